From an optimization exercise on the open Yosys and OpenROAD flow, aimed at small area; shortcuts taken in it are not production practice. RTL that was checked went through simulation tests only; none was proved equivalent to the original. The runs stand in the order in which they began. Some may have run side by side, so a run need not build on the results above it, and the first need not be the original design. Not every run is shown, and edits may drop behaviour that the tests do not exercise. For runs 4 to 7, only the layout was checked, not whether the RTL still works. The clock port is modelled as an ideal driver; clocking choices that lean on that would not hold on a real chip.

**config.mk**
```make
export PLATFORM = sky130hd
export DESIGN_NAME = hex_to_decimal
export DESIGN_NICKNAME = hex_to_decimal
export VERILOG_FILES = /design/flow/design.v
export SDC_FILE = /design/flow/constraint.sdc
export NUM_CORES = 4
export LEC_CHECK = 0
export CAP_MARGIN = 20
export CORE_MARGIN = 2
export CORE_UTILIZATION = 40
export SLEW_MARGIN = 20
```
**constraint.sdc**
```tcl
create_clock -name core_clock -period 3.0 [get_ports {CLK}]
set_input_delay 0.6000 -clock core_clock [delete_from_list [all_inputs] [get_ports {CLK}]]
set_output_delay 0.6000 -clock core_clock [all_outputs]
set_load 0.01 [all_outputs]
```
**design.v**
```verilog
`timescale 1ns / 10ps
module hex_to_decimal(
	CLK,
	RST,
	INP_VALID,
	INP_HEX_DATA,
	OUT_DEC_DATA
);
parameter	IDLE		=	3'b000;
parameter	FIRST_SHIFT	=	3'b001;
parameter	SHIFTING	=	3'b010;
parameter	DONE		=	3'b011;
input	CLK;
input	RST;
input	INP_VALID;
input	[15:0]	INP_HEX_DATA;
output	[15:0]	OUT_DEC_DATA;
wire 	CLK;
wire	RST;
wire	INP_VALID;
wire	[15:0]	INP_HEX_DATA;
reg	[15:0]	OUT_DEC_DATA;
reg	[15:0]	local_dec_data;
reg	[15:0]	inp_data_reg;
reg	[15:0]	inp_conv_data;
reg	[2:0]	state;
reg	[3:0]	count;
always @(*)
begin
	if(inp_conv_data[3:0] > 4'h4)
		local_dec_data[3:0]	=	inp_conv_data[3:0]	+ 4'h3;
	else
		local_dec_data[3:0]	=	inp_conv_data[3:0];
	if(inp_conv_data[7:4] > 4'h4)
		local_dec_data[7:4]	=	inp_conv_data[7:4]	+ 4'h3;
	else
		local_dec_data[7:4]	=	inp_conv_data[7:4];
	if(inp_conv_data[11:8] > 4'h4)
		local_dec_data[11:8]	=	inp_conv_data[11:8]	+ 4'h3;
	else
		local_dec_data[11:8]	=	inp_conv_data[11:8];
	if(inp_conv_data[15:12] > 4'h4)
		local_dec_data[15:12]	=	inp_conv_data[15:12]	+ 4'h3;
	else
		local_dec_data[15:12]	=	inp_conv_data[15:12];
end
always @(posedge CLK or posedge RST)
begin
	if(RST)
	begin
		OUT_DEC_DATA	<=	16'h0000;
		inp_conv_data	<=	16'h0000;
		state		<=	3'b000;
		count		<=	4'h0;
	end
	else
	begin
		case(state)
			IDLE:
			begin
				if(INP_VALID)
					state		<=	FIRST_SHIFT;
				else
					state		<=	IDLE;
				count			<=	4'hF;
			end
			FIRST_SHIFT:
			begin
				if(INP_VALID)
					state		<=	FIRST_SHIFT;
				else
				begin
					inp_conv_data	<=	{13'h0, inp_data_reg[15:13]};		
					count		<=	4'hC;
					state		<=	SHIFTING;
				end
			end
			SHIFTING:
			begin
				if(INP_VALID)
					state		<=	FIRST_SHIFT;
				else
				begin
					inp_conv_data	<=	{local_dec_data[14:0], inp_data_reg[count]};		
					count		<=	count - 4'h1;
					if(count	==	0)
						state	<=	DONE;
					else
						state	<=	SHIFTING;
				end
			end
			DONE:
			begin
				OUT_DEC_DATA		<=	inp_conv_data;
				if(INP_VALID)
					state		<=	FIRST_SHIFT;
				else
					state		<=	IDLE;
			end
			default:	state		<=	IDLE;
		endcase
	end
end
always @(posedge CLK or posedge RST)
begin
	if(RST)
	begin
		inp_data_reg	<=	16'h0000;
	end
	else
	begin
		if(INP_VALID)
			inp_data_reg	<=	INP_HEX_DATA;
		else
			inp_data_reg	<=	inp_data_reg;
	end
end
endmodule
```
**run.sh**
```bash
#!/bin/bash
# synth_recipe.tcl (not shown) runs the flow's synth.tcl, then flattens the netlist and writes it again
# the make line also repeats each setting of config.mk as NAME=value (left out here)
make -C /OpenROAD-flow-scripts/flow DESIGN_CONFIG=/design/flow/config.mk WORK_HOME=/design/flow/orfs CLKGATE_MAP_FILE= SYNTH_SCRIPT=/design/flow/synth_recipe.tcl finish
```
==> results by group, run 1 <==
STA
  • Fmax: 541.3 MHz
  • Worst-Margin Slew: 0.7441 ns
  • RSZ-0062 raised after global routing: no
  • Slew Limit Fails: 0
  • Final Skew: 0.009778 ns
  • Hold Vio Cnt, Final: 0
  • Setup violators final: 0
  • Sum of negative setup slack: 0 ns
  • Worst slew margin: 50.39%
  • Crit path time final: 1.847 ns
  • Crit share post-route: 61.58%

Logic synthesis
  • Synth area leader: dfrtp_1
  • Cell count after synthesis: 218
  • Yosys warns: 1
  • Post-synthesis async set-or-reset flop share: 100.0%
  • Mapped Area: 0.002605 sq mm
  • Net Count, Synth: 247
  • Syn_area_per_cell: 11.95 sq um
  • Synth Register Bits: 54
  • Distinct cell type count after synthesis: 38
  • Top FF cell, synth: dfrtp_1
  • Sequential area share after synthesis: 51.87%
  • Area contributors post-synth: dfrtp_1 52%, mux2_2 14%, ha_1 4.8%, inv_1 2.6%, mux4_1 2.0%
  • Share of the synthesized area in the top cell type: 51.87%
  • Post-synth EDFFs: 0

Placement
  • GP Congestion: 0.7685
  • Detail Placement HPWL: 3302 um
  • PortBufs: 34

Detailed routing
  • Via count: 1759
  • Post-route ant nets: 0
  • Final wirelength: 4721 um
  • Vias per Instance: 5.347
  • DR WL/cell: 14.35 um
  • Pre-antenna DRT Iters: 4
  • Remaining DRCs: 0
  • DR iter-0 viols: 93

Clock tree
  • H-tree levels: 2
  • Post-CTS Setup Bufs: 0
  • Post-CTS Resized: 0
  • CTS tree: built
  • Hold Buf Count CTS: 0
  • Worst-path clk slew: 0.09 ns
  • Clock tree buffer depth: 2
  • Clk root buf: clkbuf_8
  • Clk Latency, worst-skew pair: 0.31 ns
  • TritonCTS Buffers: 5
  • Clk sinks: 54

Critical path
  • Worst endpoint required time: 3.23 ns
  • CP endpoint kind: flip-flop
  • Max FO, Critical Path: 11
  • Critical path class: flip-flop to flip-flop
  • Worst EP arrival: 2.08 ns
  • CP startpoint kind: flip-flop

Floorplanning
  • Die ar.: 0.007174 sq mm
  • Die Width: 84.70 um
  • Starting Density: 41.26%
  • Chip height: 84.70 um
  • Core area: 0.006314 sq mm
  • Ports: 35
  • FP Rows: 29

Final layout
  • Area Overhead vs Synth: 20.89%
  • Share of cells above drive strength 1: 19.84%
  • Antenna cells: 0
  • Nets: 280

Global routing
  • Congestion Overflow GR: 0
  • Largest net degree at the start of global routing: 55
  • Initial antenna violation count: 0
  • Vias in the first global route: 1738
  • First-pass GRT wire length: 8487 um
  • GRT Total Usage: 14.68%

Flow run
  • Total of max-cap violations: 0

Worst hold path
  • Min-delay worst type: flip-flop to flip-flop

Outcome
  • Outcome: timing/DRC/antenna clean
[routing by layer]
layer,track usage (%),up-vias,wire (um)
met4,3.752,0,51
met3,3.441,5,182
met1,20.33,870,2300
met5,0,-,0
li1,-,848,-
met2,23.41,36,2186
[worst max-delay path: stages (launching register included)]
cell and delay, ns:
dfrtp_1 0.44, inv_1 0.08, ha_1 0.39, inv_2 0.12, nor2_1 0.47, a21oi_1 0.13
o21ai_0 0.15
[cells by family (layout without fill, tap and decap cells)]
logic type | Yosys count | count (layout) | share of synthesized area (%)
simple gates | 33 | 33 | 6.485
mux | 41 | 41 | 19.12
fa+ha+maj | 10 | 10 | 4.803
compound gates | 47 | 47 | 11.77
xor+xnor | 3 | 3 | 1.009
buf+inv | 30 | 64 | 4.947
flops | 54 | 54 | 51.87
[path summary, 6_finish.rpt]
path / startpoint / end / slack (ns) / cells after the start
hold / removal: inp_data_reg[12] / inp_data_reg[12] / 0.51 / 1
setup / recovery: state[0] / count[0] / 1.15 / 6
hold reg to reg: inp_data_reg[12] / inp_data_reg[12] / 0.51 / 1
min in group asynchronous: RST / inp_conv_data[15] / 0.78 / 3
setup reg to reg: state[0] / count[0] / 1.15 / 6
max in group asynchronous: RST / OUT_DEC_DATA[1] / 1.75 / 3
[cells in the mapped netlist, types with 5 or more instances]
cell     number
buf_2         7
o21ai_0       9
nor2_1       10
ha_1         10
o21ai_1       5
mux2_2       33
a21oi_1       9
o22ai_1       7
nand2_1       5
dfrtp_1      54
inv_1        18
nor3_1        6
[per-stage QoR]
| stage | setup WS [ns] | utilization [%] | cells | area (sq um) | hold slack [ns] |
|---|---|---|---|---|---|
| after floorplan | 1.085 | - | 218 | 2605 | 0.4720 |
| after global placement | 0.9179 | 47.62 | 321 | 3007 | 0.4826 |
| after detailed placement | 0.8663 | 47.62 | 321 | 3007 | 0.4880 |
| after CTS | 1.111 | 49.88 | 329 | 3149 | 0.5113 |
| after global routing | 0.9761 | 49.88 | 329 | 3149 | 0.5320 |
| final | 1.153 | 49.88 | 329 | 3149 | 0.5082 |
[final cells by class]
type,instances,area (sq um)
Timing Repair Buffer,37,362.8
Tap cell,77,96.34
Clock buffer,6,82.58
Sequential cell,54,1351
Inverter,19,71.32
Clock inverter,2,60.06
Multi-Input combinational cell,134,1125
Fill cell,603,3164
[cells in the final DEF, fill, tap and decap left out, types with 3 or more instances in the layout]
cell type,count
o31ai_1,4
dfrtp_1,54
o21ai_1,5
inv_1,17
a32o_1,4
a21oi_1,9
nor4_1,3
nand2_1,5
clkdlybuf4s50_1,34
nor3_1,6
ha_1,10
o22ai_1,7
mux2_2,33
mux2i_1,4
clkbuf_8,6
nor2_1,10
buf_4,3
o21ai_0,9
xnor2_1,3
Power of run 1 is not shown: the default activity estimate is doubtful for this run.
==> inputs of run 2 (changes only) <==
==> design.v (replaced) <==
module hex_to_decimal(
	input		CLK,
	input		RST,
	input		INP_VALID,
	input	[15:0]	INP_HEX_DATA,
	output reg [15:0] OUT_DEC_DATA
);
reg	[13:0]	bin;
reg	[15:0]	acc;
reg	[3:0]	cnt;
wire	done = (cnt == 4'd1);
function [3:0] dbl;
	input [3:0] x;
	begin
		dbl[3] = x[3] | (x[2] & (x[1] | x[0]));
		dbl[2] = (x[3] & x[0]) | (x[2] & ~x[1] & ~x[0]);
		dbl[1] = (x[1] & (~x[2] | x[0])) | (x[3] & ~x[0]);
		dbl[0] = (~x[3] & ~x[2] & x[0]) | (x[2] & x[1] & ~x[0]) | (x[3] & ~x[0]);
	end
endfunction
wire	[3:0]	a0 = dbl(acc[3:0]);
wire	[3:0]	a1 = dbl(acc[7:4]);
wire	[3:0]	a2 = dbl(acc[11:8]);
wire	[3:0]	a3 = dbl(acc[15:12]);
wire	[15:0]	step = {a3[2:0], a2[3], a2[2:0], a1[3], a1[2:0], a0[3], a0[2:0], bin[13]};
always @(posedge CLK)
begin
	if(INP_VALID)
	begin
		bin	<=	INP_HEX_DATA[13:0];
		acc	<=	{14'h0, INP_HEX_DATA[15:14]};
	end
	else
	begin
		bin	<=	{bin[12:0], INP_HEX_DATA[0]};
		acc	<=	step;
	end
end
always @(posedge CLK or posedge RST)
begin
	if(RST)
	begin
		cnt		<=	4'h0;
		OUT_DEC_DATA	<=	16'h0000;
	end
	else
	begin
		if(INP_VALID)
			cnt	<=	4'hF;
		else if(cnt != 4'h0)
			cnt	<=	cnt - 4'h1;
		if(done)
			OUT_DEC_DATA	<=	acc;
	end
end
endmodule
==> results by group, run 2 <==
Placement
  • GP Congestion: 0.6979
  • Detail Placement HPWL: 2202 um
  • PortBufs: 34

Final layout
  • Biggest register: OUT_DEC_DATA
  • Area Overhead vs Synth: 26.86%
  • Commonest non-fill, non-tap cell in the layout: clkdlybuf4s50_1
  • Max reg flops: 16
  • Flip-flop and latch area: 0.001101 sq mm
  • Share of cells above drive strength 1: 20.92%
  • Nets: 217
  • Multi-input logic area: 710.7 sq um
  • Antenna cells: 0
  • Most frequent cells in the layout: 34 x clkdlybuf4s50_1, 30 x mux2_2, 30 x dfxtp_1, 20 x dfrtp_1, 12 x inv_1
  • Fill count: 400

STA
  • Setup violators final: 0
  • Fmax: 524.9 MHz
  • RSZ-0062 raised after global routing: no
  • Final Skew: 0.009786 ns
  • Crit share post-route: 63.50%
  • Worst-Margin Slew: 0.8544 ns
  • Sum of negative setup slack: 0 ns
  • Slew Limit Fails: 0
  • Hold Vio Cnt, Final: 0
  • Crit path time final: 1.905 ns
  • Worst slew margin: 42.98%

Critical path
  • Critical path class: flip-flop to flip-flop
  • FF-to-FF End: OUT_DEC_DATA[4]
  • Max FO, Critical Path: 16
  • CP endpoint kind: flip-flop
  • CP startpoint kind: flip-flop
  • FF-to-FF Start: cnt[1]
  • CP endpoint: OUT_DEC_DATA[4]
  • R2r setup slk: 1.09 ns
  • CP startpoint: cnt[1]
  • Worst endpoint required time: 3.17 ns
  • Worst EP arrival: 2.08 ns
  • Cell count of the worst reg-to-reg path: 4

Clock tree
  • TritonCTS Buffers: 5
  • Post-CTS Setup Bufs: 0
  • Clk Latency, worst-skew pair: 0.29 ns
  • Clock tree buffer depth: 2
  • Clk sinks: 50
  • Hold Buf Count CTS: 0
  • H-tree levels: 2
  • Post-CTS Resized: 0
  • Worst-path clk slew: 0.09 ns
  • CTS tree: built
  • Clk root buf: clkbuf_8

Logic synthesis
  • Syn_area_per_cell: 12.02 sq um
  • Yosys warns: 1
  • Mapped Area: 0.001887 sq mm
  • Top FF cell, synth: dfxtp_1
  • Net Count, Synth: 179
  • Post-synth EDFFs: 0
  • Synth Register Bits: 50
  • Synth area leader: dfxtp_1
  • Area contributors post-synth: dfxtp_1 32%, dfrtp_1 27%, mux2_2 18%, a21oi_1 2.9%, o21ai_0 2.4%
  • Post-synthesis async set-or-reset flop share: 40.00%
  • Cell count after synthesis: 157
  • Top cells by count, synth: 30 x dfxtp_1, 30 x mux2_2, 20 x dfrtp_1
  • Share of the synthesized area in the top cell type: 31.83%
  • Sequential area share after synthesis: 58.36%
  • Distinct cell type count after synthesis: 24

Detailed routing
  • DR iter-0 viols: 68
  • Via count: 1266
  • Remaining DRCs: 0
  • DR WL/cell: 12.75 um
  • Final wirelength: 3161 um
  • Vias per Instance: 5.105
  • Post-route ant nets: 0
  • Pre-antenna DRT Iters: 4

Worst hold path
  • Min-delay worst type: flip-flop to flip-flop

Global routing
  • GRT Total Usage: 13.26%
  • First-pass GRT wire length: 5313 um
  • Congestion Overflow GR: 0
  • Largest net degree at the start of global routing: 21
  • Vias in the first global route: 1235
  • Initial antenna violation count: 0

Floorplanning
  • Chip height: 72.68 um
  • Core area: 0.004444 sq mm
  • Die Width: 72.68 um
  • Die ar.: 0.005282 sq mm
  • Ports: 35
  • Starting Density: 42.45%
  • FP Rows: 24

Outcome
  • Outcome: timing/DRC/antenna clean

Flow run
  • Total of max-cap violations: 0
-- run 2: changes by cell type after synthesis, moves of 5 or more --
| cell | change |
|---|---|
| dfrtp_1 | -34 |
| dfxtp_1 | +30 |
| ha_1 | -7 |
| inv_1 | -6 |
| nand2_1 | -5 |
| o21ai_1 | -5 |
| o22ai_1 | -7 |
-- run 2: through the flow --
| stage | setup WS (ns) | cells | utilization [%] | hold WS (ns) | instance area (sq um) |
|---|---|---|---|---|---|
| 6_report | 1.095 | 248 | 53.86 | 0.4576 | 2394 |
| 5_1_grt | 0.9597 | 248 | 53.86 | 0.4694 | 2394 |
| 4_1_cts | 1.051 | 248 | 53.86 | 0.4634 | 2394 |
| 3_5_place_dp | 0.7822 | 240 | 51.24 | 0.4442 | 2277 |
| 3_3_place_gp | 0.8434 | 240 | 51.24 | 0.4374 | 2277 |
| 2_1_floorplan | 1.467 | 157 | - | 0.4340 | 1887 |
-- run 2: worst min-delay path by stage --
stage,from,endpoint,slack [ns],cells after the start
after floorplan,bin[13],acc[0],0.43,1
after global placement,bin[12],bin[13],0.44,1
after detailed placement,bin[12],bin[13],0.44,1
after CTS,bin[5],bin[6],0.46,1
after global routing,bin[12],bin[13],0.47,1
final,bin[5],bin[6],0.46,1
-- run 2: area by class of cell --
| cell class | count | area share, % |
|---|---|---|
| Sequential cell | 50 | 46.00 |
| Inverter | 12 | 1.882 |
| Timing Repair Buffer | 36 | 14.85 |
| Clock buffer | 7 | 3.607 |
| Multi-Input combinational cell | 90 | 29.69 |
| Clock inverter | 1 | 1.255 |
| Tap cell | 52 | 2.718 |
-- run 2: critical path, cell delays in order (launching register included) --
cell and delay [ns]:
dfrtp_1 0.40, inv_1 0.10, ha_1 0.15, nor3b_4 0.72, mux2_2 0.42
-- run 2: routing by layer --
layer	vias to the layer above	GRT usage, %	part of all wire, %
met1	610	14.75	43
met3	4	5.249	7.8
li1	616	-	-
met2	36	22.32	48
met4	0	5.967	1.3
met5	-	0	0
-- run 2: logic make-up (layout without fill, tap and decap cells) --
group	after synthesis	after routing	synth area share [%]
simple gates	24	24	7.095
compound gates	32	32	10.21
mux	30	30	17.90
buf+inv	17	56	3.978
fa+ha+maj	3	3	1.990
xor+xnor	1	1	0.4643
flops	50	50	58.36
Power of run 2 is not shown: the default activity estimate is doubtful for this run.
==> inputs of run 3 (changes only) <==
==> flow/run.sh (new file) <==
#!/bin/bash
# Standard ORFS layout, with the smallest buffer on every port and a clock tree
# without dummy loads.
set -euo pipefail
bash standard.sh \
  "BUFFER_PORTS_ARGS=-buffer_cell sky130_fd_sc_hd__buf_1" \
  "CTS_ARGS=-sink_clustering_enable -repair_clock_nets -dont_use_dummy_load -buf_list sky130_fd_sc_hd__clkbuf_8" \
  finish > make_finish.log 2>&1
==> standard.sh (new file) <==
#!/bin/bash
# synth_recipe.tcl (not shown) runs the flow's synth.tcl, then flattens the netlist and writes it again
# the make line also repeats each setting of config.mk as NAME=value (left out here)
make -C /OpenROAD-flow-scripts/flow DESIGN_CONFIG=/design/flow/config.mk WORK_HOME=/design/flow/orfs CLKGATE_MAP_FILE= SYNTH_SCRIPT=/design/flow/synth_recipe.tcl "${@:-finish}"
removed: run.sh
==> results by group, run 3 <==
Outcome
  • Outcome: timing/DRC/antenna clean

Critical path
  • Worst endpoint required time: 3.17 ns
  • Critical path class: flip-flop to flip-flop
  • CP startpoint kind: flip-flop
  • CP startpoint: cnt[1]
  • CP endpoint: OUT_DEC_DATA[8]
  • CP endpoint kind: flip-flop
  • FF-to-FF Start: cnt[1]
  • FF-to-FF End: OUT_DEC_DATA[8]
  • R2r setup slk: 1.14 ns
  • Worst EP arrival: 2.04 ns
  • Max FO, Critical Path: 16
  • Cell count of the worst reg-to-reg path: 4

Clock tree
  • Clk Latency, worst-skew pair: 0.29 ns
  • Post-CTS Setup Bufs: 0
  • Clk sinks: 50
  • CTS tree: built
  • H-tree levels: 2
  • Clk root buf: clkbuf_8
  • Post-CTS Resized: 0
  • Clock tree buffer depth: 2
  • Worst-path clk slew: 0.07 ns
  • Hold Buf Count CTS: 0
  • TritonCTS Buffers: 5

STA
  • Final Skew: 0.006459 ns
  • Setup violators final: 0
  • Hold Vio Cnt, Final: 0
  • Fmax: 536.3 MHz
  • Sum of negative setup slack: 0 ns
  • Crit share post-route: 62.15%
  • Worst slew margin: 45.05%
  • RSZ-0062 raised after global routing: no
  • Worst-Margin Slew: 0.8234 ns
  • Crit path time final: 1.864 ns
  • Slew Limit Fails: 0

Floorplanning
  • Chip height: 72.68 um
  • Core area: 0.004444 sq mm
  • Starting Density: 42.45%
  • FP Rows: 24
  • Ports: 35
  • Die ar.: 0.005282 sq mm
  • Die Width: 72.68 um

Final layout
  • Most frequent cells in the layout: 34 x buf_1, 30 x mux2_2, 30 x dfxtp_1, 20 x dfrtp_1, 12 x inv_1
  • Biggest register: OUT_DEC_DATA
  • Max reg flops: 16
  • Nets: 216
  • Share of cells above drive strength 1: 19.79%
  • Area Overhead vs Synth: 12.67%
  • Commonest non-fill, non-tap cell in the layout: buf_1
  • Antenna cells: 0

Logic synthesis
  • Cell count after synthesis: 157
  • Net Count, Synth: 179
  • Distinct cell type count after synthesis: 24
  • Top FF cell, synth: dfxtp_1
  • Post-synth EDFFs: 0
  • Yosys warns: 1
  • Post-synthesis async set-or-reset flop share: 40.00%
  • Top cells by count, synth: 30 x dfxtp_1, 30 x mux2_2, 20 x dfrtp_1
  • Mapped Area: 0.001887 sq mm
  • Share of the synthesized area in the top cell type: 31.83%
  • Sequential area share after synthesis: 58.36%
  • Syn_area_per_cell: 12.02 sq um
  • Synth area leader: dfxtp_1
  • Synth Register Bits: 50
  • Area contributors post-synth: dfxtp_1 32%, dfrtp_1 27%, mux2_2 18%, a21oi_1 2.9%, o21ai_0 2.4%

Global routing
  • Initial antenna violation count: 0
  • GRT Total Usage: 12.65%
  • Vias in the first global route: 1202
  • Congestion Overflow GR: 0
  • Largest net degree at the start of global routing: 38
  • First-pass GRT wire length: 5181 um

Detailed routing
  • Vias per Instance: 4.947
  • Post-route ant nets: 0
  • DR WL/cell: 12.88 um
  • Final wirelength: 3142 um
  • Pre-antenna DRT Iters: 4
  • DR iter-0 viols: 29
  • Via count: 1207
  • Remaining DRCs: 0

Placement
  • GP Congestion: 0.7274
  • Detail Placement HPWL: 2163 um
  • PortBufs: 34

Flow run
  • Total of max-cap violations: 0

Worst hold path
  • Min-delay worst type: primary input to flip-flop
run 3: cell counts after synthesis:
Identical to the previous run, type by type.
run 3: worst min path at each step:
stage	depth (start not counted)	end	start	slack, ns
CTS	1	bin[0]	INP_HEX_DATA[0]	0.39
global placement	1	bin[13]	bin[12]	0.43
detailed placement	1	bin[1]	bin[0]	0.44
global route	1	bin[0]	INP_HEX_DATA[0]	0.39
floorplan	1	acc[0]	bin[13]	0.43
finish	1	bin[0]	INP_HEX_DATA[0]	0.40
run 3: cell type report:
type	instances	area [sq um]
Inverter	12	45.04
Tap cell	52	65.06
Timing Repair Buffer	35	135.1
Sequential cell	50	1101
Fill cell	426	2318
Multi-Input combinational cell	90	710.7
Clock buffer	5	68.82
run 3: worst max-delay path: stages, from the launching register on:
cell and delay (ns):
dfrtp_1 0.40, inv_1 0.10, ha_1 0.15, nor3b_4 0.69, mux2_2 0.41
run 3: logic make-up (layout without fill, tap and decap cells):
| group | Yosys count | count (layout) | synth area share, % |
|---|---|---|---|
| DFF | 50 | 50 | 58.36 |
| AOI/OAI and AO/OA | 32 | 32 | 10.21 |
| muxes | 30 | 30 | 17.90 |
| and+or+nand+nor | 24 | 24 | 7.095 |
| buffers and inverters | 17 | 52 | 3.978 |
| adders and majority gates | 3 | 3 | 1.990 |
| xor gates and xnor gates | 1 | 1 | 0.4643 |
run 3: per-layer routing:
metal  share of wire (%)  track usage [%]  up-vias
met1                  45            14.64      564
li1                    -                -      608
met4                 1.1            5.350        0
met3                 6.7            5.249        5
met2                  47            20.61       30
met5                   0                0        -
run 3: through the flow:
stage	setup slack [ns]	instance area, sq um	hold slack, ns	std cells	utilization [%]
2_1_floorplan	1.467	1887	0.4340	157	-
3_3_place_gp	1.212	2057	0.4347	239	46.28
3_5_place_dp	1.114	2057	0.4412	239	46.28
4_1_cts	1.117	2126	0.3919	244	47.83
5_1_grt	0.9927	2126	0.3865	244	47.83
6_report	1.136	2126	0.4024	244	47.83
Power of run 3 is not shown: the default activity estimate is doubtful for this run.
==> inputs of run 4 (changes only) <==
==> design.v (replaced) <==
module hex_to_decimal(
	input		CLK,
	input		RST,
	input		INP_VALID,
	input	[15:0]	INP_HEX_DATA,
	output reg [15:0] OUT_DEC_DATA
);
reg	[18:0]	sr;
reg	[3:0]	cnt;
wire	done = (cnt == 4'd14);
wire	en1 = (cnt >= 4'd3);
wire	en2 = (cnt >= 4'd7);
wire	en3 = (cnt >= 4'd11);
function [3:0] dbl;
	input [3:0] x;
	input en;
	begin
		if(en)
		begin
			dbl[3] = x[3] | (x[2] & (x[1] | x[0]));
			dbl[2] = (x[3] & x[0]) | (x[2] & ~x[1] & ~x[0]);
			dbl[1] = (x[1] & (~x[2] | x[0])) | (x[3] & ~x[0]);
			dbl[0] = (~x[3] & ~x[2] & x[0]) | (x[2] & x[1] & ~x[0]) | (x[3] & ~x[0]);
		end
		else
			dbl = x;
	end
endfunction
wire	[3:0]	d0 = dbl(sr[3:0], 1'b1);
wire	[3:0]	d1 = dbl(sr[7:4], en1);
wire	[3:0]	d2 = dbl(sr[11:8], en2);
wire	[3:0]	d3 = dbl(sr[15:12], en3);
wire	[18:0]	step = {sr[17:16], d3, d2, d1, d0, sr[18]};
always @(posedge CLK)
begin
	if(INP_VALID)
		sr	<=	{INP_HEX_DATA[13:0], 3'b000, INP_HEX_DATA[15:14]};
	else
		sr	<=	step;
end
always @(posedge CLK or posedge RST)
begin
	if(RST)
	begin
		cnt		<=	4'hF;
		OUT_DEC_DATA	<=	16'h0000;
	end
	else
	begin
		if(INP_VALID)
			cnt	<=	4'h0;
		else if(cnt != 4'hF)
			cnt	<=	cnt + 4'h1;
		if(done)
			OUT_DEC_DATA	<=	sr[15:0];
	end
end
endmodule
==> results by group, run 4 <==
Floorplanning
  • Die Width: 70.72 um
  • Die ar.: 0.005001 sq mm
  • Core area: 0.004324 sq mm
  • Starting Density: 41.17%
  • FP Rows: 24
  • Chip height: 70.72 um
  • Ports: 35

Final layout
  • Finished layout cell area: 0.001991 sq mm
  • Final cell count without fillers: 251
  • Nets: 222
  • Share of cells above drive strength 1: 16.08%
  • Area Overhead vs Synth: 11.81%
  • Most frequent cells in the layout: 34 x buf_1, 19 x o21ai_0, 16 x dfrtp_1, 16 x dfxtp_1, 12 x nand2_1
  • Fill count: 427
  • Antenna cells: 0
  • Commonest non-fill, non-tap cell in the layout: buf_1

STA
  • Worst slew margin: 47.97%
  • Crit share post-route: 56.78%
  • Final Skew: 0.01693 ns
  • Worst-Margin Slew: 0.7795 ns
  • Hold Vio Cnt, Final: 0
  • Fmax: 587.0 MHz
  • Setup violators final: 0
  • RSZ-0062 raised after global routing: no
  • Sum of negative setup slack: 0 ns
  • Crit path time final: 1.704 ns
  • Setup ws final: 1.296 ns
  • Slew Limit Fails: 0

Logic synthesis
  • Synth area leader: dfrtp_1
  • Yosys warns: 1
  • Post-synthesis async set-or-reset flop share: 51.28%
  • Net Count, Synth: 188
  • Sequential area share after synthesis: 51.44%
  • Top cells by count, synth: 19 x o21ai_0, 16 x dfrtp_1, 16 x dfxtp_1
  • XOR/XNOR Fraction of Synth Area: 0.4919%
  • Top FF cell, synth: dfxtp_1
  • Most common cell in the netlist: o21ai_0
  • Post-synthesis compound-gate area fraction: 16.30%
  • Synth Register Bits: 39
  • Mapped Area: 0.001780 sq mm
  • Post-synth EDFFs: 3
  • Share of the synthesized area in the top cell type: 22.49%
  • Distinct cell type count after synthesis: 41
  • Post-synthesis adder-cell area fraction: 1.405%
  • Syn_area_per_cell: 10.66 sq um
  • Largest family of logic cells by synthesized area: compound AO/OA/AOI/OAI gates
  • Area contributors post-synth: dfrtp_1 22%, dfxtp_1 18%, mux2_4 8.4%, dfstp_2 5.9%, o21ai_0 5.3%
  • Cell count after synthesis: 167
  • Synth Area in Simple Gates: 13.56%
  • Mux share of post-synthesis cell area: 10.96%

Critical path
  • Critical path class: flip-flop to flip-flop
  • CP startpoint kind: flip-flop
  • Worst EP arrival: 1.73 ns
  • CP endpoint kind: flip-flop
  • Worst endpoint required time: 3.03 ns
  • Max FO, Critical Path: 10

Placement
  • Area after DPL: 0.001922 sq mm
  • Worst slack at placement: 1.077 ns
  • GP Congestion: 0.7559
  • PortBufs: 34
  • Placed Instances: 246
  • Detail Placement HPWL: 2329 um

Detailed routing
  • Final wirelength: 3256 um
  • Remaining DRCs: 0
  • Vias per Instance: 5.108
  • Post-route ant nets: 0
  • DR iter-0 viols: 83
  • Via count: 1282
  • DR WL/cell: 12.97 um
  • Pre-antenna DRT Iters: 5

Clock tree
  • Worst-path clk slew: 0.08 ns
  • Post-CTS Resized: 0
  • Post-CTS Setup Bufs: 0
  • Clock tree buffer depth: 2
  • Hold Buf Count CTS: 0
  • Clk sinks: 39
  • H-tree levels: 2
  • Clk root buf: clkbuf_8
  • Clk Latency, worst-skew pair: 0.29 ns
  • TritonCTS Buffers: 5
  • CTS tree: built

Global routing
  • GRT Total Usage: 14.16%
  • Largest net degree at the start of global routing: 22
  • Initial antenna violation count: 0
  • First-pass GRT wire length: 5492 um
  • Congestion Overflow GR: 0
  • Vias in the first global route: 1195

Worst hold path
  • Min-delay worst type: primary input to asynchronous set/reset pin

Outcome
  • Outcome: timing/DRC/antenna clean

Flow run
  • Total of max-cap violations: 0
==> run 4: changes by cell type after synthesis, moves of 3 or more <==
cell,previous run,this run
nand2_1,0,12
nor2b_1,0,3
a31oi_1,0,5
mux2_2,30,4
dfstp_2,0,4
o21ai_0,9,19
dfxtp_1,30,16
dfrtp_1,20,16
mux2_4,0,10
a22oi_1,4,1
edfxtp_1,0,3
buf_6,1,4
==> run 4: final timing paths <==
check	start	endpoint	slack [ns]	cells past startpoint
setup / recovery	cnt[0]	flip-flop	1.30	3
hold / removal	RST	OUT_DEC_DATA[6]	0.42	2
setup reg to reg	cnt[0]	flip-flop	1.30	3
hold reg to reg	sr[18]	sr[0]	0.46	1
max in group asynchronous	RST	OUT_DEC_DATA[15]	2.08	2
min in group core_clock	sr[18]	sr[0]	0.46	1
==> run 4: metal layers <==
| layer | share of wire, % | up-vias | wire [um] | global-route usage [%] |
|---|---|---|---|---|
| li1 | - | 654 | - | - |
| met1 | 48 | 592 | 1554 | 18.97 |
| met2 | 46 | 32 | 1510 | 21.08 |
| met3 | 4.8 | 4 | 156 | 4.274 |
| met4 | 1.0 | 0 | 34 | 6.499 |
| met5 | 0 | - | 0 | 0 |
==> run 4: cell families (layout without fill, tap and decap cells) <==
family / Yosys count / after routing
compound gates: 47 / 47
xor+xnor: 1 / 1
fa+ha+maj: 2 / 2
buf+inv: 19 / 51
flops: 39 / 39
mux: 14 / 14
simple gates: 45 / 45
==> run 4: metrics by stage <==
stage	utilization, %	hold slack (ns)
final	46.04	0.4192
after global routing	46.04	0.4821
after CTS	46.04	0.4497
after detailed placement	44.44	0.4471
after global placement	44.44	0.4365
after floorplan	-	0.4339
==> run 4: area by class of cell <==
class	count	area, sq um	area share, %
Inverter	10	37.54	1.886
Sequential cell	39	915.9	46.01
Multi-Input combinational cell	109	760.7	38.21
Clock buffer	5	68.82	3.457
Timing Repair Buffer	36	142.6	7.165
Tap cell	52	65.06	3.268
==> run 4: critical path, cell delays in order, from the launching register on <==
cell     delay [ns]
dfstp_2        0.57
ha_1           0.38
a21oi_1        0.17
or3_1          0.33
Power of run 4 is not shown: the default activity estimate is doubtful for this run.
==> inputs of run 5 (changes only) <==
==> flow/run.sh (replaced) <==
#!/bin/bash
# Standard ORFS layout, with the smallest buffer on every port, logic cells
# shrunk to their smallest size after placement (the repair steps then fix
# what needs it), and a clock tree without dummy loads.
set -euo pipefail
here=$(pwd)
bash standard.sh \
  "BUFFER_PORTS_ARGS=-buffer_cell sky130_fd_sc_hd__buf_1" \
  "POST_GLOBAL_PLACE_TCL=$here/flow/downsize.tcl" \
  "CTS_ARGS=-sink_clustering_enable -repair_clock_nets -dont_use_dummy_load -buf_list sky130_fd_sc_hd__clkbuf_4 sky130_fd_sc_hd__clkbuf_8" \
  finish > make_finish.log 2>&1
==> flow/downsize.tcl (new file) <==
# Swap every logic cell for the smallest cell with the same function; the
# repair steps that follow fix any slew, capacitance or timing this breaks.
proc my_downsize {} {
  set n 0
  foreach inst [get_cells *] {
    set lc [get_lib_cells -of_objects $inst]
    set name [get_name $lc]
    if {[string match *dfxtp* $name] || [string match *df*tp* $name] || [string match *clkbuf* $name] || [string match *tap* $name]} { continue }
    set best $lc
    set best_area [get_property $lc area]
    set equivs [sta::equiv_cells $lc]
    if {$equivs eq ""} { continue }
    foreach e $equivs {
      set en [get_name $e]
      if {[string match *lpflow* $en] || [string match *probe* $en] || [string match *clk* $en]} { continue }
      set a [get_property $e area]
      if {$a < $best_area - 1e-6} { set best $e; set best_area $a }
    }
    if {$best ne $lc} {
      replace_cell $inst $best
      incr n
    }
  }
  puts "my_downsize: resized $n cells"
}
my_downsize
==> results by group, run 5 <==
Logic synthesis
  • Top cells by count, synth: 19 x o21ai_0, 16 x dfrtp_1, 16 x dfxtp_1
  • Synth Register Bits: 39
  • Post-synthesis adder-cell area fraction: 1.405%
  • Yosys warns: 1
  • Cell count after synthesis: 167
  • Post-synth EDFFs: 3
  • Post-synthesis compound-gate area fraction: 16.30%
  • Top FF cell, synth: dfxtp_1
  • Post-synthesis async set-or-reset flop share: 51.28%
  • Net Count, Synth: 188
  • Synth Area in Simple Gates: 13.56%
  • Distinct cell type count after synthesis: 41
  • Sequential area share after synthesis: 51.44%
  • XOR/XNOR Fraction of Synth Area: 0.4919%
  • Mapped Area: 0.001780 sq mm
  • Mux share of post-synthesis cell area: 10.96%
  • Syn_area_per_cell: 10.66 sq um
  • Area contributors post-synth: dfrtp_1 22%, dfxtp_1 18%, mux2_4 8.4%, dfstp_2 5.9%, o21ai_0 5.3%
  • Largest family of logic cells by synthesized area: compound AO/OA/AOI/OAI gates
  • Share of the synthesized area in the top cell type: 22.49%
  • Synth area leader: dfrtp_1
  • Most common cell in the netlist: o21ai_0

Floorplanning
  • Ports: 35
  • Chip height: 70.72 um
  • Starting Density: 41.17%
  • Die Width: 70.72 um
  • FP Rows: 24

Outcome
  • Stage reached: global placement (3_3_place_gp)
  • Outcome: aborted with a tool error
  • Run Error: Error: global_place.tcl, 78 Wrong number of arguments :sta::equiv_cells cell1 cell2  argument 2

Placement
  • PortBufs: 34
-- run 5: cell counts after synthesis --
Identical to the previous run, type by type.
-- run 5: cell families after synthesis --
family / after synthesis
flip-flops: 39
AND/OR/NAND/NOR: 45
multiplexers: 14
AO/OA/AOI/OAI: 47
adder cells (fa/ha/maj): 2
buffers and inverters: 19
XOR/XNOR: 1
==> inputs of run 6 (changes only) <==
--- a/flow/downsize.tcl
+++ b/flow/downsize.tcl
@@ -8,9 +8,9 @@
     if {[string match *dfxtp* $name] || [string match *df*tp* $name] || [string match *clkbuf* $name] || [string match *tap* $name]} { continue }
     set best $lc
     set best_area [get_property $lc area]
-    set equivs [sta::equiv_cells $lc]
-    if {$equivs eq ""} { continue }
-    foreach e $equivs {
+    if {![regexp {^(.*)_[0-9]+$} $name -> base]} { continue }
+    foreach e [get_lib_cells */${base}_*] {
+      if {![sta::equiv_cells $lc $e]} { continue }
       set en [get_name $e]
       if {[string match *lpflow* $en] || [string match *probe* $en] || [string match *clk* $en]} { continue }
       set a [get_property $e area]
==> results by group, run 6 <==
Logic synthesis
  • Sequential area share after synthesis: 51.44%
  • Synth Register Bits: 39
  • Distinct cell type count after synthesis: 41
  • Yosys warns: 1
  • Top cells by count, synth: 19 x o21ai_0, 16 x dfrtp_1, 16 x dfxtp_1
  • Top FF cell, synth: dfxtp_1
  • Net Count, Synth: 188
  • Synth area leader: dfrtp_1
  • Post-synth EDFFs: 3
  • Syn_area_per_cell: 10.66 sq um
  • Area contributors post-synth: dfrtp_1 22%, dfxtp_1 18%, mux2_4 8.4%, dfstp_2 5.9%, o21ai_0 5.3%
  • Post-synthesis async set-or-reset flop share: 51.28%
  • Share of the synthesized area in the top cell type: 22.49%
  • Most common cell in the netlist: o21ai_0
  • Mapped Area: 0.001780 sq mm
  • Cell count after synthesis: 167

Outcome
  • Outcome: aborted with a tool error
  • Stage reached: global placement (3_3_place_gp)
  • Run Error: [ERROR STA-2204] get_property NULL is not an object.

Placement
  • PortBufs: 34

Floorplanning
  • FP Rows: 24
  • Chip height: 70.72 um
  • Ports: 35
  • Starting Density: 41.17%
  • Die Width: 70.72 um
==> run 6: cell counts after synthesis <==
Identical to the previous run, type by type.
==> run 6: kinds of logic after synthesis <==
kind of cell | synth area share (%)
adders and majority gates | 1.405
and+or+nand+nor | 13.56
muxes | 10.96
DFF | 51.44
AOI/OAI and AO/OA | 16.30
xor gates and xnor gates | 0.4920
buffers and inverters | 5.833
==> inputs of run 7 (changes only) <==
--- a/flow/downsize.tcl
+++ b/flow/downsize.tcl
@@ -3,7 +3,8 @@
 proc my_downsize {} {
   set n 0
   foreach inst [get_cells *] {
-    set lc [get_lib_cells -of_objects $inst]
+    set lc [get_lib_cells -quiet -of_objects $inst]
+    if {$lc eq "" || $lc eq "NULL"} { continue }
     set name [get_name $lc]
     if {[string match *dfxtp* $name] || [string match *df*tp* $name] || [string match *clkbuf* $name] || [string match *tap* $name]} { continue }
     set best $lc
==> results by group, run 7 <==
Logic synthesis
  • Synth area leader: dfrtp_1
  • Syn_area_per_cell: 10.66 sq um
  • Synth Register Bits: 39
  • Sequential area share after synthesis: 51.44%
  • Mapped Area: 0.001780 sq mm
  • Post-synth EDFFs: 3
  • Cell count after synthesis: 167
  • Top FF cell, synth: dfxtp_1
  • Top cells by count, synth: 19 x o21ai_0, 16 x dfrtp_1, 16 x dfxtp_1
  • Area contributors post-synth: dfrtp_1 22%, dfxtp_1 18%, mux2_4 8.4%, dfstp_2 5.9%, o21ai_0 5.3%
  • Post-synthesis async set-or-reset flop share: 51.28%
  • Yosys warns: 1
  • Most common cell in the netlist: o21ai_0
  • Distinct cell type count after synthesis: 41
  • Share of the synthesized area in the top cell type: 22.49%
  • Net Count, Synth: 188

Floorplanning
  • FP Rows: 24
  • Starting Density: 41.17%
  • Die Width: 70.72 um
  • Ports: 35
  • Chip height: 70.72 um

Outcome
  • Outcome: aborted with a tool error
  • Stage reached: clock tree synthesis (4_1_cts)
  • Run Error: [ERROR STA-0564] clock_tree_synthesis positional arguments not supported.

Placement
  • PortBufs: 34
  • Detail Placement HPWL: 2294 um
-- run 7: cell counts after synthesis --
Identical to the previous run, type by type.
-- run 7: cells by family after synthesis --
family | count (synthesis) | share of synthesized area [%]
AO/OA/AOI/OAI | 47 | 16.30
buffers and inverters | 19 | 5.833
adder cells (fa/ha/maj) | 2 | 1.405
XOR/XNOR | 1 | 0.4920
flip-flops | 39 | 51.44
AND/OR/NAND/NOR | 45 | 13.56
multiplexers | 14 | 10.96
-- run 7: worst min path at each step --
stage                        end  slack [ns]  cells past startpoint
after global placement    sr[18]        0.44                      1
after floorplan            sr[0]        0.43                      1
after detailed placement   sr[0]        0.44                      1
-- run 7: metrics by stage --
step           worst slack (ns)  cell area (sq um)  std cells  util, %
2_1_floorplan             1.497               1780        167        -
3_5_place_dp             0.8966               1851        246    42.80
3_3_place_gp              1.095               1922        246    44.44
==> inputs of run 8 (changes only) <==
==> design.v (replaced) <==
module hex_to_decimal(
	input		CLK,
	input		RST,
	input		INP_VALID,
	input	[15:0]	INP_HEX_DATA,
	output reg [15:0] OUT_DEC_DATA
);
reg	[18:0]	sr;
reg	[3:0]	cnt;
wire	done = &cnt;
wire	en1 = cnt[3] | cnt[2];
wire	en2 = cnt[3];
wire	en3 = cnt[3] & cnt[2];
function [3:0] dbl;
	input [3:0] x;
	input en;
	reg c;
	begin
		c = en & (x[3] | (x[2] & (x[1] | x[0])));
		dbl[3] = x[3] | c;
		dbl[2] = c ? (x[3] & x[0]) : x[2];
		dbl[1] = c ? ~(x[1] ^ x[0]) : x[1];
		dbl[0] = x[0] ^ c;
	end
endfunction
wire	[3:0]	d0 = dbl(sr[3:0], 1'b1);
wire	[3:0]	d1 = dbl(sr[7:4], en1);
wire	[3:0]	d2 = dbl(sr[11:8], en2);
wire	[3:0]	d3 = dbl(sr[15:12], en3);
wire	[18:0]	step = {sr[17:15], d3[2:0], d2, d1, d0, sr[18]};
always @(posedge CLK)
begin
	if(INP_VALID)
		sr	<=	{INP_HEX_DATA[13:0], 3'b000, INP_HEX_DATA[15:14]};
	else
		sr	<=	step;
end
always @(posedge CLK or posedge RST)
begin
	if(RST)
	begin
		cnt		<=	4'h0;
		OUT_DEC_DATA	<=	16'h0000;
	end
	else
	begin
		cnt[0]	<=	INP_VALID | ((|cnt[3:1]) & ~cnt[0]);
		cnt[1]	<=	~INP_VALID & (cnt[1] ^ cnt[0]);
		cnt[2]	<=	~INP_VALID & (cnt[2] ^ (cnt[1] & cnt[0]));
		cnt[3]	<=	~INP_VALID & (cnt[3] ^ (cnt[2] & cnt[1] & cnt[0]));
		if(done)
			OUT_DEC_DATA	<=	sr[15:0];
	end
end
endmodule
==> flow/run.sh (replaced) <==
#!/bin/bash
# The standard ORFS layout, with three changes that only save area:
#  - synthesis maps the logic with an area-oriented ABC script (flow/area.abc);
#  - every port gets the smallest buffer, sky130_fd_sc_hd__buf_1;
#  - after global placement every logic cell is swapped for the smallest cell
#    of the same function (flow/downsize.tcl); the repair steps after it fix
#    any slew, capacitance or timing this breaks;
#  - the clock tree is built without dummy loads.
# Each tool's output stays in orfs/logs/, and make's in make_*.log here.
set -euo pipefail
here=$(pwd)
export FLOW_ABC_SCRIPT=$here/flow/area.abc
export FLOW_SYNTH_TCL=$here/synth_recipe.tcl
bash standard.sh "SYNTH_SCRIPT=$here/flow/synth.tcl" synth > make_synth.log 2>&1
bash standard.sh \
  "SYNTH_SCRIPT=$here/flow/synth.tcl" \
  "BUFFER_PORTS_ARGS=-buffer_cell sky130_fd_sc_hd__buf_1" \
  "POST_GLOBAL_PLACE_TCL=$here/flow/downsize.tcl" \
  "CTS_ARGS=-sink_clustering_enable -repair_clock_nets -dont_use_dummy_load -buf_list {sky130_fd_sc_hd__clkbuf_4 sky130_fd_sc_hd__clkbuf_8}" \
  finish > make_finish.log 2>&1
==> flow/area.abc (new file) <==
strash
dch -f
map -a -D 100000
strash
dch -f
map -a -D 100000
==> flow/synth.tcl (new file) <==
# The standard synthesis (synth_recipe.tcl), with the logic mapped by an
# area-oriented ABC script instead of ORFS's speed script, and no adder
# extraction. Registers are
# mapped before ABC runs, so they come out exactly as in the standard run.
proc abc {args} {
  set i [lsearch -exact $args -script]
  if {$i >= 0} {
    lset args [expr {$i + 1}] $::env(FLOW_ABC_SCRIPT)
  }
  yosys abc {*}$args
}
# Half and full adders are left to ABC too: extract_fa's picks are larger
# here than what ABC makes of the same logic.
proc extract_fa {args} {}
source $::env(FLOW_SYNTH_TCL)
==> results by group, run 8 <==
Outcome
  • Outcome: timing/DRC/antenna clean

Critical path
  • Crit-path max cell delay: 0.65 ns
  • Slowest CP cell: clkinv_1
  • Crit path top cell by count: buf_1
  • CP endpoint kind: flip-flop
  • R2r setup slk: 1.07 ns
  • CP startpoint: INP_VALID
  • Max FO, Critical Path: 22
  • CP Cell Sequence: buf_1, buf_1, clkinv_1, o21ai_0, nor2_1
  • Worst EP arrival: 2.24 ns
  • FF-to-FF Start: cnt[1]
  • Critical path class: primary input to flip-flop
  • CP startpoint kind: primary input
  • Worst endpoint required time: 3.22 ns

Floorplanning
  • Starting Density: 42.89%
  • Die ar.: 0.004163 sq mm
  • Core area: 0.003416 sq mm
  • Chip height: 64.52 um
  • FP Rows: 21
  • Die Width: 64.52 um
  • Ports: 35

Detailed routing
  • Pre-antenna DRT Iters: 4
  • Wl on met1: 1443 um
  • Met2 WL: 1417 um
  • WL met3: 130 um
  • Post-route ant nets: 0
  • DR iter-0 viols: 98
  • DR WL/cell: 11.71 um
  • Vias per Instance: 4.745
  • Highest metal used: met4
  • Final wirelength: 3033 um
  • Remaining DRCs: 0
  • Via count: 1229

Global routing
  • Initial antenna violation count: 0
  • First-pass GRT wire length: 5223 um
  • Congestion Overflow GR: 0
  • Largest net degree at the start of global routing: 26
  • GRT Total Usage: 16.38%
  • Vias in the first global route: 1179

Clock tree
  • TritonCTS Buffers: 5
  • H-tree levels: 2
  • Clk sinks: 39
  • CTS tree: built
  • Post-CTS Resized: 0
  • Post-CTS Setup Bufs: 0
  • Clk root buf: clkbuf_4
  • Clock tree buffer depth: 2
  • Clk Latency, worst-skew pair: 0.35 ns
  • Hold Buf Count CTS: 0
  • Worst-path clk slew: 0.12 ns

STA
  • Sum of negative setup slack: 0 ns
  • RSZ-0062 raised after global routing: no
  • Final Skew: 0.02157 ns
  • Worst-Margin Slew: 0.8163 ns
  • Slew Limit Fails: 0
  • Setup violators final: 0
  • Crit share post-route: 67.22%
  • Hold WS: 0.2442 ns
  • Fmax: 495.9 MHz
  • Crit path time final: 2.017 ns
  • Worst slew margin: 45.58%
  • Hold Vio Cnt, Final: 0

Final layout
  • Fin util: 49.52%
  • Share of cells above drive strength 1: 2.817%
  • Biggest register: sr
  • Nets: 234
  • Fill count: 368
  • Finished layout cell area: 0.001692 sq mm
  • Max reg flops: 19
  • Most frequent cells in the layout: 61 x nand2_1, 35 x buf_1, 23 x o21ai_0, 20 x dfrtp_1, 19 x dfxtp_1
  • Commonest non-fill, non-tap cell in the layout: nand2_1
  • Area Overhead vs Synth: 15.46%
  • Antenna cells: 0

Logic synthesis
  • Cell count after synthesis: 173
  • Top cells by count, synth: 61 x nand2_1, 23 x o21ai_0, 20 x dfrtp_1
  • Most common cell in the netlist: nand2_1
  • Area contributors post-synth: dfrtp_1 34%, dfxtp_1 26%, nand2_1 16%, o21ai_0 7.9%, nor2_1 4.6%
  • Distinct cell type count after synthesis: 12
  • Net Count, Synth: 192
  • Post-synth EDFFs: 0
  • Top FF cell, synth: dfrtp_1
  • Synth Register Bits: 39
  • Syn_area_per_cell: 8.469 sq um
  • Synth area leader: dfrtp_1
  • Post-synthesis async set-or-reset flop share: 51.28%
  • Share of the synthesized area in the top cell type: 34.16%
  • Yosys warns: 1
  • Mapped Area: 0.001465 sq mm
  • Sequential area share after synthesis: 60.12%

Flow run
  • Total of max-cap violations: 0

Placement
  • PortBufs: 34
  • Area after DPL: 0.001654 sq mm
  • Detail Placement HPWL: 2195 um

Worst hold path
  • Min-delay worst type: primary input to asynchronous set/reset pin
==> run 8: cell types whose count changed after synthesis, moves of 5 or more <==
| cell | change |
|---|---|
| inv_1 | -10 |
| mux2_4 | -10 |
| nor2_1 | +7 |
| nand2b_1 | -5 |
| nand2_1 | +49 |
| clkinv_1 | +15 |
==> run 8: worst paths after layout <==
kind,end,cells past startpoint
worst max-delay path,cnt[1],5
worst min-delay path,OUT_DEC_DATA[2],2
worst max register to register,OUT_DEC_DATA[14],6
worst min register to register,sr[0],2
max in group asynchronous,OUT_DEC_DATA[7],2
min in group core_clock,sr[0],2
==> run 8: critical path, delay by kind of cell <==
kind,cells,cell delay [ns]
AOI/OAI and AO/OA,1,0.23
buffers and inverters,3,1.32
and+or+nand+nor,1,0.07
==> run 8: cells by family (layout without fill, tap and decap cells) <==
logic type	count (synthesis)	count (layout)	share of synthesized area, %
AO/OA/AOI/OAI	36	36	13.58
buffers and inverters	15	55	3.843
XOR/XNOR	3	3	1.794
flip-flops	39	39	60.12
AND/OR/NAND/NOR	80	80	20.67
==> run 8: cell type report <==
| class | count | area (sq um) | area share, % |
|---|---|---|---|
| Clock buffer | 5 | 37.54 | 2.219 |
| Tap cell | 46 | 57.56 | 3.402 |
| Timing Repair Buffer | 35 | 131.4 | 7.766 |
| Sequential cell | 39 | 880.8 | 52.07 |
| Multi-Input combinational cell | 119 | 528.0 | 31.21 |
| Inverter | 15 | 56.30 | 3.328 |
==> run 8: per-layer routing <==
layer | global-route usage, % | vias to the layer above
met5 | 0 | -
met4 | 6.383 | 0
met3 | 4.340 | 4
met2 | 26.43 | 33
met1 | 21.01 | 551
li1 | - | 641
==> run 8: per-stage QoR <==
| stage | setup slack (ns) | std cells |
|---|---|---|
| floorplan | 1.538 | 173 |
| global placement | 1.029 | 254 |
| detailed placement | 0.5996 | 254 |
| CTS | 0.9670 | 259 |
| global route | 0.6991 | 259 |
| finish | 0.9833 | 259 |
Power of run 8 is not shown: the default activity estimate is doubtful for this run.
==> inputs of run 9 (changes only) <==
--- a/design.v
+++ b/design.v
@@ -5,7 +5,8 @@
 	input	[15:0]	INP_HEX_DATA,
 	output reg [15:0] OUT_DEC_DATA
 );
-reg	[18:0]	sr;
+reg	[18:0]	sr_n;	 
+wire	[18:0]	sr = ~sr_n;
 reg	[3:0]	cnt;
 wire	done = &cnt;
 wire	en1 = cnt[3] | cnt[2];
@@ -31,9 +32,9 @@
 always @(posedge CLK)
 begin
 	if(INP_VALID)
-		sr	<=	{INP_HEX_DATA[13:0], 3'b000, INP_HEX_DATA[15:14]};
+		sr_n	<=	~{INP_HEX_DATA[13:0], 3'b000, INP_HEX_DATA[15:14]};
 	else
-		sr	<=	step;
+		sr_n	<=	~step;
 end
 always @(posedge CLK or posedge RST)
 begin
--- a/flow/run.sh
+++ b/flow/run.sh
@@ -16,5 +16,6 @@
   "SYNTH_SCRIPT=$here/flow/synth.tcl" \
   "BUFFER_PORTS_ARGS=-buffer_cell sky130_fd_sc_hd__buf_1" \
   "POST_GLOBAL_PLACE_TCL=$here/flow/downsize.tcl" \
+  "POST_CTS_TCL=$here/flow/downsize.tcl" \
   "CTS_ARGS=-sink_clustering_enable -repair_clock_nets -dont_use_dummy_load -buf_list {sky130_fd_sc_hd__clkbuf_4 sky130_fd_sc_hd__clkbuf_8}" \
   finish > make_finish.log 2>&1
==> results by group, run 9 <==
STA
  • RSZ-0062 raised after global routing: no
  • Fmax: 461.1 MHz
  • Crit share post-route: 72.29%
  • Final Skew: 0.004066 ns
  • Setup ws final: 0.8312 ns
  • Crit path time final: 2.169 ns
  • Sum of negative setup slack: 0 ns
  • Worst-Margin Slew: 0.8936 ns
  • Worst slew margin: 40.43%
  • Setup violators final: 0
  • Hold Vio Cnt, Final: 0
  • Slew Limit Fails: 0

Floorplanning
  • Starting Density: 42.30%
  • Ports: 35
  • Die ar.: 0.004079 sq mm
  • Core area: 0.003390 sq mm
  • Die Width: 63.87 um
  • Chip height: 63.87 um
  • FP Rows: 21

Critical path
  • Worst endpoint required time: 3.19 ns
  • Worst EP arrival: 2.36 ns
  • Slowest CP cell: buf_1
  • Critical path class: flip-flop to flip-flop
  • Max FO, Critical Path: 23
  • WP buf/inv: 2
  • CP Cell Sequence: clkinv_1, nor3_2, buf_1, a21oi_1
  • Crit-path max cell delay: 0.74 ns
  • CP startpoint kind: flip-flop
  • Top Family by Delay on Critical Path: buffers and inverters
  • CP endpoint kind: flip-flop

Final layout
  • Flip-flop and latch area: 880.8 sq um
  • Commonest non-fill, non-tap cell in the layout: nor2_1
  • Most frequent cells in the layout: 37 x nor2_1, 36 x buf_1, 24 x a21oi_1, 20 x dfrtp_1, 19 x dfxtp_1
  • Fill count: 369
  • Share of cells above drive strength 1: 2.956%
  • Multi-input logic area: 506.7 sq um
  • Fin util: 49.17%
  • Max reg flops: 19
  • Antenna cells: 0
  • Final cell count without fillers: 249
  • Nets: 224
  • Area Overhead vs Synth: 16.23%
  • Biggest register: sr_n

Clock tree
  • Worst-path clk slew: 0.10 ns
  • Clk sinks: 39
  • Clk Latency, worst-skew pair: 0.33 ns
  • CTS tree: built

Placement
  • Worst slack at placement: 0.4153 ns
  • Placed Instances: 244
  • Detail Placement HPWL: 2071 um
  • PortBufs: 34

Outcome
  • Outcome: timing/DRC/antenna clean

Logic synthesis
  • Synth Register Bits: 39
  • Top cells by count, synth: 37 x nor2_1, 24 x a21oi_1, 20 x dfrtp_1
  • Yosys warns: 1
  • Synth area leader: dfrtp_1
  • Syn_area_per_cell: 8.851 sq um
  • Sequential area share after synthesis: 61.43%
  • Share of the synthesized area in the top cell type: 34.90%
  • Area contributors post-synth: dfrtp_1 35%, dfxtp_1 27%, nor2_1 9.7%, a21oi_1 8.4%, o21ai_0 5.6%
  • Post-synth EDFFs: 0
  • Top FF cell, synth: dfrtp_1
  • Distinct cell type count after synthesis: 14
  • Mapped Area: 0.001434 sq mm
  • Cell count after synthesis: 162
  • Post-synthesis async set-or-reset flop share: 51.28%
  • Most common cell in the netlist: nor2_1
  • Net Count, Synth: 181

Global routing
  • Largest net degree at the start of global routing: 25
  • Congestion Overflow GR: 0
  • GRT Total Usage: 15.89%
  • GR Layer Usage met1: 18.54%
  • First-pass GRT wire length: 4947 um
  • Routing usage on met2: 27.08%
  • Vias in the first global route: 1116
  • GR peak layer: met2
  • Routing usage on met3: 5.282%
  • Initial antenna violation count: 0

Detailed routing
  • Post-route ant nets: 0
  • Final wirelength: 2916 um
  • DR WL/cell: 11.71 um
  • Vias per Instance: 4.904
  • Remaining DRCs: 0
  • Via count: 1221
  • Pre-antenna DRT Iters: 5
  • DR iter-0 viols: 78

Worst hold path
  • Min-delay worst type: primary input to asynchronous set/reset pin

Flow run
  • Total of max-cap violations: 0
[run 9: area by class of cell]
| cell class | count | area share, % |
|---|---|---|
| Clock buffer | 5 | 2.252 |
| Inverter | 13 | 2.928 |
| Multi-Input combinational cell | 110 | 30.41 |
| Sequential cell | 39 | 52.85 |
| Tap cell | 46 | 3.453 |
| Timing Repair Buffer | 36 | 8.108 |
[run 9: through the flow]
stage	area, sq um	hold WS [ns]
after floorplan	1434	0.4085
after global placement	1639	0.4293
final	1667	0.2604
after global routing	1667	0.2801
after detailed placement	1624	0.4302
[run 9: logic make-up after synthesis]
| logic type | after synthesis | synth area share [%] |
|---|---|---|
| buffers and inverters | 13 | 3.403 |
| DFF | 39 | 61.43 |
| AOI/OAI and AO/OA | 50 | 18.85 |
| and+or+nand+nor | 60 | 16.32 |
[run 9: routing by layer]
metal | vias to the layer above | wire length, um
met5 | - | 0
met3 | 5 | 141
li1 | 630 | -
met4 | 0 | 48
met1 | 559 | 1289
met2 | 27 | 1436
[run 9: worst paths after layout]
kind / slack, ns / cells after the start / endpoint / startpoint
setup / recovery: 0.83 / 4 / OUT_DEC_DATA[4] / cnt[3]
hold / removal: 0.26 / 2 / cnt[2] / RST
setup reg to reg: 0.83 / 4 / OUT_DEC_DATA[4] / cnt[3]
hold reg to reg: 0.44 / 1 / OUT_DEC_DATA[14] / sr_n[14]
max in group asynchronous: 2.38 / 2 / OUT_DEC_DATA[5] / RST
min in group core_clock: 0.42 / 2 / sr_n[16] / INP_HEX_DATA[11]
Power of run 9 is not shown: the default activity estimate is doubtful for this run.
==> inputs of run 10 (changes only) <==
==> flow/area.abc (replaced) <==
strash
&get -n
&dch -f
&nf -a -p
&put
strash
&get -n
&dch -f
&nf -a -p
&put
strash
&get -n
&dch -f
&nf -a -p
&put
==> results by group, run 10 <==
Placement
  • Area after DPL: 0.001608 sq mm
  • Worst slack at placement: 0.5611 ns
  • Detail Placement HPWL: 1923 um
  • PortBufs: 34

Detailed routing
  • Via count: 1139
  • DR iter-0 viols: 77
  • Vias per Instance: 4.974
  • Post-route ant nets: 0
  • Pre-antenna DRT Iters: 4
  • DR WL/cell: 12.11 um
  • Remaining DRCs: 0
  • Final wirelength: 2774 um

STA
  • Setup violators final: 0
  • Final Skew: 0.02127 ns
  • Worst-Margin Slew: 0.8734 ns
  • Hold WS: 0.2363 ns
  • Setup ws final: 0.9340 ns
  • Hold Vio Cnt, Final: 0
  • Fmax: 484.0 MHz
  • Slew Limit Fails: 0
  • RSZ-0062 raised after global routing: no
  • Worst slew margin: 41.63%
  • Sum of negative setup slack: 0 ns
  • Crit share post-route: 68.87%
  • Crit path time final: 2.066 ns

Logic synthesis
  • Syn_area_per_cell: 9.922 sq um
  • Post-synthesis async set-or-reset flop share: 51.28%
  • Synth area leader: dfrtp_1
  • Area contributors post-synth: dfrtp_1 35%, dfxtp_1 27%, o21ai_0 7.8%, nand2_1 6.1%, o22ai_1 4.4%
  • Post-synth EDFFs: 0
  • Net Count, Synth: 162
  • Mapped Area: 0.001419 sq mm
  • Yosys warns: 1
  • Sequential area share after synthesis: 62.08%
  • Cell count after synthesis: 143
  • Synth Register Bits: 39
  • Top cells by count, synth: 23 x nand2_1, 22 x o21ai_0, 20 x dfrtp_1
  • Share of the synthesized area in the top cell type: 35.27%
  • Top FF cell, synth: dfrtp_1
  • Distinct cell type count after synthesis: 19
  • Most common cell in the netlist: nand2_1

Final layout
  • Fill count: 356
  • Biggest register: sr_n
  • Most frequent cells in the layout: 35 x buf_1, 23 x nand2_1, 22 x o21ai_0, 20 x dfrtp_1, 19 x dfxtp_1
  • Max reg flops: 19
  • Finished layout cell area: 0.001645 sq mm
  • Antenna cells: 0
  • Area Overhead vs Synth: 15.96%
  • Nets: 204
  • Commonest non-fill, non-tap cell in the layout: buf_1
  • Share of cells above drive strength 1: 2.732%

Critical path
  • CP Cell Sequence: buf_1, buf_1, clkinv_1, nand2_1, o22ai_1
  • Top Family by Delay on Critical Path: buffers and inverters
  • Max FO, Critical Path: 20
  • Worst EP arrival: 2.25 ns
  • Crit-path max cell delay: 0.71 ns
  • Critical path class: primary input to flip-flop
  • Crit path top cell by count: buf_1
  • Slowest CP cell: clkinv_1
  • CP startpoint kind: primary input
  • WP buf/inv: 3
  • Worst endpoint required time: 3.19 ns
  • CP endpoint kind: flip-flop

Floorplanning
  • Starting Density: 42.19%
  • FP Rows: 21
  • Die ar.: 0.004039 sq mm
  • Ports: 35
  • Chip height: 63.56 um
  • Core area: 0.003363 sq mm
  • Die Width: 63.56 um

Clock tree
  • Worst-path clk slew: 0.11 ns
  • Clk Latency, worst-skew pair: 0.34 ns
  • CTS tree: built
  • Clk sinks: 39

Worst hold path
  • Min-delay worst type: primary input to asynchronous set/reset pin

Global routing
  • Initial antenna violation count: 0
  • First-pass GRT wire length: 4747 um
  • Largest net degree at the start of global routing: 34
  • Vias in the first global route: 1106
  • GRT Total Usage: 15.04%
  • Congestion Overflow GR: 0

Outcome
  • Outcome: timing/DRC/antenna clean

Flow run
  • Total of max-cap violations: 0
## run 10: worst paths after layout
check,from,to,slack (ns),cells past startpoint
worst max-delay path,INP_VALID,sr_n[12],0.93,5
worst min-delay path,RST,OUT_DEC_DATA[4],0.24,2
worst max register to register,cnt[2],OUT_DEC_DATA[10],1.35,4
worst min register to register,sr_n[17],sr_n[18],0.47,2
max in group asynchronous,RST,OUT_DEC_DATA[11],2.40,2
min in group core_clock,INP_HEX_DATA[11],sr_n[16],0.42,2
## run 10: layout make-up
class | instances | area (sq um) | area share (%)
Sequential cell | 39 | 880.8 | 53.54
Multi-Input combinational cell | 102 | 530.5 | 32.24
Timing Repair Buffer | 35 | 131.4 | 7.985
Tap cell | 46 | 57.56 | 3.498
Clock buffer | 5 | 37.54 | 2.281
Inverter | 2 | 7.507 | 0.4563
## run 10: cells by family (layout without fill, tap and decap cells)
| kind of cell | count (synthesis) | after routing | synth area share (%) |
|---|---|---|---|
| AO/OA/AOI/OAI | 57 | 57 | 23.55 |
| flip-flops | 39 | 39 | 62.08 |
| multiplexers | 2 | 2 | 1.411 |
| AND/OR/NAND/NOR | 42 | 42 | 11.82 |
| XOR/XNOR | 1 | 1 | 0.6174 |
| buffers and inverters | 2 | 42 | 0.5293 |
## run 10: through the flow
stage,instances,utilization (%)
finish,229,48.92
global route,229,48.92
detailed placement,224,47.81
global placement,224,47.92
floorplan,143,-
## run 10: layer usage
layer  vias up  global-route usage (%)  share of wire, %
li1        592                       -                 -
met1       517                   16.95                46
met2        25                   26.18                47
met3         5                   4.464               5.3
met4         0                   6.522               1.6
met5         -                       0                 0
Power of run 10 is not shown: the default activity estimate is doubtful for this run.
==> inputs of run 11 (changes only) <==
--- a/config.mk
+++ b/config.mk
@@ -8,4 +8,5 @@
 export CAP_MARGIN = 20
 export CORE_MARGIN = 2
 export CORE_UTILIZATION = 40
+export GPL_TIMING_DRIVEN = 0
 export SLEW_MARGIN = 20
==> results by group, run 11 <==
Critical path
  • Cell count of the worst reg-to-reg path: 4
  • FF-to-FF Start: cnt[2]
  • CP startpoint: INP_VALID
  • CP endpoint kind: flip-flop
  • Critical path class: primary input to flip-flop
  • R2r setup slk: 1.35 ns
  • CP endpoint: sr_n[13]
  • Max FO, Critical Path: 20
  • CP startpoint kind: primary input
  • Worst endpoint required time: 3.25 ns
  • FF-to-FF End: OUT_DEC_DATA[14]
  • Worst EP arrival: 2.27 ns

Clock tree
  • Worst-path clk slew: 0.11 ns
  • Clk Latency, worst-skew pair: 0.33 ns
  • CTS tree: built
  • Clk sinks: 39

STA
  • Final Skew: 0.01146 ns
  • RSZ-0062 raised after global routing: no
  • Crit path time final: 2.017 ns
  • Setup violators final: 0
  • Worst slew margin: 42.24%
  • Hold Vio Cnt, Final: 0
  • Sum of negative setup slack: 0 ns
  • Worst-Margin Slew: 0.8643 ns
  • Crit share post-route: 67.23%
  • Slew Limit Fails: 0
  • Fmax: 495.8 MHz

Detailed routing
  • DR iter-0 viols: 16
  • DR WL/cell: 12.00 um
  • Wl on met1: 1245 um
  • Remaining DRCs: 0
  • Pre-antenna DRT Iters: 4
  • Via count: 1175
  • WL met3: 113 um
  • Highest metal used: met4
  • Post-route ant nets: 0
  • Vias per Instance: 5.154
  • Final wirelength: 2735 um
  • Met2 WL: 1327 um

Logic synthesis
  • Synth area leader: dfrtp_1
  • Top cells by count, synth: 23 x nand2_1, 22 x o21ai_0, 20 x dfrtp_1
  • Share of the synthesized area in the top cell type: 35.27%
  • Mapped Area: 0.001419 sq mm
  • Syn_area_per_cell: 9.922 sq um
  • Post-synthesis async set-or-reset flop share: 51.28%
  • Net Count, Synth: 162
  • Synth Register Bits: 39
  • Top FF cell, synth: dfrtp_1
  • Sequential area share after synthesis: 62.08%
  • Most common cell in the netlist: nand2_1
  • Post-synth EDFFs: 0
  • Area contributors post-synth: dfrtp_1 35%, dfxtp_1 27%, o21ai_0 7.8%, nand2_1 6.1%, o22ai_1 4.4%
  • Yosys warns: 1
  • Cell count after synthesis: 143
  • Distinct cell type count after synthesis: 19

Final layout
  • Max reg flops: 19
  • Biggest register: sr_n
  • Most frequent cells in the layout: 34 x buf_1, 23 x nand2_1, 22 x o21ai_0, 20 x dfrtp_1, 19 x dfxtp_1
  • Share of cells above drive strength 1: 2.747%
  • Area Overhead vs Synth: 15.70%
  • Commonest non-fill, non-tap cell in the layout: buf_1
  • Antenna cells: 0
  • Nets: 203

Global routing
  • Vias in the first global route: 1109
  • First-pass GRT wire length: 4650 um
  • Congestion Overflow GR: 0
  • Initial antenna violation count: 0
  • Largest net degree at the start of global routing: 34
  • GRT Total Usage: 14.76%

Placement
  • PortBufs: 34
  • Detail Placement HPWL: 1921 um

Worst hold path
  • Min-delay worst type: primary input to asynchronous set/reset pin

Floorplanning
  • Core area: 0.003363 sq mm
  • Die ar.: 0.004039 sq mm
  • Starting Density: 42.19%
  • Die Width: 63.56 um
  • Chip height: 63.56 um
  • FP Rows: 21
  • Ports: 35

Flow run
  • Total of max-cap violations: 0

Outcome
  • Outcome: timing/DRC/antenna clean
run 11: cell types whose count changed in the layout (fill, tap and decap cells not counted), sizes merged:
cell  change
buf       -1
run 11: cells by family (layout without fill, tap and decap cells):
logic type | Yosys count | in the layout | synth area share [%]
AOI/OAI and AO/OA | 57 | 57 | 23.55
xor gates and xnor gates | 1 | 1 | 0.6174
buffers and inverters | 2 | 41 | 0.5293
DFF | 39 | 39 | 62.08
muxes | 2 | 2 | 1.411
and+or+nand+nor | 42 | 42 | 11.82
run 11: routing by layer:
| layer | vias up | global-route usage [%] |
|---|---|---|
| met3 | 7 | 3.393 |
| met1 | 553 | 16.21 |
| li1 | 594 | - |
| met4 | 0 | 7.337 |
| met5 | - | 0 |
| met2 | 21 | 26.45 |
run 11: final cells by class:
type	count	area (sq um)
Sequential cell	39	880.8
Clock buffer	5	37.54
Timing Repair Buffer	34	127.6
Fill cell	352	1722
Multi-Input combinational cell	102	530.5
Tap cell	46	57.56
Inverter	2	7.507
run 11: how the worst min path moves through the flow:
stage,slack [ns],startpoint,cells past startpoint,end
after floorplan,0.44,sr_n[18],2,sr_n[0]
after global placement,0.44,sr_n[18],2,sr_n[0]
after detailed placement,0.46,sr_n[16],2,sr_n[17]
after global routing,0.28,RST,2,OUT_DEC_DATA[14]
final,0.25,RST,2,OUT_DEC_DATA[15]
run 11: worst max-delay path, stage by stage:
cell,delay (ns)
buf_1,0.58
clkinv_1,0.71
o22ai_1,0.37
run 11: metrics by stage:
step	hold slack [ns]	instance area, sq um	worst slack (ns)	util [%]	instances
floorplan	0.4370	1419	1.652	-	143
global placement	0.4394	1604	0.6787	47.69	223
detailed placement	0.4567	1604	0.6399	47.69	223
global route	0.2787	1642	0.8017	48.81	228
finish	0.2487	1642	0.9832	48.81	228
Power of run 11 is not shown: the default activity estimate is doubtful for this run.
==> inputs of run 12 (changes only) <==
==> flow/run.sh (replaced) <==
#!/bin/bash
# The standard ORFS layout, with these changes, which only save area:
#  - synthesis maps the logic with an area-oriented ABC script (flow/area.abc);
#  - every port gets the smallest buffer, sky130_fd_sc_hd__buf_1;
#  - after global placement every logic cell is swapped for the smallest cell
#    of the same function (flow/downsize.tcl); the repair steps after it fix
#    any slew, capacitance or timing this breaks;
#  - the clock tree is built without dummy loads, and its root buffer, which
#    drives only the leaf buffers, is the smallest clock buffer.
# Each tool's output stays in orfs/logs/, and make's in make_*.log here.
set -euo pipefail
here=$(pwd)
export FLOW_ABC_SCRIPT=$here/flow/area.abc
export FLOW_SYNTH_TCL=$here/synth_recipe.tcl
bash standard.sh "SYNTH_SCRIPT=$here/flow/synth.tcl" synth > make_synth.log 2>&1
bash standard.sh \
  "SYNTH_SCRIPT=$here/flow/synth.tcl" \
  "BUFFER_PORTS_ARGS=-buffer_cell sky130_fd_sc_hd__buf_1" \
  "POST_GLOBAL_PLACE_TCL=$here/flow/downsize.tcl" \
  "POST_CTS_TCL=$here/flow/post_cts.tcl" \
  "CTS_ARGS=-sink_clustering_enable -repair_clock_nets -dont_use_dummy_load -buf_list {sky130_fd_sc_hd__clkbuf_4 sky130_fd_sc_hd__clkbuf_8}" \
  finish > make_finish.log 2>&1
==> flow/post_cts.tcl (new file) <==
# After CTS: the root buffer only drives the four leaf buffers, so the
# smallest clock buffer does; then shrink the logic again (downsize.tcl).
set root [[ord::get_db_block] findInst clkbuf_0_CLK]
if {$root ne "NULL"} {
  replace_cell clkbuf_0_CLK sky130_fd_sc_hd__clkbuf_1
}
source [file join [file dirname [info script]] downsize.tcl]
==> results by group, run 12 <==
Global routing
  • First-pass GRT wire length: 4664 um
  • Initial antenna violation count: 0
  • GRT Total Usage: 14.87%
  • Congestion Overflow GR: 0
  • Vias in the first global route: 1108
  • Largest net degree at the start of global routing: 34

Logic synthesis
  • Post-synthesis async set-or-reset flop share: 51.28%
  • Most common cell in the netlist: nand2_1
  • Post-synth EDFFs: 0
  • Net Count, Synth: 162
  • Sequential area share after synthesis: 62.08%
  • Distinct cell type count after synthesis: 19
  • Area contributors post-synth: dfrtp_1 35%, dfxtp_1 27%, o21ai_0 7.8%, nand2_1 6.1%, o22ai_1 4.4%
  • Mapped Area: 0.001419 sq mm
  • Yosys warns: 1
  • Share of the synthesized area in the top cell type: 35.27%
  • Synth Register Bits: 39
  • Top cells by count, synth: 23 x nand2_1, 22 x o21ai_0, 20 x dfrtp_1
  • Synth area leader: dfrtp_1
  • Syn_area_per_cell: 9.922 sq um
  • Top FF cell, synth: dfrtp_1
  • Cell count after synthesis: 143

Floorplanning
  • FP Rows: 21
  • Ports: 35
  • Chip height: 63.56 um
  • Core area: 0.003363 sq mm
  • Die Width: 63.56 um
  • Starting Density: 42.19%
  • Die ar.: 0.004039 sq mm

STA
  • Fmax: 523.8 MHz
  • Setup ws final: 1.091 ns
  • Hold Vio Cnt, Final: 0
  • Setup violators final: 0
  • Sum of negative setup slack: 0 ns
  • Crit path time final: 1.909 ns
  • Worst-Margin Slew: 0.8683 ns
  • Hold WS: 0.1349 ns
  • RSZ-0062 raised after global routing: no
  • Worst slew margin: 41.98%
  • Slew Limit Fails: 0
  • Final Skew: 0.01088 ns
  • Crit share post-route: 63.63%

Clock tree
  • Clk Latency, worst-skew pair: 0.46 ns
  • Worst-path clk slew: 0.11 ns
  • CTS tree: built
  • Clk sinks: 39

Placement
  • Detail Placement HPWL: 1921 um
  • PortBufs: 34
  • Worst slack at placement: 0.6399 ns

Final layout
  • Share of cells above drive strength 1: 2.198%
  • Fin util: 48.70%
  • Max reg flops: 19
  • Biggest register: sr_n
  • Antenna cells: 0
  • Area Overhead vs Synth: 15.43%
  • Commonest non-fill, non-tap cell in the layout: buf_1
  • Most frequent cells in the layout: 34 x buf_1, 23 x nand2_1, 22 x o21ai_0, 20 x dfrtp_1, 19 x dfxtp_1
  • Nets: 203

Worst hold path
  • Min-delay worst type: primary input to asynchronous set/reset pin

Outcome
  • Outcome: timing/DRC/antenna clean

Detailed routing
  • Remaining DRCs: 0
  • Vias per Instance: 5.127
  • DR WL/cell: 12.06 um
  • Post-route ant nets: 0
  • Via count: 1169
  • Final wirelength: 2750 um
  • DR iter-0 viols: 15
  • Pre-antenna DRT Iters: 4

Critical path
  • Max FO, Critical Path: 20
  • Critical path class: primary input to flip-flop
  • CP Cell Sequence: buf_1, clkinv_1, o22ai_1
  • Slowest CP cell: clkinv_1
  • Worst EP arrival: 2.28 ns
  • CP startpoint kind: primary input
  • Worst endpoint required time: 3.38 ns
  • Crit-path max cell delay: 0.72 ns
  • CP endpoint kind: flip-flop

Flow run
  • Total of max-cap violations: 0
## run 12: cell counts after synthesis
No cell type changed its count.
## run 12: kinds of logic after synthesis
| family | Yosys count | share of synthesized area (%) |
|---|---|---|
| AOI/OAI and AO/OA | 57 | 23.55 |
| and+or+nand+nor | 42 | 11.82 |
| DFF | 39 | 62.08 |
| muxes | 2 | 1.411 |
| buffers and inverters | 2 | 0.5293 |
| xor gates and xnor gates | 1 | 0.6174 |
## run 12: final timing paths
check / startpoint / to / slack [ns] / cells past startpoint
max in group asynchronous: RST / OUT_DEC_DATA[8] / 2.51 / 2
min: RST / cnt[1] / 0.13 / 2
max: INP_VALID / sr_n[13] / 1.09 / 3
min reg2reg: sr_n[16] / sr_n[17] / 0.47 / 2
max reg2reg: cnt[2] / OUT_DEC_DATA[0] / 1.34 / 4
min in group core_clock: INP_HEX_DATA[12] / sr_n[17] / 0.30 / 2
## run 12: layer usage
metal / routed length, um / share of wire (%) / GRT usage [%] / up-vias
met1: 1227 / 45 / 16.21 / 547
met4: 44 / 1.6 / 7.337 / 0
met5: 0 / 0 / 0 / -
li1: - / - / - / 594
met3: 112 / 4.1 / 3.929 / 5
met2: 1365 / 50 / 26.45 / 23
## run 12: cell type report
cell class	instances	area, sq um
Clock buffer	5	33.78
Fill cell	352	1725
Inverter	2	7.507
Multi-Input combinational cell	102	530.5
Sequential cell	39	880.8
Tap cell	46	57.56
Timing Repair Buffer	34	127.6
## run 12: critical path: cells and delay by family
kind                   cells  cell delay, ns
buffers and inverters      2            1.31
AOI/OAI and AO/OA          1            0.37
## run 12: metrics by stage
step                cells  cell area, sq um
detailed placement    223              1604
global placement      223              1604
finish                228              1638
floorplan             143              1419
global route          228              1638
Power of run 12 is not shown: the default activity estimate is doubtful for this run.
==> inputs of run 13 (changes only) <==
==> flow/area.abc (replaced) <==
strash
dc2
&get -n
&dch -f
&nf -a -p -R 200
&put
strash
&get -n
&dch -f
&nf -a -p -R 200
&put
strash
&get -n
&dch -f
&nf -a -p -R 200
&put
==> results by group, run 13 <==
Critical path
  • Max FO, Critical Path: 24
  • Cell count of the worst reg-to-reg path: 3
  • Top Family by Delay on Critical Path: buffers and inverters
  • CP startpoint kind: primary input
  • FF-to-FF End: OUT_DEC_DATA[11]
  • R2r setup slk: 1.38 ns
  • CP Cell Sequence: buf_1, clkinv_1, o21ai_0, a21oi_1
  • Crit-path max cell delay: 0.73 ns
  • WP buf/inv: 2
  • CP endpoint kind: flip-flop
  • Worst EP arrival: 2.24 ns
  • Slowest CP cell: buf_1
  • FF-to-FF Start: cnt[2]
  • Worst endpoint required time: 3.32 ns
  • Critical path class: primary input to flip-flop

Placement
  • Detail Placement HPWL: 1899 um
  • PortBufs: 34
  • Placed Instances: 224

Final layout
  • Share of cells above drive strength 1: 2.186%
  • Final cell count without fillers: 229
  • Biggest register: sr_n
  • Nets: 204
  • Flip-flop and latch area: 880.8 sq um
  • Multi-input logic area: 514.2 sq um
  • Most frequent cells in the layout: 34 x buf_1, 32 x o21ai_0, 25 x nand2_1, 20 x dfrtp_1, 19 x dfxtp_1
  • Commonest non-fill, non-tap cell in the layout: buf_1
  • Max reg flops: 19
  • Antenna cells: 0
  • Area Overhead vs Synth: 15.61%
  • Fill count: 369

Detailed routing
  • Vias per Instance: 4.974
  • DR WL/cell: 11.55 um
  • Pre-antenna DRT Iters: 4
  • Via count: 1139
  • Final wirelength: 2644 um
  • Post-route ant nets: 0
  • DR iter-0 viols: 21
  • Remaining DRCs: 0

STA
  • Worst slew margin: 32.17%
  • Worst-Margin Slew: 1.017 ns
  • Hold Vio Cnt, Final: 0
  • Hold WS: 0.1229 ns
  • RSZ-0062 raised after global routing: no
  • Crit share post-route: 63.98%
  • Sum of negative setup slack: 0 ns
  • Crit path time final: 1.920 ns
  • Setup violators final: 0
  • Final Skew: 0.02386 ns
  • Slew Limit Fails: 0
  • Fmax: 521.0 MHz

Flow run
  • Total of max-cap violations: 0

Logic synthesis
  • Cell count after synthesis: 144
  • Most common cell in the netlist: o21ai_0
  • Distinct cell type count after synthesis: 20
  • Share of the synthesized area in the top cell type: 35.68%
  • Post-synth EDFFs: 0
  • Top FF cell, synth: dfrtp_1
  • Mapped Area: 0.001403 sq mm
  • Area contributors post-synth: dfrtp_1 36%, dfxtp_1 27%, o21ai_0 11%, nand2_1 6.7%, a21oi_1 5.7%
  • Top cells by count, synth: 32 x o21ai_0, 25 x nand2_1, 20 x dfrtp_1
  • Synth Register Bits: 39
  • Sequential area share after synthesis: 62.80%
  • Yosys warns: 1
  • Post-synthesis async set-or-reset flop share: 51.28%
  • Net Count, Synth: 163
  • Syn_area_per_cell: 9.740 sq um
  • Synth area leader: dfrtp_1

Worst hold path
  • Min-delay worst type: primary input to asynchronous set/reset pin

Global routing
  • Vias in the first global route: 1075
  • First-pass GRT wire length: 4567 um
  • GRT Total Usage: 14.61%
  • Congestion Overflow GR: 0
  • Initial antenna violation count: 0
  • Largest net degree at the start of global routing: 33

Outcome
  • Outcome: timing/DRC/antenna clean

Clock tree
  • Worst-path clk slew: 0.11 ns
  • Clk Latency, worst-skew pair: 0.46 ns
  • CTS tree: built
  • Clk sinks: 39

Floorplanning
  • Chip height: 63.22 um
  • Core area: 0.003363 sq mm
  • FP Rows: 21
  • Starting Density: 41.70%
  • Die ar.: 0.003996 sq mm
  • Ports: 35
  • Die Width: 63.22 um
[run 13: cell count changes after synthesis, moves of 2 or more]
cell / delta
o21ai_0: +10
o22ai_1: -7
a21o_1: -5
a21oi_1: +4
nor2_1: -4
a31o_1: -2
nand2_1: +2
nor3_1: +2
o31ai_1: -2
[run 13: per-stage QoR]
step	utilization (%)	cell area (sq um)	setup slack [ns]
finish	48.21	1622	1.080
global route	48.21	1622	0.9138
global placement	47.21	1588	0.5891
floorplan	-	1403	1.658
detailed placement	47.21	1588	0.5989
[run 13: logic make-up after synthesis]
group	synth area share, %
compound gates	21.77
xor+xnor	1.249
buf+inv	0.5354
flops	62.80
mux	1.516
simple gates	12.13
[run 13: worst register-to-register path, stage by stage (launching register included)]
cell     delay [ns]
dfrtp_1        0.42
and3_1         0.23
nand2_1        0.51
o21ai_0        0.37
[run 13: final cells by class]
| type | instances | area share (%) |
|---|---|---|
| clock buffer | 5 | 2.083 |
| inverter | 2 | 0.4630 |
| multi-input combinational | 103 | 31.71 |
| sequential | 39 | 54.32 |
| tap | 46 | 3.549 |
| timing repair buffer | 34 | 7.870 |
[run 13: worst max path at each step]
stage	from	end	cells after the start	slack, ns
floorplan	cnt[1]	OUT_DEC_DATA[0]	3	1.66
global placement	INP_VALID	sr_n[12]	3	0.59
detailed placement	INP_VALID	sr_n[12]	4	0.60
global route	INP_VALID	sr_n[9]	3	0.91
finish	INP_VALID	cnt[3]	4	1.08
[run 13: routing by layer]
| metal | part of all wire (%) | track usage, % | routed length, um | vias up |
|---|---|---|---|---|
| li1 | - | - | - | 585 |
| met1 | 43 | 15.98 | 1150 | 528 |
| met2 | 49 | 25.53 | 1294 | 21 |
| met3 | 5.7 | 5.536 | 152 | 5 |
| met4 | 1.7 | 5.707 | 46 | 0 |
| met5 | 0 | 0 | 0 | - |
Power of run 13 is not shown: the default activity estimate is doubtful for this run.

==> re-timing with driven ports <==
The flow's constraints put no driver on any port. The routed layouts listed below were extracted and timed again, unchanged, in two steps.
Step 1: set_driving_cell puts a clkbuf_16 on CLK and a buf_2 on each other input, an assumption about the parent block.
Step 2 also shifts input and output timing later by t, the mid clock arrival at the registers, as if the neighbouring blocks saw the same clock.
Slacks: no drivers / after step 1 / after step 2; pairs: no drivers / after step 1.
| run | t (ns) | setup WS [ns] | worst setup path at the end | latest minus earliest clock arrival (ns) |
|---|---|---|---|---|
| run 1 | 0.330 | 1.153 / 1.153 / 0.902 | input to register | 0.010 / 0.010 |
| run 2 | 0.317 | 1.095 / 1.095 / 0.784 | input to register | 0.010 / 0.010 |
| run 3 | 0.311 | 1.136 / 1.136 / 1.136 | register to register | 0.007 / 0.007 |
| run 4 | 0.307 | 1.296 / 1.296 / 1.121 | input to register | 0.017 / 0.017 |
| run 8 | 0.355 | 0.983 / 0.981 / 0.625 | input to register | 0.022 / 0.021 |
| run 9 | 0.354 | 0.831 / 0.831 / 0.610 | input to register | 0.005 / 0.004 |
| run 10 | 0.355 | 0.934 / 0.930 / 0.575 | input to register | 0.022 / 0.022 |
| run 11 | 0.348 | 0.983 / 0.973 / 0.625 | input to register | 0.012 / 0.012 |
| run 12 | 0.472 | 1.091 / 1.080 / 0.609 | input to register | 0.012 / 0.011 |
| run 13 | 0.470 | 1.080 / 1.074 / 0.604 | input to register | 0.025 / 0.024 |
After both steps every run listed still meets setup and hold. For run 12, which loses most, drivers alone change the setup slack by -0.011 ns; drivers and shift together by -0.482 ns.
